This design comes from an exercise in tuning for small area on the open sky130 flow, not from production work.
RTL that was checked went through simulation tests only; none was proved equivalent to the original.
Runs are listed by start time; runs that overlapped did not see each other's results, and the first one shown may already differ from the original design.
Not every run is shown, and edits may drop behaviour that the tests do not exercise.
Only the layout flow was run in runs 1 and 3; the RTL was not checked for function there.
No driver is modelled on the clock port, so clocking that relies on it looks cheaper here than on a real chip.
Power figures rest on the tool's default switching activity, not on a simulated workload.

<file path="flow/config.mk">
export PLATFORM = sky130hd
export DESIGN_NAME = my_fifo
export DESIGN_NICKNAME = my_fifo
export VERILOG_FILES = /design/flow/design.v
export SDC_FILE = /design/flow/constraint.sdc
export NUM_CORES = 4
export LEC_CHECK = 0
export CAP_MARGIN = 20
export CORE_MARGIN = 2
export CORE_UTILIZATION = 40
export SLEW_MARGIN = 20
</file>
<file path="flow/constraint.sdc">
create_clock -name core_clock -period 5.0 [get_ports {clk}]
set_input_delay 1.0000 -clock core_clock [delete_from_list [all_inputs] [get_ports {clk}]]
set_output_delay 1.0000 -clock core_clock [all_outputs]
set_load 0.01 [all_outputs]
</file>
<file path="flow/design.v">
module my_fifo #(
                   parameter DATA_W           = 128      ,         
                   parameter DEPTH            = 10      ,         
                   parameter UPP_TH           = 4      ,         
                   parameter LOW_TH           = 2                
                )
                (
                   input                   clk         ,         
                   input                   rstn        ,         
                   input                   i_wren      ,         
                   input  [DATA_W - 1 : 0] i_wrdata    ,         
                   output                  o_alm_full  ,         
                   output                  o_full      ,         
                   input                   i_rden      ,         
                   output [DATA_W - 1 : 0] o_rddata    ,         
                   output                  o_alm_empty ,         
                   output                  o_empty               
                );
logic [DATA_W - 1        : 0] data_rg [DEPTH] ;         
logic [$clog2(DEPTH) - 1 : 0] wrptr_rg        ;         
logic [$clog2(DEPTH) - 1 : 0] rdptr_rg        ;         
logic [$clog2(DEPTH)     : 0] dcount_rg       ;         
logic                         wren_s          ;         
logic                         rden_s          ;         
logic                         full_s          ;         
logic                         empty_s         ;         
always @ (posedge clk) begin
   if (!rstn) begin      
      for (int i = 0; i < DEPTH; i++) data_rg[i] <= '0 ;
      wrptr_rg  <= 0              ;
      rdptr_rg  <= 0              ;      
      dcount_rg <= 0              ;
   end
   else begin   
      if (wren_s) begin                          
         data_rg [wrptr_rg] <= i_wrdata ;         
         if (wrptr_rg == DEPTH - 1) begin
            wrptr_rg <= 0               ;         
         end
         else begin
            wrptr_rg <= wrptr_rg + 1    ;         
         end
      end
      if (rden_s) begin         
         if (rdptr_rg == DEPTH - 1) begin
            rdptr_rg <= 0               ;         
         end
         else begin
            rdptr_rg <= rdptr_rg + 1    ;         
         end
      end
      if (wren_s && !rden_s) begin                
         dcount_rg <= dcount_rg + 1 ;
      end                    
      else if (!wren_s && rden_s) begin           
         dcount_rg <= dcount_rg - 1 ;         
      end
   end
end
assign full_s      = (dcount_rg == DEPTH) ? 1'b1 : 0                ; 
assign empty_s     = (dcount_rg == 0    ) ? 1'b1 : 0                ;
assign wren_s      = i_wren & !full_s                               ;  
assign rden_s      = i_rden & !empty_s                              ;
assign o_full      = full_s                             ;
assign o_empty     = empty_s                                        ;
assign o_alm_full  = ((dcount_rg > UPP_TH) ? 1'b1 : 0)              ;
assign o_alm_empty = (dcount_rg < LOW_TH) ? 1'b1 : 0                ;  
assign o_rddata    = data_rg [rdptr_rg]                             ;   
endmodule
</file>
<file path="flow/run.sh">
#!/bin/bash
# synth_recipe.tcl (not shown) runs the flow's synth.tcl, then flattens the netlist and writes it again
# the make line also repeats each setting of config.mk as NAME=value (left out here)
make -C /OpenROAD-flow-scripts/flow DESIGN_CONFIG=/design/flow/config.mk WORK_HOME=/design/flow/orfs CLKGATE_MAP_FILE= SYNTH_SCRIPT=/design/flow/synth_recipe.tcl finish
</file>
==> impl_metrics.env, run 1 <==
export IMPL_drive_gt1_frac=0.1983
export IMPL_power_total_mw=43.13
export IMPL_final_cells=8050
export IMPL_fp_dieW_um=461.8
export IMPL_die_height_um=461.8
export IMPL_synthFlopType="edfxtp_1"
export IMPL_path_max_fanout=16
export IMPL_cts_tree="yes"
export IMPL_area_sequential_um2=61850
export IMPL_p_leak_nw=32.39
export IMPL_ir_drop_uv=325.9
export IMPL_yosysMostFrequentCell="edfxtp_1"
export IMPL_post_cts_resized=0
export IMPL_start_util=0.4013
export IMPL_place_inst=7683
export IMPL_power_frac_seq=0.458
export IMPL_gp_congestion=0.7343
export IMPL_switchingPower_mw=10.92
export IMPL_dp_hpwl_mm=116.7
export IMPL_grt_max_degree=129
export IMPL_cts_inserted_buffers=206
export IMPL_maxSlewHeadroom=0.2927
export IMPL_cpPeakStageDelay_ns=0.80
export IMPL_cts_setup_buffers=0
export IMPL_area_growth_pct=15.97
export IMPL_drv_max_cap_violation_count=0
export IMPL_yosysTopAreaCellShare=0.7335
export IMPL_overflow=0
export IMPL_vias_per_cell=5.571
export IMPL_drt_iter0_markers=4932
export IMPL_cts_hold_buf=0
export IMPL_placement_setup_worst_slack_ns=0.8125
export IMPL_yosys_warnings=1
export IMPL_sw_frac_of_total=0.2531
export IMPL_ys_ff_latch=2065
export IMPL_multi_input_area_um2=20240
export IMPL_finalSetupViolCount=0
export IMPL_antenna_found_initial=11
export IMPL_period_needed_ns=4.788
export IMPL_ys_types=46
export IMPL_synth_edff_count=2048
export IMPL_synth_top_area_cell="edfxtp_1"
export IMPL_yosys_top_cells_area="edfxtp_1 (73%), mux4_2 (14%), nor2_1 (4.8%)"
export IMPL_firstDrtPassIters=5
export IMPL_crit_type="reg2out"
export IMPL_drt_antenna_violating_nets=0
export IMPL_ys_seq_area_frac=0.7376
export IMPL_internal_power_mw=32.21
export IMPL_power_frac_comb=0.191
export IMPL_synth_nets=4955
export IMPL_htreeDepth=4
export IMPL_start_kind="flop"
export IMPL_ctsRootBufferMaster="clkbuf_16"
export IMPL_vias=44847
export IMPL_synthArstFlopShare=0
export IMPL_critPathRequiredTime_ns=4.00
export IMPL_clkTransAtPathRegs_ns=0.06
export IMPL_synth_common_cells="edfxtp_1 (2048), nor2_1 (1069), mux4_2 (512)"
export IMPL_setup_ws_ns=0.2121
export IMPL_die_area_um2=213300
export IMPL_avgSynthCellArea_um2=17.40
export IMPL_slew_viol_final=0
export IMPL_fillers=17766
export IMPL_wl_mm=224.7
export IMPL_coreArea_um2=208900
export IMPL_clock_skew_final_ns=0.02741
export IMPL_rsz0062_at_grt="false"
export IMPL_grt_usage=0.2111
export IMPL_fmax_mhz=208.9
export IMPL_status="timing/DRC/antenna clean"
export IMPL_syn_inst=4818
export IMPL_hold_violations=0
export IMPL_tns_ns=0
export IMPL_syn_area_um2=83840
export IMPL_ioPinCount=264
export IMPL_worstPathArrival_ns=3.79
export IMPL_port_buffers=263
export IMPL_cp_cell_sequence="or2_2 > o22ai_1 > nor2_1 > clkdlybuf4s50_1"
export IMPL_p_clk_frac=0.351
export IMPL_fp_row_count=168
export IMPL_grt_pass1_vias=46141
export IMPL_crit_slowest_cell="dfxtp_1"
export IMPL_cts_buffer_depth=3
export IMPL_clkLatencyLatePin_ns=0.86
export IMPL_worstMarginPinSlew_ns=1.056
export IMPL_power_density_nw_per_um2=443.6
export IMPL_endpoint_kind="primary output"
export IMPL_drc=0
export IMPL_finalCritPeriodShare=0.9576
export IMPL_hold_path_class="reg2reg"
export IMPL_wl_per_cell_um=27.91
export IMPL_cts_sinks=2065
export IMPL_utilization=0.4653
export IMPL_grt_pass1_wl_mm=323.4
export IMPL_num_nets_final=5223
-- layer usage --
layer  global-route usage  wire [µm]  part of all wire
met5                    0         81           0.00036
met4              0.05857       5707             0.025
met3              0.04305      18140             0.081
met2               0.3367     107000              0.48
met1               0.2954      93790              0.42
-- placed cells by master (no fill, tap or decap), types with 5 or more instances in the layout --
cell / Yosys / layout
dfxtp_1: 17 / 14
o22ai_1: 43 / 43
nand2_2: 110 / 110
nand2b_1: 9 / 8
clkinv_16: 0 / 6
and2_1: 130 / 129
nor2_1: 1069 / 1064
nand4_1: 5 / 5
clkbuf_16: 0 / 209
inv_6: 0 / 5
clkdlybuf4s50_1: 0 / 263
nand2_4: 0 / 8
clkinv_2: 0 / 23
mux4_2: 512 / 512
inv_1: 133 / 133
buf_4: 4 / 29
clkbuf_1: 131 / 51
nand2_1: 148 / 140
buf_12: 0 / 86
a22oi_1: 214 / 214
clkinv_1: 1 / 49
a21oi_1: 7 / 7
bufinv_16: 0 / 17
edfxtp_1: 2048 / 2048
-- power by group through the flow --
stage                     Combinational, mW  Clock (mW)  Sequential, mW
after detailed placement               8.40           0            20.1
final                                  8.23        15.1            19.8
after CTS                              8.44        15.4            19.8
after global routing                   8.84        16.0            19.8
after floorplan                        5.36           0            20.0
after global placement                 8.38           0            20.1
-- worst max-delay path, delay by kind of cell (launching register included) --
| family | cells | cell delay, ns |
|---|---|---|
| and+or+nand+nor | 2 | 1.26 |
| AOI/OAI and AO/OA | 1 | 0.19 |
| buffers and inverters | 1 | 0.67 |
| DFF | 1 | 0.80 |
-- logic make-up after synthesis --
| logic type | synth area share |
|---|---|
| muxes | 0.1380 |
| buffers and inverters | 0.02362 |
| adders and majority gates | 0.0008357 |
| DFF | 0.7376 |
| and+or+nand+nor | 0.07532 |
| AOI/OAI and AO/OA | 0.02433 |
| xor gates and xnor gates | 0.0003134 |
-- metrics by stage --
| stage | instance area (µm²) | hold WS [ns] |
|---|---|---|
| after floorplan | 83910 | 0.4661 |
| after global placement | 90670 | 0.4961 |
| after detailed placement | 90670 | 0.5060 |
| after CTS | 97220 | 0.5305 |
| after global routing | 97230 | 0.5627 |
| final | 97230 | 0.5420 |
-- final timing paths --
kind / slack [ns] / from / end / depth (start not counted)
worst max-delay path: 0.21 / flop / o_rddata[78] / 4
worst min-delay path: 0.54 / dcount_rg[4] / dcount_rg[4] / 2
worst max register to register: 1.96 / dcount_rg[0] / dcount_rg[4] / 9
worst min register to register: 0.54 / dcount_rg[4] / dcount_rg[4] / 2
-- final cells by class --
cell class / count / share of cell area
multi-input combinational: 2300 / 0.2081
timing repair buffer: 378 / 0.04702
clock inverter: 102 / 0.01104
sequential: 2065 / 0.6361
tap: 2805 / 0.03610
clock buffer: 264 / 0.05633
antenna: 1 / 0.00002574
inverter: 135 / 0.005212
-- registers in the layout (all words and copies together), names as in the netlist, named ones only --
signal     cells
data_rg     2048
rdptr_rg       4
dcount_rg      5
wrptr_rg       4
==> run 2, diff against run 1 <==
==> flow/design.v (replaced) <==
module my_fifo #(
                   parameter DATA_W           = 128      ,         
                   parameter DEPTH            = 10      ,         
                   parameter UPP_TH           = 4      ,         
                   parameter LOW_TH           = 2                
                )
                (
                   input                   clk         ,         
                   input                   rstn        ,         
                   input                   i_wren      ,         
                   input  [DATA_W - 1 : 0] i_wrdata    ,         
                   output                  o_alm_full  ,         
                   output                  o_full      ,         
                   input                   i_rden      ,         
                   output [DATA_W - 1 : 0] o_rddata    ,         
                   output                  o_alm_empty ,         
                   output                  o_empty               
                );
localparam AW = $clog2(DEPTH);
logic [DEPTH - 1 : 0] wrsel_rg  ;         
logic [DEPTH - 1 : 0] rdsel_rg  ;         
logic [AW        : 0] dcount_rg ;         
wire full_s  = (dcount_rg == DEPTH);
wire empty_s = (dcount_rg == 0);
wire wren_s  = i_wren & ~full_s;
wire rden_s  = i_rden & ~empty_s;
always @ (posedge clk) begin
   if (!rstn) begin
      wrsel_rg  <= 1;
      rdsel_rg  <= 1;
      dcount_rg <= 0;
   end
   else begin
      if (wren_s) wrsel_rg <= {wrsel_rg[DEPTH - 2 : 0], wrsel_rg[DEPTH - 1]};
      if (rden_s) rdsel_rg <= {rdsel_rg[DEPTH - 2 : 0], rdsel_rg[DEPTH - 1]};
      if (wren_s && !rden_s)      dcount_rg <= dcount_rg + 1;
      else if (!wren_s && rden_s) dcount_rg <= dcount_rg - 1;
   end
end
logic [DATA_W - 1 : 0] rddata_s;
genvar g;
generate
   for (g = 0; g < DEPTH; g++) begin : g_word
      logic [DATA_W - 1 : 0] data_rg;
      always @ (posedge clk)
         if (wren_s & wrsel_rg[g]) data_rg <= i_wrdata;
   end
endgenerate
always_comb begin
   rddata_s = '0;
   rddata_s = rddata_s | ({DATA_W{rdsel_rg[0]}} & g_word[0].data_rg);
   rddata_s = rddata_s | ({DATA_W{rdsel_rg[1]}} & g_word[1].data_rg);
   rddata_s = rddata_s | ({DATA_W{rdsel_rg[2]}} & g_word[2].data_rg);
   rddata_s = rddata_s | ({DATA_W{rdsel_rg[3]}} & g_word[3].data_rg);
   rddata_s = rddata_s | ({DATA_W{rdsel_rg[4]}} & g_word[4].data_rg);
   rddata_s = rddata_s | ({DATA_W{rdsel_rg[5]}} & g_word[5].data_rg);
   rddata_s = rddata_s | ({DATA_W{rdsel_rg[6]}} & g_word[6].data_rg);
   rddata_s = rddata_s | ({DATA_W{rdsel_rg[7]}} & g_word[7].data_rg);
   rddata_s = rddata_s | ({DATA_W{rdsel_rg[8]}} & g_word[8].data_rg);
   rddata_s = rddata_s | ({DATA_W{rdsel_rg[9]}} & g_word[9].data_rg);
end
assign o_full      = full_s;
assign o_empty     = empty_s;
assign o_alm_full  = (dcount_rg > UPP_TH);
assign o_alm_empty = (dcount_rg < LOW_TH);
assign o_rddata    = rddata_s;
endmodule
==> run 2 against run 1 <==
Via count decreased by 45%. Hold slack got worse by 0.064 ns. First-iteration DRC count decreased by 48%. Fmax increased by 15%. Synthesized area decreased by 45%. Clock power decreased by about 40%. Clock skew decreased by 0.012 ns. Register-to-register slack got worse by 0.27 ns. Sequential share of layout area increased by 7.5 points. Design area decreased by 44%. Largest power group unchanged.
==> impl_metrics.env, run 2 <==
export IMPL_utilization=0.4794
export IMPL_crit_buf_inv=2
export IMPL_yosys_warnings=1
export IMPL_clock_skew_final_ns=0.01571
export IMPL_gp_congestion=0.7443
export IMPL_r2r_slack_ns=1.69
export IMPL_yosys_top_cells_area="edfxtp_1 (83%), a22oi_1 (6.3%), a221oi_1 (2.4%)"
export IMPL_top_register="g_word.data_rg"
export IMPL_internal_power_mw=18.81
export IMPL_worstHoldPathCells=2
export IMPL_min_from="wrsel_rg[0]"
export IMPL_tns_ns=0
export IMPL_finalCritPeriodShare=0.8305
export IMPL_cts_tree="yes"
export IMPL_slew_viol_final=0
export IMPL_hold_path_class="reg2reg"
export IMPL_status="timing/DRC/antenna clean"
export IMPL_drv_max_cap_violation_count=0
export IMPL_die_area_um2=118000
export IMPL_die_height_um=343.6
export IMPL_cts_sinks=1305
export IMPL_synth_common_cells="edfxtp_1 (1280), a22oi_1 (384), a221oi_1 (128), a22o_1 (128), nand4_1 (128)"
export IMPL_rr_worst_depth=9
export IMPL_crit_slowest_cell="dfxtp_4"
export IMPL_drt_antenna_violating_nets=0
export IMPL_ys_ff_latch=1305
export IMPL_yosysTopAreaCellShare=0.8334
export IMPL_crit_type="reg2out"
export IMPL_dp_hpwl_mm=60.97
export IMPL_firstDrtPassIters=7
export IMPL_final_cell_area_um2=54820
export IMPL_drive_gt1_frac=0.08973
export IMPL_critPathRequiredTime_ns=4.00
export IMPL_syn_area_um2=46120
export IMPL_vias_per_cell=5.849
export IMPL_vias=24636
export IMPL_antenna_found_initial=21
export IMPL_path_max_fanout=56
export IMPL_power_frac_seq=0.512
export IMPL_cts_hold_buf=0
export IMPL_ir_drop_uv=265.4
export IMPL_ys_seq_area_frac=0.8442
export IMPL_synthArstFlopShare=0
export IMPL_r2r_start="dcount_rg[0]"
export IMPL_reg_top3="g_word.data_rg x1280, rdsel_rg x10, wrsel_rg x10"
export IMPL_synthFlopType="edfxtp_1"
export IMPL_grt_pass1_wl_mm=173.5
export IMPL_ctsRootBufferMaster="clkbuf_16"
export IMPL_coreArea_um2=114300
export IMPL_ys_types=37
export IMPL_sw_frac_of_total=0.2288
export IMPL_clkLatencyLatePin_ns=0.70
export IMPL_maxSlewHeadroom=0.2774
export IMPL_worstPathArrival_ns=3.15
export IMPL_grt_usage=0.2018
export IMPL_post_cts_resized=0
export IMPL_overflow=0
export IMPL_grt_max_degree=87
export IMPL_setup_ws_ns=0.8476
export IMPL_cp_top_family="flip-flops"
export IMPL_p_leak_nw=16.76
export IMPL_clkTransAtPathRegs_ns=0.06
export IMPL_start_util=0.4034
export IMPL_synth_top_area_cell="edfxtp_1"
export IMPL_cts_inserted_buffers=121
export IMPL_fmax_mhz=240.8
export IMPL_final_cell_mix="edfxtp_1 (1280), a22oi_1 (384), clkdlybuf4s50_1 (263)"
export IMPL_ioPinCount=264
export IMPL_cts_setup_buffers=0
export IMPL_synth_nets=2446
export IMPL_power_frac_comb=0.117
export IMPL_cpPeakStageDelay_ns=1.02
export IMPL_reg2reg_to="dcount_rg[3]"
export IMPL_yosysMostFrequentCell="edfxtp_1"
export IMPL_hold_end="wrsel_rg[0]"
export IMPL_wl_mm=121.0
export IMPL_start_kind="flop"
export IMPL_wl_per_cell_um=28.73
export IMPL_power_density_nw_per_um2=445.0
export IMPL_cts_buffer_depth=3
export IMPL_endpoint_kind="primary output"
export IMPL_post_dp_cell_area_um2=50900
export IMPL_period_needed_ns=4.152
export IMPL_port_buffers=263
export IMPL_synth_edff_count=1280
export IMPL_area_growth_pct=18.86
export IMPL_avgSynthCellArea_um2=19.97
export IMPL_syn_inst=2309
export IMPL_hold_violations=0
export IMPL_largest_register_ff_count=1280
export IMPL_fp_row_count=124
export IMPL_fp_dieW_um=343.6
export IMPL_grt_pass1_vias=25006
export IMPL_p_clk_frac=0.371
export IMPL_num_nets_final=2736
export IMPL_cp_cell_sequence="buf_12 > a22o_1 > a221oi_1 > nand4_1 > clkdlybuf4s50_1"
export IMPL_htreeDepth=3
export IMPL_placement_setup_worst_slack_ns=1.520
export IMPL_rsz0062_at_grt="false"
export IMPL_worstMarginPinSlew_ns=1.084
export IMPL_switchingPower_mw=5.582
export IMPL_drt_iter0_markers=2545
export IMPL_drc=0
export IMPL_finalSetupViolCount=0
export IMPL_final_common_cell="edfxtp_1"
## run 2: kinds of logic after synthesis
group / Yosys count / share of synthesized area
XOR/XNOR: 2 / 0.0003799
AND/OR/NAND/NOR: 178 / 0.02431
multiplexers: 12 / 0.002604
AO/OA/AOI/OAI: 658 / 0.1141
flip-flops: 1305 / 0.8442
adder cells (fa/ha/maj): 5 / 0.001519
buffers and inverters: 149 / 0.01283
## run 2: how the worst max path moves through the flow
stage / end / startpoint / cells after the start
3_5_place_dp: g_word[7].data_rg[18] / i_wren / 5
2_1_floorplan: g_word[8].data_rg[0] / i_wren / 3
3_3_place_gp: dcount_rg[3] / i_wren / 10
6_report: o_rddata[10] / rdsel_rg[0] / 5
4_1_cts: o_rddata[29] / rdsel_rg[0] / 5
5_1_grt: o_rddata[4] / rdsel_rg[0] / 4
## run 2: area by class of cell
cell class / count / area, µm²
inverter: 2 / 7.507
tap: 1512 / 1892
timing repair buffer: 314 / 3428
clock buffer: 159 / 3328
clock inverter: 62 / 586.8
sequential: 1305 / 38970
multi-input combinational: 855 / 6595
antenna: 3 / 7.507
fill: 9280 / 59520
## run 2: worst reg2reg max path, stage by stage, from the launching register on
cell	delay, ns
dfxtp_1	0.38
or3_4	0.43
o31ai_4	0.77
ha_1	0.34
inv_1	0.13
ha_1	0.31
a21o_1	0.12
a21oi_1	0.08
or4b_2	0.62
nand3_1	0.09
## run 2: layer usage
metal,up-vias,track usage,part of all wire
met5,-,0,0.0018
met1,12895,0.2773,0.41
met3,170,0.04288,0.084
met2,997,0.3282,0.48
li1,10540,-,-
met4,34,0.05267,0.021
## run 2: power groups by stage
stage          Clock, mW  Combinational (mW)  Sequential [mW]
6_report            9.05                2.86             12.5
5_1_grt             9.61                3.06             12.5
4_1_cts             9.21                2.90             12.5
3_5_place_dp           0                2.89             12.7
3_3_place_gp           0                2.87             12.7
2_1_floorplan          0                1.34             12.5
## run 2: per-stage QoR
| stage | total power, mW | hold WS (ns) | std cells |
|---|---|---|---|
| after detailed placement | 15.60 | 0.4629 | 3988 |
| after global placement | 15.56 | 0.4583 | 3988 |
| after floorplan | 13.88 | 0.4391 | 2309 |
| final | 24.39 | 0.4777 | 4212 |
| after CTS | 24.59 | 0.4775 | 4209 |
| after global routing | 25.16 | 0.4988 | 4210 |
==> run 3, diff against run 2 <==
--- a/flow/design.v
+++ b/flow/design.v
@@ -48,15 +48,15 @@
 endgenerate
-always_comb begin
-   rddata_s = '0;
-   rddata_s = rddata_s | ({DATA_W{rdsel_rg[0]}} & g_word[0].data_rg);
-   rddata_s = rddata_s | ({DATA_W{rdsel_rg[1]}} & g_word[1].data_rg);
-   rddata_s = rddata_s | ({DATA_W{rdsel_rg[2]}} & g_word[2].data_rg);
-   rddata_s = rddata_s | ({DATA_W{rdsel_rg[3]}} & g_word[3].data_rg);
-   rddata_s = rddata_s | ({DATA_W{rdsel_rg[4]}} & g_word[4].data_rg);
-   rddata_s = rddata_s | ({DATA_W{rdsel_rg[5]}} & g_word[5].data_rg);
-   rddata_s = rddata_s | ({DATA_W{rdsel_rg[6]}} & g_word[6].data_rg);
-   rddata_s = rddata_s | ({DATA_W{rdsel_rg[7]}} & g_word[7].data_rg);
-   rddata_s = rddata_s | ({DATA_W{rdsel_rg[8]}} & g_word[8].data_rg);
-   rddata_s = rddata_s | ({DATA_W{rdsel_rg[9]}} & g_word[9].data_rg);
-end
+genvar b;
+generate
+   for (b = 0; b < DATA_W; b++) begin : g_bit
+      logic [2 : 0] grp_n;
+      my_fifo_aoi222 u_g0 (.a({g_word[0].data_rg[b], g_word[1].data_rg[b], g_word[2].data_rg[b]}),
+                           .s(rdsel_rg[2 : 0]), .y(grp_n[0]));
+      my_fifo_aoi222 u_g1 (.a({g_word[3].data_rg[b], g_word[4].data_rg[b], g_word[5].data_rg[b]}),
+                           .s(rdsel_rg[5 : 3]), .y(grp_n[1]));
+      my_fifo_aoi222 u_g2 (.a({g_word[6].data_rg[b], g_word[7].data_rg[b], g_word[8].data_rg[b]}),
+                           .s(rdsel_rg[8 : 6]), .y(grp_n[2]));
+      my_fifo_tail   u_t  (.g(grp_n), .a(g_word[9].data_rg[b]), .s(rdsel_rg[9]), .y(rddata_s[b]));
+   end
+endgenerate
 assign o_full      = full_s;
@@ -67 +67,7 @@
 endmodule
+module my_fifo_aoi222 (input [2 : 0] a, input [2 : 0] s, output y);
+   assign y = ~((a[0] & s[2]) | (a[1] & s[1]) | (a[2] & s[0]));
+endmodule
+module my_fifo_tail (input [2 : 0] g, input a, input s, output y);
+   assign y = ~(g[0] & g[1] & g[2] & ~(a & s));
+endmodule
--- a/flow/config.mk
+++ b/flow/config.mk
@@ -11 +11,2 @@
 export SLEW_MARGIN = 20
+export SYNTH_HIERARCHICAL = 1
==> run 3 against run 2 <==
Still clean on timing, DRC and antenna. Final cell count decreased by 2.4%. Via count down 1.7%. Design area fell by 0.65%. Clock skew up 0.013 ns. Clock power grew 8.5%. Wire length fell by 3.1%. Sequential power is essentially flat. Setup slack got worse by 0.019 ns. Core utilization is 1.2 points higher. Critical path type unchanged. Largest cell class unchanged.
==> impl_metrics.env, run 3 <==
export IMPL_syn_area_um2=44780
export IMPL_hold_end="wrsel_rg[0]"
export IMPL_gp_congestion=0.7348
export IMPL_start_util=0.4041
export IMPL_synth_top_area_cell="edfxtp_1"
export IMPL_yosysTopAreaCellShare=0.8584
export IMPL_wl_mm=117.3
export IMPL_yosys_top_cells_area="edfxtp_1 (86%), a222oi_1 (8.6%), nand4_1 (1.8%)"
export IMPL_drt_antenna_violating_nets=0
export IMPL_drive_gt1_frac=0.1073
export IMPL_multi_input_area_um2=5794
export IMPL_final_cell_area_um2=54460
export IMPL_power_frac_comb=0.107
export IMPL_synth_compound_area_frac=0.08894
export IMPL_fp_dieW_um=338.6
export IMPL_avgSynthCellArea_um2=21.94
export IMPL_clock_skew_final_ns=0.02838
export IMPL_drt_iter0_markers=3322
export IMPL_ctsRootBufferMaster="clkbuf_16"
export IMPL_grt_pass1_vias=25071
export IMPL_p_clk_frac=0.394
export IMPL_synth_top_family_by_area="compound AO/OA/AOI/OAI gates"
export IMPL_coreArea_um2=110800
export IMPL_worstPathArrival_ns=3.17
export IMPL_port_buffers=263
export IMPL_vias=24222
export IMPL_area_sequential_um2=38970
export IMPL_slew_viol_final=0
export IMPL_synthFlopType="edfxtp_1"
export IMPL_cts_hold_buf=0
export IMPL_synth_nets=2178
export IMPL_wl_per_cell_um=28.55
export IMPL_top_register="g_word.data_rg"
export IMPL_crit_type="reg2out"
export IMPL_yosys_warnings=7
export IMPL_drc=0
export IMPL_worstMarginPinSlew_ns=0.9101
export IMPL_ys_ff_latch=1305
export IMPL_rr_worst_depth=9
export IMPL_grt_usage=0.2014
export IMPL_reg_top3="g_word.data_rg x1280, rdsel_rg x10, wrsel_rg x10"
export IMPL_reg2reg_to="dcount_rg[3]"
export IMPL_post_cts_resized=0
export IMPL_tns_ns=0
export IMPL_start_kind="flop"
export IMPL_hold_path_class="reg2reg"
export IMPL_clkLatencyLatePin_ns=0.74
export IMPL_grt_pass1_wl_mm=170.3
export IMPL_cts_tree="yes"
export IMPL_die_area_um2=114600
export IMPL_syn_inst=2041
export IMPL_synthArstFlopShare=0
export IMPL_final_common_cell="edfxtp_1"
export IMPL_utilization=0.4914
export IMPL_dp_hpwl_mm=64.33
export IMPL_yosysMostFrequentCell="edfxtp_1"
export IMPL_antenna_found_initial=24
export IMPL_power_frac_seq=0.500
export IMPL_critPathRequiredTime_ns=4.00
export IMPL_htreeDepth=4
export IMPL_power_density_nw_per_um2=457.9
export IMPL_synth_area_mux_share=0.002682
export IMPL_post_dp_cell_area_um2=50060
export IMPL_finalCritPeriodShare=0.8344
export IMPL_grt_max_degree=87
export IMPL_vias_per_cell=5.895
export IMPL_fp_row_count=122
export IMPL_synth_edff_count=1280
export IMPL_r2r_start="dcount_rg[0]"
export IMPL_ioPinCount=264
export IMPL_die_height_um=338.6
export IMPL_drv_max_cap_violation_count=0
export IMPL_rsz0062_at_grt="false"
export IMPL_hold_violations=0
export IMPL_ys_seq_area_frac=0.8696
export IMPL_fmax_mhz=239.7
export IMPL_ir_drop_uv=292.4
export IMPL_cts_sinks=1305
export IMPL_synth_adder_area_share=0.001565
export IMPL_status="timing/DRC/antenna clean"
export IMPL_r2r_slack_ns=1.79
export IMPL_path_max_fanout=47
export IMPL_final_cell_mix="edfxtp_1 (1280), a222oi_1 (384), clkdlybuf4s50_1 (263)"
export IMPL_num_nets_final=2639
export IMPL_endpoint_kind="primary output"
export IMPL_p_leak_nw=16.80
export IMPL_sw_frac_of_total=0.2333
export IMPL_synth_common_cells="edfxtp_1 (1280), a222oi_1 (384), nand2_1 (134)"
export IMPL_cts_inserted_buffers=136
export IMPL_largest_register_ff_count=1280
export IMPL_min_from="wrsel_rg[0]"
export IMPL_fillers=8949
export IMPL_switchingPower_mw=5.818
export IMPL_cts_setup_buffers=0
export IMPL_internal_power_mw=19.12
export IMPL_maxSlewHeadroom=0.3913
export IMPL_overflow=0
export IMPL_synth_xor_xnor_area_share=0.0003912
export IMPL_ys_types=33
export IMPL_worstHoldPathCells=2
export IMPL_cts_buffer_depth=3
export IMPL_clkTransAtPathRegs_ns=0.06
export IMPL_area_growth_pct=21.63
export IMPL_period_needed_ns=4.172
export IMPL_yosys_area_share_simple=0.03577
export IMPL_firstDrtPassIters=14
export IMPL_finalSetupViolCount=0
[run 3: changes by cell type in the layout (fill, tap and decap cells not counted), moves of 3 or more]
cell,change
buf_4,+26
inv_6,+5
diode_2,+9
a22oi_1,-384
clkinv_1,+3
a221oi_1,-128
clkinv_8,+7
clkinv_2,-4
a22o_1,-128
buf_12,-10
clkbuf_16,+11
nand2_1,+128
a222oi_1,+384
clkinvlp_4,+3
[run 3: cell families (layout without fill, tap and decap cells)]
| logic type | Yosys count | after routing |
|---|---|---|
| AOI/OAI and AO/OA | 402 | 402 |
| xor gates and xnor gates | 2 | 2 |
| adders and majority gates | 5 | 5 |
| buffers and inverters | 9 | 577 |
| DFF | 1305 | 1305 |
| muxes | 12 | 12 |
| other | 0 | 12 |
| and+or+nand+nor | 306 | 306 |
[run 3: worst max path at each step]
stage / cells past startpoint / to / start
after floorplan: 3 / g_word[8].data_rg[0] / i_wren
after global placement: 10 / dcount_rg[3] / i_wren
after CTS: 4 / o_rddata[17] / rdsel_rg[0]
final: 4 / o_rddata[58] / rdsel_rg[3]
after detailed placement: 10 / dcount_rg[3] / i_wren
after global routing: 4 / o_rddata[58] / rdsel_rg[3]
[run 3: cell type report]
class,instances,share of cell area
sequential,1305,0.7156
antenna,12,0.0005514
clock inverter,78,0.01466
multi-input combinational,727,0.1064
inverter,2,0.0001378
timing repair buffer,330,0.06286
clock buffer,167,0.06559
tap,1488,0.03418
[run 3: power by group through the flow]
stage / Combinational [mW] / Clock, mW / Sequential, mW
final: 2.66 / 9.82 / 12.5
after global routing: 2.84 / 10.4 / 12.5
after CTS: 2.72 / 10.0 / 12.5
after detailed placement: 2.70 / 0 / 12.7
after global placement: 2.69 / 0 / 12.7
after floorplan: 0.984 / 0 / 12.7
[run 3: critical path, cell delays in order, from the launching register on]
cell and delay (ns):
dfxtp_4 0.83, buf_4 0.50, a222oi_1 0.16, nand4_1 0.31, clkdlybuf4s50_1 0.61
[run 3: per-layer routing]
layer,vias up,GRT usage,wire (µm)
met5,-,0,177
met4,28,0.06333,2484
met3,187,0.04884,10310
met2,1169,0.3411,58580
met1,12471,0.2559,45740
li1,10367,-,-
[run 3: per-module statistics from Yosys (local to each module, per instance)]
module / times used / cell area (µm²) / cells / flip-flops and latches
my_fifo: 1 / 39650 / 1401 / 1305
my_fifo_aoi222: 384 / 10.01 / 1 / 0
my_fifo_tail: 128 / 10.01 / 2 / 0
[run 3: stage by stage]
stage	hold WS (ns)	setup WS (ns)	cells	power, mW
after floorplan	0.4391	0.4297	2041	13.68
after global placement	0.4656	1.369	3852	15.36
after detailed placement	0.4671	1.494	3852	15.39
after CTS	0.4781	0.7867	4097	25.18
after global routing	0.5049	0.7229	4103	25.75
final	0.4850	0.8282	4109	24.94
==> run 4, diff against run 3 <==
--- a/flow/design.v
+++ b/flow/design.v
@@ -44,4 +44,8 @@
       logic [DATA_W - 1 : 0] data_rg;
+      logic [DATA_W - 1 : 0] next_s;
+      wire we_s   = wren_s & wrsel_rg[g];
+      wire hold_s = ~we_s;
+      my_fifo_ao22 #(.W(DATA_W)) u_hold (.a(i_wrdata), .sa(we_s), .b(data_rg), .sb(hold_s), .y(next_s));
       always @ (posedge clk)
-         if (wren_s & wrsel_rg[g]) data_rg <= i_wrdata;
+         data_rg <= next_s;
    end
@@ -73 +77,4 @@
 endmodule
+module my_fifo_ao22 #(parameter W = 1) (input [W - 1 : 0] a, input sa, input [W - 1 : 0] b, input sb, output [W - 1 : 0] y);
+   assign y = ({W{sa}} & a) | ({W{sb}} & b);
+endmodule
==> run 4 against run 3 <==
Still clean on timing, DRC and antenna. Sequential cell count stayed put. Die area is 1.7% higher. Sequential power grew 3%. Setup slack worse by 0.26 ns. Non-clock buffer count is 5 higher. Wire length rose by 35%. Power is 11% higher. Combinational power up 64%. Synthesized area increased by 1.7%. Synthesized cell count grew 77%. Critical path depth stayed put. Clock skew is 0.0084 ns higher. Critical endpoint is now o_rddata[31]. Largest cell class unchanged.
==> impl_metrics.env, run 4 <==
export IMPL_status="timing/DRC/antenna clean"
export IMPL_start_kind="flop"
export IMPL_period_needed_ns=4.427
export IMPL_die_height_um=341.4
export IMPL_cp_cell_sequence="buf_12 > a222oi_1 > nand4_1 > clkdlybuf4s50_1"
export IMPL_grt_max_degree=130
export IMPL_fillers=10033
export IMPL_clock_skew_final_ns=0.03674
export IMPL_ir_drop_uv=312.6
export IMPL_r2r_start="dcount_rg[0]"
export IMPL_yosys_warnings=7
export IMPL_yosysTopAreaCellShare=0.5736
export IMPL_fmax_mhz=225.9
export IMPL_largest_register_ff_count=1280
export IMPL_avgSynthCellArea_um2=12.61
export IMPL_reg2reg_to="dcount_rg[4]"
export IMPL_tns_ns=0
export IMPL_area_sequential_um2=26160
export IMPL_fp_row_count=123
export IMPL_grt_pass1_vias=35358
export IMPL_cts_sinks=1305
export IMPL_min_from="g_word[9].data_rg[37]"
export IMPL_worstHoldPathCells=1
export IMPL_clkTransAtPathRegs_ns=0.05
export IMPL_num_nets_final=3936
export IMPL_drv_max_cap_violation_count=0
export IMPL_crit_slowest_cell="dfxtp_4"
export IMPL_grt_usage=0.2603
export IMPL_cts_buffer_depth=3
export IMPL_gp_congestion=0.7389
export IMPL_post_cts_resized=0
export IMPL_htreeDepth=4
export IMPL_syn_inst=3611
export IMPL_cts_setup_buffers=0
export IMPL_worstPathArrival_ns=3.43
export IMPL_clkLatencyLatePin_ns=0.76
export IMPL_drt_iter0_markers=5175
export IMPL_worstMarginPinSlew_ns=1.136
export IMPL_ys_seq_area_frac=0.5736
export IMPL_hold_end="g_word[9].data_rg[37]"
export IMPL_hold_path_class="reg2reg"
export IMPL_endpoint_kind="primary output"
export IMPL_finalCritPeriodShare=0.8854
export IMPL_rsz0062_at_grt="false"
export IMPL_antenna_found_initial=19
export IMPL_firstDrtPassIters=9
export IMPL_fp_dieW_um=341.4
export IMPL_synth_common_cells="dfxtp_1 (1305), a22o_1 (1280), a222oi_1 (384)"
export IMPL_path_max_fanout=59
export IMPL_synth_top_area_cell="dfxtp_1"
export IMPL_yosysMostFrequentCell="dfxtp_1"
export IMPL_critPathRequiredTime_ns=4.00
export IMPL_wl_mm=158.4
export IMPL_synth_nets=3748
export IMPL_wl_per_cell_um=29.27
export IMPL_rr_worst_depth=10
export IMPL_coreArea_um2=112700
export IMPL_placement_setup_worst_slack_ns=1.025
export IMPL_utilization=0.4726
export IMPL_ys_ff_latch=1305
export IMPL_top_register="g_word.data_rg"
export IMPL_synthArstFlopShare=0
export IMPL_hold_violations=0
export IMPL_dp_hpwl_mm=77.53
export IMPL_drt_antenna_violating_nets=0
export IMPL_final_cell_mix="dfxtp_1 (1295), a22o_1 (1280), a222oi_1 (384)"
export IMPL_reg_top3="g_word.data_rg x1280, rdsel_rg x10, wrsel_rg x10"
export IMPL_maxSlewHeadroom=0.2428
export IMPL_ys_types=33
export IMPL_final_common_cell="dfxtp_1"
export IMPL_synth_edff_count=0
export IMPL_cts_tree="yes"
export IMPL_ctsRootBufferMaster="clkbuf_16"
export IMPL_synthFlopType="dfxtp_1"
export IMPL_p_leak_nw=20.63
export IMPL_cpPeakStageDelay_ns=0.97
export IMPL_slew_viol_final=0
export IMPL_area_growth_pct=16.89
export IMPL_overflow=0
export IMPL_vias=35850
export IMPL_cts_inserted_buffers=138
export IMPL_syn_area_um2=45550
export IMPL_cts_hold_buf=0
export IMPL_yosys_top_cells_area="dfxtp_1 (57%), a22o_1 (25%), a222oi_1 (8.4%)"
export IMPL_drive_gt1_frac=0.07937
export IMPL_setup_ws_ns=0.5729
export IMPL_multi_input_area_um2=17000
export IMPL_finalSetupViolCount=0
export IMPL_start_util=0.4043
export IMPL_power_density_nw_per_um2=519.0
export IMPL_vias_per_cell=6.625
export IMPL_ioPinCount=264
export IMPL_grt_pass1_wl_mm=234.3
export IMPL_power_total_mw=27.63
export IMPL_crit_type="reg2out"
export IMPL_die_area_um2=116600
export IMPL_drc=0
export IMPL_port_buffers=263
export IMPL_r2r_slack_ns=1.35
[run 4: worst max-delay path by stage]
| stage | startpoint | end | slack [ns] | depth (start not counted) |
|---|---|---|---|---|
| floorplan | rdsel_rg[8] | o_rddata[0] | 1.15 | 2 |
| global placement | i_wren | dcount_rg[4] | 1.01 | 10 |
| detailed placement | i_wren | dcount_rg[4] | 1.03 | 10 |
| CTS | rdsel_rg[0] | o_rddata[83] | 0.63 | 5 |
| global route | rdsel_rg[8] | o_rddata[32] | 0.53 | 4 |
| finish | rdsel_rg[8] | o_rddata[31] | 0.57 | 4 |
[run 4: critical path: cells and delay by family, from the launching register on]
kind	cells	cell delay (ns)
buffers and inverters	2	1.04
flip-flops	1	0.97
AND/OR/NAND/NOR	1	0.31
AO/OA/AOI/OAI	1	0.20
[run 4: kinds of logic (layout without fill, tap and decap cells)]
logic type	after synthesis	after routing	share of synthesized area
adders and majority gates	5	5	0.001538
xor gates and xnor gates	2	2	0.0003847
buffers and inverters	299	594	0.05480
muxes	12	12	0.002637
AOI/OAI and AO/OA	1682	1682	0.3335
DFF	1305	1305	0.5736
and+or+nand+nor	306	306	0.03357
other	0	5	0
[run 4: modules after synthesis, one instance, submodules excluded, excerpt]
module          copies in the design  flip-flops and latches  cells  cell area (µm²)
my_fifo                            1                    1305   1411            26800
my_fifo_aoi222                   384                       0      1            10.01
my_fifo_tail                     128                       0      2            10.01
[run 4: power breakdown]
group / total [mW] / switching [mW] / leakage [nW] / internal (mW)
clock: 10.4 / 4.35 / 2.24 / 6.04
combinational: 4.35 / 2.09 / 7.69 / 2.26
sequential: 12.9 / 0.970 / 10.7 / 11.9
total: 27.6 / 7.40 / 20.6 / 20.2
[run 4: metrics by stage]
step | instance area, µm² | hold slack [ns] | cells
floorplan | 45550 | 0.4353 | 3611
global placement | 48660 | 0.4515 | 5159
detailed placement | 48660 | 0.4522 | 5159
CTS | 53230 | 0.4716 | 5406
global route | 53240 | 0.4743 | 5411
finish | 53240 | 0.4677 | 5411
[run 4: layout make-up]
cell class,count,area share
multi-input combinational,2007,0.3193
sequential,1305,0.4914
tap,1500,0.03525
inverter,12,0.001786
clock inverter,39,0.009941
antenna,5,0.0002350
clock buffer,208,0.07591
timing repair buffer,335,0.06618
[run 4: per-layer routing]
metal | vias up | share of wire | global-route usage
li1 | 15546 | - | -
met2 | 1887 | 0.46 | 0.4169
met5 | - | 0.0010 | 0
met3 | 310 | 0.083 | 0.04861
met4 | 24 | 0.029 | 0.09747
met1 | 18083 | 0.42 | 0.3490
==> run 5, diff against run 4 <==
==> flow/design.v (replaced) <==
module my_fifo #(
                   parameter DATA_W           = 128      ,         
                   parameter DEPTH            = 10      ,         
                   parameter UPP_TH           = 4      ,         
                   parameter LOW_TH           = 2                
                )
                (
                   input                   clk         ,         
                   input                   rstn        ,         
                   input                   i_wren      ,         
                   input  [DATA_W - 1 : 0] i_wrdata    ,         
                   output                  o_alm_full  ,         
                   output                  o_full      ,         
                   input                   i_rden      ,         
                   output [DATA_W - 1 : 0] o_rddata    ,         
                   output                  o_alm_empty ,         
                   output                  o_empty               
                );
localparam NB = DEPTH - 1;                        
localparam CW = $clog2(DEPTH + 1);                
logic [CW - 1     : 0] dcount_rg ;                
logic [NB - 1     : 0] wrsel_rg  ;                
logic [NB - 1     : 0] rdsel_rg  ;                
logic [NB - 1     : 0] pol_rg    ;                
logic [DATA_W - 1 : 0] head_rg   ;                
logic                  headpol_rg;                
wire full_s   = (dcount_rg == DEPTH);
wire empty_s  = (dcount_rg == 0);
wire one_s    = (dcount_rg == 1);
wire wren_s   = i_wren & ~full_s;
wire rden_s   = i_rden & ~empty_s;
wire head_d_s = wren_s & (empty_s | (one_s & rden_s));    
wire head_b_s = rden_s & ~empty_s & ~one_s;              
wire head_h_s = ~(head_d_s | head_b_s);                  
wire bwr_s    = wren_s & ~head_d_s;                      
always @ (posedge clk) begin
   if (!rstn) begin
      dcount_rg <= 0;
      wrsel_rg  <= 1;
      rdsel_rg  <= 1;
   end
   else begin
      if (bwr_s)    wrsel_rg <= {wrsel_rg[NB - 2 : 0], wrsel_rg[NB - 1]};
      if (head_b_s) rdsel_rg <= {rdsel_rg[NB - 2 : 0], rdsel_rg[NB - 1]};
      if (wren_s && !rden_s)      dcount_rg <= dcount_rg + 1;
      else if (!wren_s && rden_s) dcount_rg <= dcount_rg - 1;
   end
end
wire [NB - 1 : 0] bwrsel_s   = {NB{bwr_s}} & wrsel_rg;        
wire [NB - 1 : 0] head_bsel_s = {NB{head_b_s}} & rdsel_rg;     
always @ (posedge clk) begin
   pol_rg <= bwrsel_s | ~pol_rg;
   if (head_b_s)      headpol_rg <= |(rdsel_rg & pol_rg);
   else if (head_d_s) headpol_rg <= 1'b0;
end
genvar g;
generate
   for (g = 0; g < NB; g++) begin : g_word
      logic [DATA_W - 1 : 0] data_rg;
      logic [DATA_W - 1 : 0] next_s;
      wire we_s   = bwrsel_s[g];
      wire hold_s = ~we_s;
      my_fifo_oai22 #(.W(DATA_W)) u_next (.a(i_wrdata), .an(hold_s), .b(data_rg), .bn(we_s), .y(next_s));
      always @ (posedge clk)
         data_rg <= next_s;
   end
endgenerate
logic [DATA_W - 1 : 0] head_next_s;
genvar b;
generate
   for (b = 0; b < DATA_W; b++) begin : g_bit
      logic [2 : 0] grp_n;
      my_fifo_aoi222 u_g0 (.a({g_word[0].data_rg[b], g_word[1].data_rg[b], g_word[2].data_rg[b]}),
                           .s(head_bsel_s[2 : 0]), .y(grp_n[0]));
      my_fifo_aoi222 u_g1 (.a({g_word[3].data_rg[b], g_word[4].data_rg[b], g_word[5].data_rg[b]}),
                           .s(head_bsel_s[5 : 3]), .y(grp_n[1]));
      my_fifo_aoi222 u_g2 (.a({g_word[6].data_rg[b], g_word[7].data_rg[b], g_word[8].data_rg[b]}),
                           .s(head_bsel_s[8 : 6]), .y(grp_n[2]));
      my_fifo_tail   u_t  (.g(grp_n), .a({i_wrdata[b], head_rg[b]}), .s({head_d_s, head_h_s}), .y(head_next_s[b]));
   end
endgenerate
always @ (posedge clk)
   head_rg <= head_next_s;
assign o_full      = full_s;
assign o_empty     = empty_s;
assign o_alm_full  = (dcount_rg > UPP_TH);
assign o_alm_empty = (dcount_rg < LOW_TH);
my_fifo_xor #(.W(DATA_W)) u_out (.a(head_rg), .s(headpol_rg), .y(o_rddata));
endmodule
module my_fifo_oai22 #(parameter W = 1) (input [W - 1 : 0] a, input an, input [W - 1 : 0] b, input bn, output [W - 1 : 0] y);
   assign y = ~((a | {W{an}}) & (b | {W{bn}}));
endmodule
module my_fifo_xor #(parameter W = 1) (input [W - 1 : 0] a, input s, output [W - 1 : 0] y);
   assign y = a ^ {W{s}};
endmodule
module my_fifo_aoi222 (input [2 : 0] a, input [2 : 0] s, output y);
   assign y = ~((a[0] & s[2]) | (a[1] & s[1]) | (a[2] & s[0]));
endmodule
module my_fifo_tail (input [2 : 0] g, input [1 : 0] a, input [1 : 0] s, output y);
   assign y = ~(g[0] & g[1] & g[2] & ~((a[0] & s[0]) | (a[1] & s[1])));
endmodule
==> flow/flow/run.sh (new file) <==
#!/bin/bash
# The standard layout, with each port buffered by the smallest buffer (buf_1)
# instead of the cell buffer_ports picks by default. ORFS writes each step's
# full log under orfs/logs/; make's own output goes to standard.log.
set -euo pipefail
export BUFFER_PORTS_ARGS="-buffer_cell sky130_fd_sc_hd__buf_1"
bash standard.sh > standard.log 2>&1
==> flow/standard.sh (new file) <==
#!/bin/bash
# synth_recipe.tcl (not shown) runs the flow's synth.tcl, then flattens the netlist and writes it again
# the make line also repeats each setting of config.mk as NAME=value (left out here)
make -C /OpenROAD-flow-scripts/flow DESIGN_CONFIG=/design/flow/config.mk WORK_HOME=/design/flow/orfs CLKGATE_MAP_FILE= SYNTH_SCRIPT=/design/flow/synth_recipe.tcl "${@:-finish}"
--- a/flow/config.mk
+++ b/flow/config.mk
@@ -10,2 +10,5 @@
 export CORE_UTILIZATION = 40
+export CTS_BUF_LIST = sky130_fd_sc_hd__clkbuf_16
+export CTS_CLUSTER_DIAMETER = 100
+export CTS_CLUSTER_SIZE = 24
 export SLEW_MARGIN = 20
removed: flow/run.sh
==> run 5 against run 4 <==
Sequential cell count grew 7. Setup slack improved by 0.85 ns. Power up 4.4%. Clock power shrank 47%. Sequential share of layout area grew 7.6 points. First-iteration DRC count down 2.0%. Combinational power increased by 94%. Design area fell by 13%. Die area shrank 4.4%. Synthesized cell count rose by 0.25%. Non-clock buffer count down 6. Clock-buffer cell count decreased by 146.
==> impl_metrics.env, run 5 <==
export IMPL_drt_iter0_markers=5072
export IMPL_crit_type="reg2out"
export IMPL_finalSetupViolCount=0
export IMPL_dp_hpwl_mm=75.06
export IMPL_overflow=0
export IMPL_coreArea_um2=107500
export IMPL_synth_common_cells="dfxtp_1 (1311), o22ai_1 (1152), a222oi_1 (385)"
export IMPL_num_nets_final=3878
export IMPL_hold_path_class="reg2reg"
export IMPL_crit_buf_inv=2
export IMPL_worstPathArrival_ns=2.58
export IMPL_fp_row_count=120
export IMPL_syn_area_um2=43500
export IMPL_status="timing/DRC/antenna clean"
export IMPL_htreeDepth=2
export IMPL_synth_nets=3758
export IMPL_syn_inst=3620
export IMPL_grt_usage=0.2576
export IMPL_ys_seq_area_frac=0.6040
export IMPL_min_from="pol_rg[8]"
export IMPL_final_cells=5159
export IMPL_final_common_cell="dfxtp_1"
export IMPL_slew_viol_final=0
export IMPL_hold_violations=0
export IMPL_synthFlopType="dfxtp_1"
export IMPL_top_register="g_word.data_rg"
export IMPL_grt_pass1_wl_mm=224.1
export IMPL_vias=35204
export IMPL_utilization=0.4310
export IMPL_clkTransAtPathRegs_ns=0.10
export IMPL_multi_input_area_um2=14730
export IMPL_reg2reg_to="head_rg[121]"
export IMPL_fmax_mhz=279.4
export IMPL_fillers=10074
export IMPL_ys_types=40
export IMPL_r2r_slack_ns=1.65
export IMPL_ctsRootBufferMaster="clkbuf_16"
export IMPL_place_inst=5080
export IMPL_cts_inserted_buffers=60
export IMPL_cts_hold_buf=0
export IMPL_cts_buffer_depth=3
export IMPL_synth_top_area_cell="dfxtp_1"
export IMPL_yosysTopAreaCellShare=0.6033
export IMPL_yosys_top_cells_area="dfxtp_1 (60%), o22ai_1 (17%), a222oi_1 (8.9%)"
export IMPL_start_util=0.4046
export IMPL_crit_slowest_cell="buf_12"
export IMPL_cp_depth=3
export IMPL_cpPeakStageDelay_ns=0.67
export IMPL_p_leak_nw=16.47
export IMPL_grt_pass1_vias=34096
export IMPL_tns_ns=0
export IMPL_yosys_warnings=7
export IMPL_reg_top3="g_word.data_rg x1152, head_rg x128"
export IMPL_period_needed_ns=3.579
export IMPL_worstHoldPathCells=1
export IMPL_cts_sinks=1312
export IMPL_drc=0
export IMPL_drv_max_cap_violation_count=0
export IMPL_r2r_start="dcount_rg[0]"
export IMPL_die_height_um=333.8
export IMPL_ys_ff_latch=1312
export IMPL_cts_tree="yes"
export IMPL_gp_congestion=0.7455
export IMPL_placement_setup_worst_slack_ns=1.525
export IMPL_wl_mm=150.8
export IMPL_maxSlewHeadroom=0.1609
export IMPL_area_sequential_um2=26280
export IMPL_synthArstFlopShare=0
export IMPL_post_cts_resized=0
export IMPL_cp_top_family="buffers and inverters"
export IMPL_clkLatencyLatePin_ns=0.71
export IMPL_power_density_nw_per_um2=622.7
export IMPL_rsz0062_at_grt="false"
export IMPL_hold_end="pol_rg[8]"
export IMPL_largest_register_ff_count=1152
export IMPL_worst_hold_slack_ns=0.3914
export IMPL_avgSynthCellArea_um2=12.02
export IMPL_die_area_um2=111400
export IMPL_wl_per_cell_um=29.22
export IMPL_firstDrtPassIters=10
export IMPL_synth_edff_count=1
export IMPL_grt_max_degree=131
export IMPL_critPathRequiredTime_ns=4.00
export IMPL_ioPinCount=264
export IMPL_endpoint_kind="primary output"
export IMPL_drive_gt1_frac=0.04380
export IMPL_cts_setup_buffers=0
export IMPL_finalCritPeriodShare=0.7159
export IMPL_worstMarginPinSlew_ns=1.259
export IMPL_area_growth_pct=6.520
export IMPL_fp_dieW_um=333.8
export IMPL_path_max_fanout=106
export IMPL_setup_ws_ns=1.421
export IMPL_rr_worst_depth=8
export IMPL_final_cell_mix="dfxtp_1 (1311), o22ai_1 (1152), a222oi_1 (385)"
export IMPL_antenna_found_initial=20
export IMPL_start_kind="flop"
export IMPL_yosysMostFrequentCell="dfxtp_1"
export IMPL_port_buffers=263
export IMPL_ir_drop_uv=812.2
export IMPL_clock_skew_final_ns=0.03409
export IMPL_cp_cell_sequence="buf_12 > xor2_1 > buf_1"
export IMPL_vias_per_cell=6.824
export IMPL_drt_antenna_violating_nets=0
==> run 5: kinds of logic after synthesis <==
family | synth area share
flops | 0.6040
xor+xnor | 0.02638
mux | 0.0002301
simple gates | 0.02569
compound gates | 0.2818
fa+ha+maj | 0.001726
buf+inv | 0.06014
==> run 5: where the power goes <==
group / switching [mW] / leakage [nW] / internal [mW]
combinational: 5.35 / 4.00 / 3.07
clock: 3.27 / 0.786 / 2.22
sequential: 1.70 / 11.7 / 13.2
total: 10.3 / 16.5 / 18.5
==> run 5: layout make-up <==
cell class              instances  share of cell area
diodes                         12           0.0006481
clock buffers                  62             0.03348
clock inverters                 4           0.0007021
inverters                      14            0.002106
multi-input cells            2023              0.3180
flip-flops and latches       1312              0.5670
well taps                    1403             0.03788
repair buffers                329             0.04018
==> run 5: how the worst max path moves through the flow <==
stage	to	slack, ns	start
global route	o_rddata[68]	1.38	headpol_rg
detailed placement	head_rg[1]	1.53	i_rden
global placement	head_rg[101]	1.55	i_rden
CTS	o_rddata[68]	1.40	headpol_rg
finish	o_rddata[68]	1.42	headpol_rg
floorplan	head_rg[100]	-3.91	i_rden
==> run 5: per-layer routing <==
layer  GRT usage  share of wire  vias up
met4     0.07523          0.021       16
met3     0.04714          0.098      237
met1      0.3679           0.44    17527
met5           0        0.00072        -
met2      0.3965           0.44     1919
li1            -              -    15505
==> run 5: per-module statistics from Yosys (local to each module, per instance), excerpt <==
module | times used | cell area [µm²] | cells inside
my_fifo | 1 | 27030 | 1434
my_fifo_aoi222 | 384 | 10.01 | 1
my_fifo_tail | 128 | 13.76 | 2
==> run 5: per-stage QoR <==
stage	total power [mW]	area, µm²
final	28.85	46340
after global routing	30.26	46320
after CTS	28.85	46300
after detailed placement	23.48	44710
after global placement	23.29	44710
after floorplan	20.23	43530
==> run 5: worst reg2reg max path: stages, from the launching register on <==
cell	delay [ns]
dfxtp_1	0.46
inv_1	0.12
ha_1	0.27
nor2_1	0.19
o31a_1	0.46
and2_4	0.94
buf_4	0.54
a222oi_1	0.18
nand4_1	0.13
==> run 6, diff against run 5 <==
==> flow/design.v (replaced) <==
module my_fifo #(
                   parameter DATA_W           = 128      ,         
                   parameter DEPTH            = 10      ,         
                   parameter UPP_TH           = 4      ,         
                   parameter LOW_TH           = 2                
                )
                (
                   input                   clk         ,         
                   input                   rstn        ,         
                   input                   i_wren      ,         
                   input  [DATA_W - 1 : 0] i_wrdata    ,         
                   output                  o_alm_full  ,         
                   output                  o_full      ,         
                   input                   i_rden      ,         
                   output [DATA_W - 1 : 0] o_rddata    ,         
                   output                  o_alm_empty ,         
                   output                  o_empty               
                );
localparam CW = $clog2(DEPTH + 1);                
logic [CW - 1 : 0] dcount_rg ;                    
logic [DEPTH - 1 : 0] pol_rg ;                    
wire full_s  = (dcount_rg == DEPTH);
wire empty_s = (dcount_rg == 0);
wire wren_s  = i_wren & ~full_s;
wire rden_s  = i_rden & ~empty_s;
wire [CW - 1 : 0] wrpos_s = rden_s ? dcount_rg - 1'b1 : dcount_rg;
logic [DEPTH - 1 : 0] ld_s;                       
logic [DEPTH - 1 : 0] sh_s;                       
logic [DEPTH - 1 : 0] hd_s;                       
always_comb begin
   for (int i = 0; i < DEPTH; i++) begin
      ld_s[i] = wren_s & (wrpos_s == i);
      sh_s[i] = (i < DEPTH - 1) ? rden_s & ~ld_s[i] : 1'b0;
      hd_s[i] = ~(ld_s[i] | sh_s[i]);
   end
end
always @ (posedge clk) begin
   if (!rstn) begin
      dcount_rg <= 0;
   end
   else begin
      if (wren_s && !rden_s)      dcount_rg <= dcount_rg + 1'b1;
      else if (!wren_s && rden_s) dcount_rg <= dcount_rg - 1'b1;
   end
end
always @ (posedge clk)
   for (int i = 0; i < DEPTH; i++)
      pol_rg[i] <= ld_s[i] | (sh_s[i] ? ~pol_rg[(i < DEPTH - 1) ? i + 1 : i] : ~pol_rg[i]);
genvar g, b;
generate
   for (g = 0; g < DEPTH; g++) begin : g_word
      logic [DATA_W - 1 : 0] data_rg;
      logic [DATA_W - 1 : 0] next_s;
      always @ (posedge clk)
         data_rg <= next_s;
   end
   for (g = 0; g < DEPTH - 1; g++) begin : g_mid
      for (b = 0; b < DATA_W; b++) begin : g_bit
         my_fifo_aoi222 u_next (.a({g_word[g].data_rg[b], g_word[g + 1].data_rg[b], i_wrdata[b]}),
                                .s({hd_s[g], sh_s[g], ld_s[g]}), .y(g_word[g].next_s[b]));
      end
   end
endgenerate
my_fifo_oai22 #(.W(DATA_W)) u_last (.a(i_wrdata), .an(~ld_s[DEPTH - 1]), .b(g_word[DEPTH - 1].data_rg),
                                    .bn(ld_s[DEPTH - 1]), .y(g_word[DEPTH - 1].next_s));
assign o_full      = full_s;
assign o_empty     = empty_s;
assign o_alm_full  = (dcount_rg > UPP_TH);
assign o_alm_empty = (dcount_rg < LOW_TH);
my_fifo_xor #(.W(DATA_W)) u_out (.a(g_word[0].data_rg), .s(pol_rg[0]), .y(o_rddata));
endmodule
module my_fifo_aoi222 (input [2 : 0] a, input [2 : 0] s, output y);
   assign y = ~((a[0] & s[0]) | (a[1] & s[1]) | (a[2] & s[2]));
endmodule
module my_fifo_oai22 #(parameter W = 1) (input [W - 1 : 0] a, input an, input [W - 1 : 0] b, input bn, output [W - 1 : 0] y);
   assign y = ~((a | {W{an}}) & (b | {W{bn}}));
endmodule
module my_fifo_xor #(parameter W = 1) (input [W - 1 : 0] a, input s, output [W - 1 : 0] y);
   assign y = a ^ {W{s}};
endmodule
==> run 6 against run 5 <==
Largest power group unchanged. Synthesized area down 6.4%. Still clean on timing, DRC and antenna. Sequential share of layout area shrank 0.42 points. Largest cell class unchanged. Global-route usage fell by 3.0 points. First-iteration DRC count rose by 58%.
==> impl_metrics.env, run 6 <==
export IMPL_grt_pass1_vias=30852
export IMPL_yosysTopAreaCellShare=0.6359
export IMPL_ioPinCount=264
export IMPL_crit_buf_inv=2
export IMPL_final_common_cell="dfxtp_1"
export IMPL_syn_area_um2=40740
export IMPL_ys_ff_latch=1294
export IMPL_finalCritPeriodShare=0.7577
export IMPL_crit_type="reg2reg"
export IMPL_dp_hpwl_mm=63.84
export IMPL_ctsRootBufferMaster="clkbuf_16"
export IMPL_maxSlewHeadroom=0.2807
export IMPL_period_needed_ns=3.789
export IMPL_endpoint_kind="flop"
export IMPL_fp_dieW_um=323.1
export IMPL_drc=0
export IMPL_num_nets_final=3339
export IMPL_crit_slowest_cell="a21oi_4"
export IMPL_slew_viol_final=0
export IMPL_ys_seq_area_frac=0.6359
export IMPL_yosys_warnings=7
export IMPL_synthArstFlopShare=0
export IMPL_cts_tree="yes"
export IMPL_cts_sinks=1294
export IMPL_coreArea_um2=101400
export IMPL_cpPeakStageDelay_ns=0.89
export IMPL_antenna_found_initial=12
export IMPL_vias_per_cell=7.164
export IMPL_wl_mm=124.5
export IMPL_clkLatencyLatePin_ns=0.67
export IMPL_clkTransAtPathRegs_ns=0.09
export IMPL_gp_congestion=0.7230
export IMPL_cts_hold_buf=0
export IMPL_die_height_um=323.1
export IMPL_start_kind="flop"
export IMPL_firstDrtPassIters=22
export IMPL_final_cell_mix="dfxtp_1 (1292), a222oi_1 (1152), buf_1 (263)"
export IMPL_drive_gt1_frac=0.05770
export IMPL_synth_top_area_cell="dfxtp_1"
export IMPL_cts_buffer_depth=3
export IMPL_p_leak_nw=16.20
export IMPL_drt_iter0_markers=8007
export IMPL_grt_usage=0.2276
export IMPL_top_register="g_word.data_rg"
export IMPL_yosysMostFrequentCell="dfxtp_1"
export IMPL_fp_row_count=117
export IMPL_yosys_top_cells_area="dfxtp_1 (64%), a222oi_1 (28%), xor2_1 (2.8%)"
export IMPL_drv_max_cap_violation_count=0
export IMPL_critPathRequiredTime_ns=5.56
export IMPL_vias=32789
export IMPL_grt_pass1_wl_mm=190.4
export IMPL_syn_inst=2864
export IMPL_area_growth_pct=13.00
export IMPL_cp_top_family="compound AO/OA/AOI/OAI gates"
export IMPL_die_area_um2=104400
export IMPL_port_buffers=263
export IMPL_htreeDepth=2
export IMPL_avgSynthCellArea_um2=14.22
export IMPL_wl_per_cell_um=27.21
export IMPL_ir_drop_uv=676.7
export IMPL_cts_setup_buffers=0
export IMPL_worstMarginPinSlew_ns=1.077
export IMPL_start_util=0.4015
export IMPL_finalSetupViolCount=0
export IMPL_fmax_mhz=264.0
export IMPL_cp_cell_sequence="inv_8 > ha_4 > or3b_4 > and2_4 > a21oi_4 > a31oi_4 > buf_12 > a222oi_1"
export IMPL_cts_inserted_buffers=60
export IMPL_grt_max_degree=129
export IMPL_rsz0062_at_grt="false"
export IMPL_clock_skew_final_ns=0.02079
export IMPL_post_cts_resized=0
export IMPL_power_density_nw_per_um2=898.6
export IMPL_hold_path_class="reg2reg"
export IMPL_worstPathArrival_ns=4.35
export IMPL_drt_antenna_violating_nets=0
export IMPL_tns_ns=0
export IMPL_overflow=0
export IMPL_synth_nets=3000
export IMPL_status="timing/DRC/antenna clean"
export IMPL_path_max_fanout=43
export IMPL_synth_edff_count=0
export IMPL_ys_types=44
export IMPL_largest_register_ff_count=1280
export IMPL_utilization=0.4537
export IMPL_synthFlopType="dfxtp_1"
export IMPL_synth_common_cells="dfxtp_1 (1294), a222oi_1 (1152), xor2_1 (130)"
export IMPL_reg_top3="g_word.data_rg x1280, pol_rg x10, dcount_rg x4"
export IMPL_hold_violations=0
==> run 6: cell count changes after synthesis, moves of 10 or more <==
cell and change:
a222oi_1 +767, buf_4 -94, buf_2 -22, and2_1 -18, buf_6 -102, nand2_1 -26
nand4_1 -127, dfxtp_1 -17, nor4_1 +10, o22ai_1 -1024, o41ai_1 +10, a22oi_1 -128
a31oi_1 +17
==> run 6: final cells by class <==
type / count / area (µm²)
Fill cell: 9402 / 55420
Sequential cell: 1294 / 25910
Multi-Input combinational cell: 1506 / 14630
Timing Repair Buffer: 334 / 2146
Tap cell: 1368 / 1712
Clock buffer: 61 / 1526
Clock inverter: 4 / 57.56
Inverter: 7 / 38.79
Antenna cell: 3 / 7.507
==> run 6: where the power goes <==
| part | switching, mW | internal (mW) | total, mW | leakage (nW) |
|---|---|---|---|---|
| logic | 9.31 | 6.98 | 16.3 | 4.48 |
| clock network | 3.18 | 2.24 | 5.41 | 0.777 |
| registers | 3.30 | 16.4 | 19.7 | 10.9 |
| total | 15.8 | 25.6 | 41.4 | 16.2 |
==> run 6: worst paths after layout <==
path                                    from                    end  slack [ns]  depth (start not counted)
worst max-delay path            dcount_rg[0]  g_word[6].data_rg[78]        1.21                          8
worst min-delay path               pol_rg[9]              pol_rg[9]        0.40                          1
worst max register to register  dcount_rg[0]  g_word[6].data_rg[78]        1.21                          8
worst min register to register     pol_rg[9]              pol_rg[9]        0.40                          1
==> run 6: kinds of logic after synthesis <==
family          synth area share
flops                     0.6359
compound gates            0.3102
buf+inv                  0.01573
fa+ha+maj               0.001229
xor+xnor                 0.02878
mux                     0.002734
simple gates            0.005406
==> run 6: per-module statistics from Yosys (local to each module, per instance), a selection <==
| module | flip-flops and latches | cell area, µm² |
|---|---|---|
| my_fifo_aoi222 | 0 | 10.01 |
| my_fifo | 1294 | 26760 |
==> run 6: layer usage <==
metal | track usage | wire length [µm] | vias up
met3 | 0.04214 | 10810 | 115
met2 | 0.3575 | 55770 | 1401
met1 | 0.3273 | 56230 | 16868
li1 | - | - | 14387
met5 | 0 | 107 | -
met4 | 0.04382 | 1619 | 18
==> run 6: per-stage QoR <==
stage	hold WS [ns]	power (mW)	setup WS (ns)	instances	area (µm²)
finish	0.3982	41.36	1.211	4577	46030
global route	0.4207	44.00	0.9658	4575	46030
CTS	0.3975	41.42	1.196	4574	46020
detailed placement	0.3770	36.04	1.171	4509	44440
global placement	0.3663	35.62	1.178	4509	44440
floorplan	0.3587	30.39	-0.2869	2864	41130
==> run 7, diff against run 6 <==
==> flow/flow/run.sh (replaced) <==
#!/bin/bash
# The standard layout (standard.sh) with two changes:
#  - each port is buffered by the smallest buffer (buf_1) instead of the cell buffer_ports picks;
#  - after clock tree synthesis, flow/downsize.tcl gives each upsized non-clock cell the smallest
#    drive strength that keeps slew, capacitance and timing within margins (area recovery).
# ORFS writes each step's full log under orfs/logs/; make's own output goes to standard.log.
set -euo pipefail
export BUFFER_PORTS_ARGS="-buffer_cell sky130_fd_sc_hd__buf_1"
export POST_CTS_TCL="$PWD/flow/downsize.tcl"
bash standard.sh > standard.log 2>&1
==> flow/flow/downsize.tcl (new file) <==
# Area recovery after CTS: give each upsized non-clock cell the smallest drive strength of its
# kind that keeps every max-slew and max-capacitance check at least 20% below its limit (the
# margin ORFS's own repair aims for), setup slack at least 0.3 ns and hold slack at least 0.
# Placement-estimated parasitics; the repair after global routing fixes what the estimate missed.
estimate_parasitics -placement
proc ds_ok {} {
  if {[sta::max_slew_check_slack_limit] < min(0.2, $::ds_slew0)} { return 0 }
  if {[sta::max_capacitance_check_slack_limit] < min(0.2, $::ds_cap0)} { return 0 }
  if {[sta::worst_slack_cmd max] < min(0.3e-9, $::ds_setup0)} { return 0 }
  if {[sta::worst_slack_cmd min] < min(0.0, $::ds_hold0)} { return 0 }
  return 1
}
set ::ds_slew0 [sta::max_slew_check_slack_limit]
set ::ds_cap0 [sta::max_capacitance_check_slack_limit]
set ::ds_setup0 [sta::worst_slack_cmd max]
set ::ds_hold0 [sta::worst_slack_cmd min]
puts "downsize: before: slew slack/limit $::ds_slew0, capacitance slack/limit $::ds_cap0, setup slack $::ds_setup0, hold slack $::ds_hold0"
set ds_saved 0.0
set ds_before [ds_ok]
puts "downsize: design ok before: $ds_before"
foreach inst [get_cells *] {
  set ref [get_property $inst ref_name]
  if {![regexp {^(sky130_fd_sc_hd__[a-z0-9]+)_([0-9]+)$} $ref -> base sz]} { continue }
  if {$sz <= 1} { continue }
  if {[regexp {__(clk|df|edf|sdf|dl|tap|fill|decap|conb|diode)} $base]} { continue }
  set dbi [[ord::get_db_block] findInst [get_full_name $inst]]
  if {[$dbi isFixed]} { continue }
  set cur [[$dbi getMaster] getName]
  set a0 [expr {[[$dbi getMaster] getWidth] * [[$dbi getMaster] getHeight] / 1e6}]
  foreach s {0 1 2 3 4 6 8 12} {
    if {$s >= $sz} { break }
    set cand ${base}_$s
    set m [[ord::get_db] findMaster $cand]
    if {$m eq "NULL" || $m eq ""} { continue }
    if {[llength [get_lib_cells -quiet */$cand]] == 0} { continue }
    set lc [get_lib_cells */$cand]
    if {[get_property $lc dont_use]} { continue }
    replace_cell $inst $cand
    if {[ds_ok]} {
      set a1 [expr {[$m getWidth] * [$m getHeight] / 1e6}]
      set ds_saved [expr {$ds_saved + $a0 - $a1}]
      break
    }
    replace_cell $inst $cur
  }
}
puts "downsize: saved $ds_saved um2"
detailed_placement
check_placement
==> run 7 against run 6 <==
Die area did not move. Clock power shrank 0.9%. Power fell by 2.2%. Core utilization is 0.98 points lower. Wire length barely moved. Design area fell by 2.2%. Clock skew about the same. Register-to-register slack lost 0.72 ns. Setup slack got worse by 0.72 ns. Via count increased by 0.33%. Hold slack worse by 0.0033 ns. Non-clock buffer count increased by 2.
==> impl_metrics.env, run 7 <==
export IMPL_multi_input_area_um2=14280
export IMPL_drc=0
export IMPL_finalCritPeriodShare=0.9019
export IMPL_area_growth_pct=10.56
export IMPL_worstPathArrival_ns=4.98
export IMPL_grt_usage=0.2278
export IMPL_final_common_cell="dfxtp_1"
export IMPL_wl_mm=124.6
export IMPL_overflow=0
export IMPL_drt_antenna_violating_nets=0
export IMPL_yosysTopAreaCellShare=0.6359
export IMPL_clkLatencyLatePin_ns=0.68
export IMPL_status="timing/DRC/antenna clean"
export IMPL_synthArstFlopShare=0
export IMPL_synth_nets=3000
export IMPL_firstDrtPassIters=17
export IMPL_ys_seq_area_frac=0.6359
export IMPL_dp_hpwl_mm=63.84
export IMPL_hold_violations=0
export IMPL_final_cell_mix="dfxtp_1 (1292), a222oi_1 (1152), buf_1 (275)"
export IMPL_ys_types=44
export IMPL_port_buffers=263
export IMPL_drv_max_cap_violation_count=0
export IMPL_syn_area_um2=40740
export IMPL_reg_top3="g_word.data_rg x1280, pol_rg x10, dcount_rg x4"
export IMPL_fmax_mhz=221.7
export IMPL_ir_drop_uv=662.3
export IMPL_gp_congestion=0.7230
export IMPL_period_needed_ns=4.510
export IMPL_yosysMostFrequentCell="dfxtp_1"
export IMPL_crit_type="reg2reg"
export IMPL_antenna_found_initial=10
export IMPL_synth_edff_count=0
export IMPL_drt_iter0_markers=7983
export IMPL_largest_register_ff_count=1280
export IMPL_clkTransAtPathRegs_ns=0.09
export IMPL_fp_dieW_um=323.1
export IMPL_start_util=0.4015
export IMPL_grt_max_degree=129
export IMPL_synth_top_area_cell="dfxtp_1"
export IMPL_fillers=9535
export IMPL_tns_ns=0
export IMPL_num_nets_final=3341
export IMPL_wl_per_cell_um=27.20
export IMPL_top_register="g_word.data_rg"
export IMPL_critPathRequiredTime_ns=5.47
export IMPL_area_sequential_um2=25910
export IMPL_synthFlopType="dfxtp_1"
export IMPL_die_area_um2=104400
export IMPL_endpoint_kind="flop"
export IMPL_grt_pass1_vias=30874
export IMPL_drive_gt1_frac=0.04271
export IMPL_rsz0062_at_grt="false"
export IMPL_fp_row_count=117
export IMPL_avgSynthCellArea_um2=14.22
export IMPL_die_height_um=323.1
export IMPL_vias_per_cell=7.185
export IMPL_ioPinCount=264
export IMPL_worst_hold_slack_ns=0.3949
export IMPL_worstMarginPinSlew_ns=1.174
export IMPL_syn_inst=2864
export IMPL_slew_viol_final=0
export IMPL_hold_path_class="reg2reg"
export IMPL_power_density_nw_per_um2=898.5
export IMPL_coreArea_um2=101400
export IMPL_synth_common_cells="dfxtp_1 (1294), a222oi_1 (1152), xor2_1 (130)"
export IMPL_path_max_fanout=50
export IMPL_cts_tree="yes"
export IMPL_p_leak_nw=15.96
export IMPL_grt_pass1_wl_mm=190.7
export IMPL_vias=32898
export IMPL_maxSlewHeadroom=0.2174
export IMPL_clock_skew_final_ns=0.02095
export IMPL_start_kind="flop"
export IMPL_ys_ff_latch=1294
export IMPL_yosys_top_cells_area="dfxtp_1 (64%), a222oi_1 (28%), xor2_1 (2.8%)"
export IMPL_finalSetupViolCount=0
export IMPL_cts_sinks=1294
export IMPL_yosys_warnings=7
[run 7: cell counts after synthesis]
Identical to the previous run, type by type.
[run 7: path summary, 6_finish.rpt]
| path | startpoint | end | slack, ns | cells after the start |
|---|---|---|---|---|
| min reg2reg | pol_rg[9] | pol_rg[9] | 0.39 | 1 |
| max | dcount_rg[0] | g_word[6].data_rg[94] | 0.49 | 9 |
| min | pol_rg[9] | pol_rg[9] | 0.39 | 1 |
| max reg2reg | dcount_rg[0] | g_word[6].data_rg[94] | 0.49 | 9 |
[run 7: power breakdown]
part           internal [mW]  switching, mW  leakage (nW)
Sequential              16.4           3.29          10.9
Clock                   2.20           3.16         0.775
Combinational           6.42           9.04          4.24
[run 7: cell families (layout without fill, tap and decap cells)]
family          Yosys count  count (layout)  synth area share
compound gates         1322            1322            0.3102
flops                  1294            1294            0.6359
xor+xnor                133             133           0.02878
buf+inv                  64             408           0.01573
simple gates             37              37          0.005406
mux                      10              10          0.002734
fa+ha+maj                 4               4          0.001229
other cells               0               3                 0
[run 7: metal layers]
metal  track usage  vias up  share of wire
li1              -    14379              -
met1        0.3293    16927           0.45
met2        0.3554     1453           0.45
met3       0.04170      125          0.089
met4       0.04599       14          0.015
met5             0        -        0.00066
[run 7: area by class of cell]
cell class	instances	share of cell area
repair buffers	336	0.03434
multi-input cells	1506	0.3170
well taps	1368	0.03801
inverters	7	0.0005834
diodes	3	0.0001667
clock buffers	61	0.03389
flip-flops and latches	1294	0.5753
clock inverters	4	0.0007223
[run 7: modules after synthesis (local to each module, per instance), a selection]
| module | times used | area (µm²) | cells inside |
|---|---|---|---|
| my_fifo | 1 | 26760 | 1414 |
| my_fifo_aoi222 | 1152 | 10.01 | 1 |
[run 7: worst max-delay path, cell delays in order (launching register included)]
cell	delay, ns
dfxtp_1	0.60
inv_1	0.21
ha_1	0.35
or3b_1	0.26
and2_2	0.55
xnor2_2	0.32
nor4_2	0.55
buf_6	0.52
buf_2	0.68
a222oi_1	0.22
[run 7: stage by stage]
step	worst slack, ns	cell area [µm²]	utilization	power (mW)	std cells
6_report	0.4904	45040	0.4439	40.47	4579
5_1_grt	0.2024	45030	0.4439	43.09	4576
3_5_place_dp	1.171	44440	0.4380	36.04	4509
3_3_place_gp	1.178	44440	0.4380	35.62	4509
2_1_floorplan	-0.2869	41130	-	30.39	2864
==> run 8, diff against run 7 <==
==> flow/flow/run.sh (replaced) <==
#!/bin/bash
set -euo pipefail
export BUFFER_PORTS_ARGS="-buffer_cell sky130_fd_sc_hd__buf_1"
export CTS_ARGS="-sink_clustering_enable -repair_clock_nets -dont_use_dummy_load -buf_list sky130_fd_sc_hd__clkbuf_16 -sink_clustering_size 28 -sink_clustering_max_diameter 100"
export POST_CTS_TCL="$PWD/flow/downsize.tcl"
bash standard.sh > standard.log 2>&1
--- a/flow/config.mk
+++ b/flow/config.mk
@@ -12,3 +12,3 @@
 export CTS_CLUSTER_DIAMETER = 100
-export CTS_CLUSTER_SIZE = 24
+export CTS_CLUSTER_SIZE = 28
 export SLEW_MARGIN = 20
==> run 8 against run 7 <==
Still clean. Register-to-register slack got worse by 0.02 ns. Via count down 0.80%. Fmax decreased by 0.55%. Synthesized cell count is the same. Largest cell class unchanged.
==> impl_metrics.env, run 8 <==
export IMPL_synthFlopType="dfxtp_1"
export IMPL_synth_nets=3000
export IMPL_dp_hpwl_mm=63.84
export IMPL_synthArstFlopShare=0
export IMPL_p_leak_nw=15.83
export IMPL_firstDrtPassIters=17
export IMPL_die_area_um2=104400
export IMPL_clkTransAtPathRegs_ns=0.10
export IMPL_worstPathArrival_ns=4.99
export IMPL_antenna_found_initial=11
export IMPL_grt_pass1_wl_mm=190.1
export IMPL_drv_max_cap_violation_count=0
export IMPL_synth_edff_count=0
export IMPL_crit_type="reg2reg"
export IMPL_grt_usage=0.2273
export IMPL_ys_types=44
export IMPL_hold_path_class="reg2reg"
export IMPL_path_max_fanout=50
export IMPL_synth_top_family_by_area="compound AO/OA/AOI/OAI gates"
export IMPL_final_cell_area_um2=44780
export IMPL_grt_max_degree=129
export IMPL_cts_sinks=1294
export IMPL_fmax_mhz=220.5
export IMPL_area_growth_pct=9.933
export IMPL_syn_area_um2=40740
export IMPL_gp_congestion=0.7230
export IMPL_finalCritPeriodShare=0.9069
export IMPL_drt_iter0_markers=8037
export IMPL_final_cell_mix="dfxtp_1 (1292), a222oi_1 (1152), buf_1 (275)"
export IMPL_largest_register_ff_count=1280
export IMPL_start_util=0.4015
export IMPL_yosys_area_share_simple=0.005406
export IMPL_rsz0062_at_grt="false"
export IMPL_vias_per_cell=7.146
export IMPL_final_common_cell="dfxtp_1"
export IMPL_grt_pass1_vias=30782
export IMPL_clkLatencyLatePin_ns=0.64
export IMPL_worstMarginPinSlew_ns=1.171
export IMPL_finalSetupViolCount=0
export IMPL_synth_common_cells="dfxtp_1 (1294), a222oi_1 (1152), xor2_1 (130)"
export IMPL_avgSynthCellArea_um2=14.22
export IMPL_worst_hold_slack_ns=0.4019
export IMPL_critPathRequiredTime_ns=5.46
export IMPL_period_needed_ns=4.534
export IMPL_reg_top3="g_word.data_rg x1280, pol_rg x10, dcount_rg x4"
export IMPL_die_height_um=323.1
export IMPL_vias=32635
export IMPL_synth_adder_area_share=0.001229
export IMPL_fp_row_count=117
export IMPL_status="timing/DRC/antenna clean"
export IMPL_r2r_slack_ns=0.47
export IMPL_ys_ff_latch=1294
export IMPL_power_density_nw_per_um2=893.9
export IMPL_synth_compound_area_frac=0.3102
export IMPL_wl_per_cell_um=27.23
export IMPL_overflow=0
export IMPL_synth_top_area_cell="dfxtp_1"
export IMPL_cts_tree="yes"
export IMPL_ys_seq_area_frac=0.6359
export IMPL_drc=0
export IMPL_drive_gt1_frac=0.03944
export IMPL_yosys_warnings=7
export IMPL_start_kind="flop"
export IMPL_drt_antenna_violating_nets=0
export IMPL_top_register="g_word.data_rg"
export IMPL_syn_inst=2864
export IMPL_yosysMostFrequentCell="dfxtp_1"
export IMPL_yosys_top_cells_area="dfxtp_1 (64%), a222oi_1 (28%), xor2_1 (2.8%)"
export IMPL_num_nets_final=3333
export IMPL_maxSlewHeadroom=0.2193
export IMPL_synth_area_mux_share=0.002734
export IMPL_synth_xor_xnor_area_share=0.02878
export IMPL_ir_drop_uv=658.8
export IMPL_ioPinCount=264
export IMPL_slew_viol_final=0
export IMPL_endpoint_kind="flop"
export IMPL_fp_dieW_um=323.1
export IMPL_post_dp_cell_area_um2=44440
export IMPL_port_buffers=263
export IMPL_clock_skew_final_ns=0.01815
export IMPL_wl_mm=124.3
export IMPL_yosysTopAreaCellShare=0.6359
export IMPL_hold_violations=0
export IMPL_coreArea_um2=101400
[run 8: cell counts after synthesis]
No cell type changed its count.
[run 8: metal layers]
| layer | wire length (µm) | GRT usage | part of all wire |
|---|---|---|---|
| met4 | 1918 | 0.04744 | 0.015 |
| met5 | 87 | 0 | 0.00070 |
| met2 | 55380 | 0.3542 | 0.45 |
| met3 | 10810 | 0.03982 | 0.087 |
| met1 | 56140 | 0.3292 | 0.45 |
[run 8: cell type report]
class | instances | area, µm²
Fill cell | 9568 | 56670
Sequential cell | 1294 | 25910
Multi-Input combinational cell | 1506 | 14280
Tap cell | 1368 | 1712
Timing Repair Buffer | 336 | 1546
Clock buffer | 52 | 1301
Inverter | 7 | 26.28
Antenna cell | 4 | 10.01
[run 8: worst max-delay path, stage by stage, from the launching register on]
cell      delay (ns)
dfxtp_1         0.61
inv_1           0.21
ha_1            0.35
or3b_1          0.27
and2_2          0.56
xnor2_2         0.32
nor4_2          0.56
buf_6           0.52
buf_2           0.68
a222oi_1        0.22
[run 8: where the power goes]
group / leakage, nW / switching, mW / internal, mW
Combinational: 4.24 / 9.03 / 6.42
Clock: 0.641 / 3.07 / 1.87
Sequential: 10.9 / 3.29 / 16.4
Total: 15.8 / 15.4 / 24.6
[run 8: cell families (layout without fill, tap and decap cells)]
family                     count (synthesis)  count (layout)
AOI/OAI and AO/OA                       1322            1322
and+or+nand+nor                           37              37
DFF                                     1294            1294
adders and majority gates                  4               4
muxes                                     10              10
buffers and inverters                     64             395
other                                      0               4
xor gates and xnor gates                 133             133
[run 8: worst paths after layout]
kind | depth (start not counted) | start | endpoint
hold / removal | 1 | pol_rg[9] | pol_rg[9]
setup / recovery | 9 | dcount_rg[0] | g_word[6].data_rg[94]
setup reg to reg | 9 | dcount_rg[0] | g_word[6].data_rg[94]
hold reg to reg | 1 | pol_rg[9] | pol_rg[9]
[run 8: metrics by stage]
| step | instances | setup TNS (ns) | setup WS, ns | total power [mW] | util |
|---|---|---|---|---|---|
| after floorplan | 2864 | -194.17 | -0.2869 | 30.39 | - |
| after global placement | 4509 | 0 | 1.178 | 35.62 | 0.4380 |
| after detailed placement | 4509 | 0 | 1.171 | 36.04 | 0.4380 |
| after global routing | 4564 | 0 | 0.2057 | 42.65 | 0.4413 |
| final | 4567 | 0 | 0.4656 | 40.03 | 0.4414 |
[run 8: Yosys stat by module, one instance, submodules excluded, a selection]
module	area, µm²	copies in the design	flip-flops and latches	cells
my_fifo	26760	1	1294	1414
my_fifo_aoi222	10.01	1152	0	1
==> run 9, diff against run 8 <==
==> flow/flow/run.sh (replaced) <==
#!/bin/bash
# The standard layout (standard.sh) with three changes:
#  - each port is buffered by the smallest buffer (buf_1) instead of the cell buffer_ports picks;
#  - clock tree synthesis builds the tree from buf_12 cells, clusters of at most 26 sinks
#    within 100 um, and no dummy loads;
#  - after clock tree synthesis, flow/downsize.tcl gives each upsized non-clock cell the smallest
#    drive strength that keeps slew, capacitance and timing within margins (area recovery).
# ORFS writes each step's full log under orfs/logs/; make's own output goes to standard.log.
set -euo pipefail
export BUFFER_PORTS_ARGS="-buffer_cell sky130_fd_sc_hd__buf_1"
export CTS_ARGS="-sink_clustering_enable -repair_clock_nets -dont_use_dummy_load -buf_list sky130_fd_sc_hd__buf_12 -sink_clustering_size 26 -sink_clustering_max_diameter 100"
export POST_CTS_TCL="$PWD/flow/downsize.tcl"
bash standard.sh > standard.log 2>&1
--- a/flow/flow/downsize.tcl
+++ b/flow/flow/downsize.tcl
@@ -3,3 +3,4 @@
 # margin ORFS's own repair aims for), setup slack at least 0.3 ns and hold slack at least 0.
-# Placement-estimated parasitics; the repair after global routing fixes what the estimate missed.
+# Cells on clock nets are left alone. Placement-estimated parasitics; the repair after global
+# routing fixes what the estimate missed.
 estimate_parasitics -placement
@@ -27,2 +28,8 @@
   if {[$dbi isFixed]} { continue }
+  set on_clock 0
+  foreach it [$dbi getITerms] {
+    set n [$it getNet]
+    if {$n ne "NULL" && $n ne "" && [$n getSigType] eq "CLOCK"} { set on_clock 1 }
+  }
+  if {$on_clock} { continue }
   set cur [[$dbi getMaster] getName]
--- a/flow/config.mk
+++ b/flow/config.mk
@@ -10,5 +10,2 @@
 export CORE_UTILIZATION = 40
-export CTS_BUF_LIST = sky130_fd_sc_hd__clkbuf_16
-export CTS_CLUSTER_DIAMETER = 100
-export CTS_CLUSTER_SIZE = 28
 export SLEW_MARGIN = 20
==> run 9 against run 8 <==
Still clean on timing, DRC and antenna. Clock skew grew 0.026 ns. Synthesized area stayed put. Via count rose by 0.59%. Die area is the same. Clock power fell by 0.8%. Sequential share of layout area is 0.24 points higher. Fmax up 0.54%. Core utilization fell by 0.18 points. Register-to-register slack better by 0.02 ns. Final cell count barely moved. Power hardly changed. Hold slack lost 0.0069 ns. Critical endpoint unchanged.
==> impl_metrics.env, run 9 <==
export IMPL_sw_frac_of_total=0.3871
export IMPL_cp_top_family="buffers and inverters"
export IMPL_status="timing/DRC/antenna clean"
export IMPL_power_density_nw_per_um2=897.3
export IMPL_reg_top3="g_word.data_rg x1280, pol_rg x10, dcount_rg x4"
export IMPL_reg2reg_to="g_word[6].data_rg[94]"
export IMPL_period_needed_ns=4.510
export IMPL_critPathRequiredTime_ns=5.41
export IMPL_clkLatencyLatePin_ns=0.62
export IMPL_cts_sinks=1294
export IMPL_crit_slowest_cell="buf_2"
export IMPL_synth_top_area_cell="dfxtp_1"
export IMPL_wl_mm=124.6
export IMPL_synth_edff_count=0
export IMPL_yosys_warnings=7
export IMPL_power_frac_seq=0.491
export IMPL_vias=32828
export IMPL_endpoint_kind="flop"
export IMPL_hold_path_class="reg2reg"
export IMPL_fp_dieW_um=323.1
export IMPL_fp_row_count=117
export IMPL_wl_per_cell_um=27.28
export IMPL_top_register="g_word.data_rg"
export IMPL_maxSlewHeadroom=0.2377
export IMPL_vias_per_cell=7.185
export IMPL_drive_gt1_frac=0.04064
export IMPL_largest_register_ff_count=1280
export IMPL_cpPeakStageDelay_ns=0.68
export IMPL_rr_worst_depth=9
export IMPL_gp_congestion=0.7230
export IMPL_hold_end="g_word[8].data_rg[76]"
export IMPL_worstPathArrival_ns=4.92
export IMPL_start_util=0.4015
export IMPL_firstDrtPassIters=15
export IMPL_overflow=0
export IMPL_drv_max_cap_violation_count=0
export IMPL_dp_hpwl_mm=63.84
export IMPL_drc=0
export IMPL_final_common_cell="dfxtp_1"
export IMPL_min_from="g_word[9].data_rg[76]"
export IMPL_crit_type="reg2reg"
export IMPL_synthArstFlopShare=0
export IMPL_path_max_fanout=50
export IMPL_drt_antenna_violating_nets=0
export IMPL_power_frac_comb=0.387
export IMPL_syn_area_um2=40740
export IMPL_start_kind="flop"
export IMPL_num_nets_final=3337
export IMPL_post_dp_cell_area_um2=44440
export IMPL_grt_max_degree=129
export IMPL_grt_usage=0.2274
export IMPL_worstHoldPathCells=1
export IMPL_grt_pass1_wl_mm=190.3
export IMPL_die_area_um2=104400
export IMPL_crit_buf_inv=3
export IMPL_rsz0062_at_grt="false"
export IMPL_finalSetupViolCount=0
export IMPL_clock_skew_final_ns=0.04459
export IMPL_utilization=0.4396
export IMPL_final_cell_area_um2=44600
export IMPL_yosysMostFrequentCell="dfxtp_1"
export IMPL_r2r_start="dcount_rg[0]"
export IMPL_avgSynthCellArea_um2=14.22
export IMPL_worstMarginPinSlew_ns=1.143
export IMPL_ys_ff_latch=1294
export IMPL_ys_seq_area_frac=0.6359
export IMPL_tns_ns=0
export IMPL_die_height_um=323.1
export IMPL_r2r_slack_ns=0.49
export IMPL_switchingPower_mw=15.49
export IMPL_synth_nets=3000
export IMPL_cp_cell_sequence="inv_1 > ha_1 > or3b_1 > and2_2 > xnor2_2 > nor4_2 > buf_6 > buf_2 > a222oi_1"
export IMPL_coreArea_um2=101400
export IMPL_area_growth_pct=9.479
export IMPL_yosys_top_cells_area="dfxtp_1 (64%), a222oi_1 (28%), xor2_1 (2.8%)"
export IMPL_yosysTopAreaCellShare=0.6359
export IMPL_fmax_mhz=221.7
export IMPL_worst_hold_slack_ns=0.3950
export IMPL_ys_types=44
export IMPL_grt_pass1_vias=30769
export IMPL_cts_tree="yes"
export IMPL_p_clk_frac=0.122
export IMPL_ir_drop_uv=666.4
export IMPL_clkTransAtPathRegs_ns=0.10
export IMPL_antenna_found_initial=10
export IMPL_p_leak_nw=15.71
export IMPL_drt_iter0_markers=8093
export IMPL_ioPinCount=264
export IMPL_internal_power_mw=24.53
export IMPL_slew_viol_final=0
export IMPL_hold_violations=0
export IMPL_synthFlopType="dfxtp_1"
export IMPL_finalCritPeriodShare=0.9020
export IMPL_port_buffers=263
export IMPL_final_cell_mix="dfxtp_1 (1292), a222oi_1 (1152), buf_1 (275)"
export IMPL_synth_common_cells="dfxtp_1 (1294), a222oi_1 (1152), xor2_1 (130)"
export IMPL_syn_inst=2864
-- run 9: kinds of logic (layout without fill, tap and decap cells) --
kind of cell | count (synthesis) | in the layout | synth area share
adder cells (fa/ha/maj) | 4 | 4 | 0.001229
AND/OR/NAND/NOR | 37 | 37 | 0.005406
multiplexers | 10 | 10 | 0.002734
AO/OA/AOI/OAI | 1322 | 1322 | 0.3102
buffers and inverters | 64 | 399 | 0.01573
XOR/XNOR | 133 | 133 | 0.02878
other | 0 | 2 | 0
flip-flops | 1294 | 1294 | 0.6359
-- run 9: per-module statistics from Yosys (local to each module, per instance), excerpt --
module | flops+latches | cells inside | copies in the design | cell area (µm²)
my_fifo_aoi222 | 0 | 1 | 1152 | 10.01
my_fifo | 1294 | 1414 | 1 | 26760
-- run 9: how the worst max path moves through the flow --
stage / startpoint / end / slack, ns / depth (start not counted)
after global routing: dcount_rg[0] / g_word[6].data_rg[10] / 0.20 / 9
after global placement: i_rden / g_word[5].data_rg[71] / 1.18 / 6
final: dcount_rg[0] / g_word[6].data_rg[94] / 0.49 / 9
after detailed placement: i_rden / g_word[5].data_rg[8] / 1.17 / 6
after floorplan: dcount_rg[0] / g_word[6].data_rg[0] / -0.29 / 11
-- run 9: routing by layer --
metal  routed length [µm]  part of all wire  up-vias  global-route usage
li1                     -                 -    14357                   -
met1                55940              0.45    16842              0.3301
met2                55610              0.45     1467              0.3555
met3                10900             0.087      146             0.03688
met4                 2086             0.017       16             0.04786
met5                   94           0.00075        -                   0
-- run 9: stage by stage --
step,setup WS [ns],power [mW],cells
6_report,0.4901,40.02,4569
5_1_grt,0.2033,42.61,4567
3_5_place_dp,1.171,36.04,4509
3_3_place_gp,1.178,35.62,4509
2_1_floorplan,-0.2869,30.39,2864
-- run 9: power by group through the flow --
| stage | logic [mW] | registers, mW | clock network [mW] |
|---|---|---|---|
| 2_1_floorplan | 11.6 | 18.8 | 0 |
| 3_5_place_dp | 16.2 | 19.8 | 0 |
| 3_3_place_gp | 15.9 | 19.7 | 0 |
| 5_1_grt | 16.9 | 20.3 | 5.39 |
| 6_report | 15.5 | 19.6 | 4.90 |
-- run 9: layout make-up --
cell class	count	area [µm²]
Timing Repair Buffer	336	1546
Clock buffer	56	1121
Multi-Input combinational cell	1506	14280
Inverter	7	26.28
Fill cell	9593	56850
Tap cell	1368	1712
Sequential cell	1294	25910
Antenna cell	2	5.005
==> run 10, diff against run 9 <==
--- a/flow/design.v
+++ b/flow/design.v
@@ -25,3 +25,5 @@
 wire rden_s  = i_rden & ~empty_s;
-wire [CW - 1 : 0] wrpos_s = rden_s ? dcount_rg - 1'b1 : dcount_rg;
+logic [DEPTH : 0] cnt_is_s;                       
+always_comb
+   for (int j = 0; j <= DEPTH; j++) cnt_is_s[j] = (dcount_rg == j);
 logic [DEPTH - 1 : 0] ld_s;                       
@@ -31,3 +33,3 @@
    for (int i = 0; i < DEPTH; i++) begin
-      ld_s[i] = wren_s & (wrpos_s == i);
+      ld_s[i] = wren_s & (rden_s ? cnt_is_s[i + 1] : cnt_is_s[i]);
       sh_s[i] = (i < DEPTH - 1) ? rden_s & ~ld_s[i] : 1'b0;
--- a/flow/flow/run.sh
+++ b/flow/flow/run.sh
@@ -3,3 +3,3 @@
 #  - each port is buffered by the smallest buffer (buf_1) instead of the cell buffer_ports picks;
-#  - clock tree synthesis builds the tree from buf_12 cells, clusters of at most 26 sinks
+#  - clock tree synthesis builds the tree from buf_12 cells, clusters of at most 28 sinks
 #    within 100 um, and no dummy loads;
@@ -10,3 +10,3 @@
 export BUFFER_PORTS_ARGS="-buffer_cell sky130_fd_sc_hd__buf_1"
-export CTS_ARGS="-sink_clustering_enable -repair_clock_nets -dont_use_dummy_load -buf_list sky130_fd_sc_hd__buf_12 -sink_clustering_size 26 -sink_clustering_max_diameter 100"
+export CTS_ARGS="-sink_clustering_enable -repair_clock_nets -dont_use_dummy_load -buf_list sky130_fd_sc_hd__buf_12 -sink_clustering_size 28 -sink_clustering_max_diameter 100"
 export POST_CTS_TCL="$PWD/flow/downsize.tcl"
==> run 10 against run 9 <==
Still clean on timing, DRC and antenna. Via count down 0.51%. Critical path depth grew 1. Fmax grew 0.67%. Clock power decreased by 3%. Sequential cell count unchanged. Combinational power decreased by 13%. Setup slack improved by 0.030 ns. Die area fell by 0.11%. Synthesized cell count about the same. Synthesized area is 0.11% lower. Critical endpoint is now g_word[5].data_rg[112].
==> impl_metrics.env, run 10 <==
export IMPL_grt_pass1_vias=31002
export IMPL_synthFlopType="dfxtp_1"
export IMPL_area_growth_pct=9.016
export IMPL_fmax_mhz=223.2
export IMPL_worstMarginPinSlew_ns=1.208
export IMPL_clkTransAtPathRegs_ns=0.11
export IMPL_gp_congestion=0.7553
export IMPL_hold_path_class="reg2reg"
export IMPL_status="timing/DRC/antenna clean"
export IMPL_yosys_warnings=7
export IMPL_p_leak_nw=15.53
export IMPL_dp_hpwl_mm=62.83
export IMPL_sw_frac_of_total=0.3750
export IMPL_grt_max_degree=130
export IMPL_multi_input_area_um2=14140
export IMPL_drt_iter0_markers=7919
export IMPL_syn_inst=2866
export IMPL_hold_end="g_word[6].data_rg[17]"
export IMPL_power_frac_comb=0.358
export IMPL_ys_ff_latch=1294
export IMPL_grt_pass1_wl_mm=192.9
export IMPL_top_register="g_word.data_rg"
export IMPL_clkLatencyLatePin_ns=0.61
export IMPL_rsz0062_at_grt="false"
export IMPL_period_needed_ns=4.480
export IMPL_wl_mm=127.3
export IMPL_crit_path_start="dcount_rg[0]"
export IMPL_final_common_cell="dfxtp_1"
export IMPL_wl_per_cell_um=27.96
export IMPL_synth_common_cells="dfxtp_1 (1294), a222oi_1 (1152), o22ai_1 (129), xor2_1 (129), buf_6 (16)"
export IMPL_cts_tree="yes"
export IMPL_clock_skew_final_ns=0.02852
export IMPL_min_from="g_word[7].data_rg[17]"
export IMPL_syn_area_um2=40690
export IMPL_slew_viol_final=0
export IMPL_switchingPower_mw=14.13
export IMPL_worst_hold_slack_ns=0.4231
export IMPL_yosys_top_cells_area="dfxtp_1 (64%), a222oi_1 (28%), xor2_1 (2.8%)"
export IMPL_cts_sinks=1294
export IMPL_reg_top3="g_word.data_rg x1280, pol_rg x10, dcount_rg x4"
export IMPL_r2r_slack_ns=0.52
export IMPL_drv_max_cap_violation_count=0
export IMPL_worstPathArrival_ns=4.89
export IMPL_synth_nets=3004
export IMPL_place_inst=4497
export IMPL_fillers=9508
export IMPL_crit_type="reg2reg"
export IMPL_yosysTopAreaCellShare=0.6367
export IMPL_drc=0
export IMPL_reg2reg_to="g_word[5].data_rg[112]"
export IMPL_die_height_um=322.9
export IMPL_overflow=0
export IMPL_path_max_fanout=75
export IMPL_finalSetupViolCount=0
export IMPL_ys_types=49
export IMPL_start_util=0.4051
export IMPL_avgSynthCellArea_um2=14.20
export IMPL_p_clk_frac=0.126
export IMPL_ir_drop_uv=563.9
export IMPL_yosysMostFrequentCell="dfxtp_1"
export IMPL_final_cells=4552
export IMPL_largest_register_ff_count=1280
export IMPL_vias_per_cell=7.175
export IMPL_num_nets_final=3334
export IMPL_start_kind="flop"
export IMPL_rr_worst_depth=10
export IMPL_endpoint_kind="flop"
export IMPL_port_buffers=263
export IMPL_power_frac_seq=0.515
export IMPL_final_cell_mix="dfxtp_1 (1293), a222oi_1 (1152), buf_1 (275)"
export IMPL_antenna_found_initial=5
export IMPL_grt_usage=0.2318
export IMPL_internal_power_mw=23.55
export IMPL_drt_antenna_violating_nets=0
export IMPL_fp_dieW_um=322.9
export IMPL_area_sequential_um2=25910
export IMPL_power_density_nw_per_um2=849.4
export IMPL_critPathRequiredTime_ns=5.41
export IMPL_tns_ns=0
export IMPL_synthArstFlopShare=0
export IMPL_maxSlewHeadroom=0.1944
export IMPL_coreArea_um2=100400
export IMPL_worstHoldPathCells=1
export IMPL_finalCritPeriodShare=0.8959
export IMPL_hold_violations=0
export IMPL_synth_edff_count=0
export IMPL_drive_gt1_frac=0.03507
export IMPL_ioPinCount=264
export IMPL_vias=32659
export IMPL_r2r_start="dcount_rg[0]"
export IMPL_synth_top_area_cell="dfxtp_1"
export IMPL_fp_row_count=116
export IMPL_firstDrtPassIters=17
export IMPL_die_area_um2=104300
export IMPL_ys_seq_area_frac=0.6367
==> run 10: cell types whose count changed in the layout (fill, tap and decap cells not counted), moves of 5 or more <==
| cell | before | now |
|---|---|---|
| nand3_1 | 1 | 7 |
| buf_4 | 17 | 22 |
| a21oi_1 | 2 | 14 |
| buf_2 | 24 | 15 |
| mux2_1 | 9 | 0 |
| o41ai_1 | 11 | 0 |
| nor4_1 | 7 | 0 |
| a31oi_1 | 14 | 3 |
==> run 10: modules after synthesis (local to each module, per instance), excerpt <==
module / cells / flip-flops and latches / times used / cell area (µm²)
my_fifo_aoi222: 1 / 0 / 1152 / 10.01
my_fifo: 1416 / 1294 / 1 / 26710
==> run 10: layer usage <==
| layer | share of wire | up-vias | global-route usage | routed length [µm] |
|---|---|---|---|---|
| met2 | 0.47 | 1512 | 0.3930 | 60040 |
| li1 | - | 14308 | - | - |
| met5 | 0.00042 | - | 0 | 53 |
| met3 | 0.087 | 141 | 0.03237 | 11080 |
| met4 | 0.017 | 8 | 0.05333 | 2135 |
| met1 | 0.42 | 16690 | 0.3125 | 53970 |
==> run 10: worst max path at each step <==
stage | end | slack [ns] | depth (start not counted)
2_1_floorplan | g_word[0].data_rg[0] | -3.55 | 5
3_3_place_gp | g_word[0].data_rg[92] | 1.56 | 5
3_5_place_dp | g_word[1].data_rg[54] | 1.51 | 5
5_1_grt | g_word[5].data_rg[112] | 0.29 | 10
6_report | g_word[5].data_rg[112] | 0.52 | 10
==> run 10: cells by family (layout without fill, tap and decap cells) <==
family          Yosys count  in the layout  synth area share
flops                  1294           1294            0.6367
simple gates             47             47          0.006673
buf+inv                  63            391           0.01550
mux                       4              4         0.0009840
compound gates         1322           1322            0.3104
xor+xnor                130            130           0.02798
other cells               0              1                 0
fa+ha+maj                 6              6          0.001845
==> run 10: final cells by class <==
| type | count | share of cell area |
|---|---|---|
| Timing Repair Buffer | 328 | 0.03433 |
| Tap cell | 1357 | 0.03828 |
| Clock buffer | 52 | 0.02347 |
| Sequential cell | 1294 | 0.5841 |
| Antenna cell | 1 | 0.00005641 |
| Multi-Input combinational cell | 1509 | 0.3188 |
| Inverter | 11 | 0.0009590 |
==> run 10: critical path: stages (launching register included) <==
cell	delay (ns)
dfxtp_1	0.48
inv_1	0.13
ha_1	0.35
or3b_1	0.46
clkinv_2	0.20
nor2_1	0.12
buf_1	0.45
inv_1	0.36
a21oi_1	0.53
buf_4	0.95
a222oi_1	0.22
==> run 10: metrics by stage <==
stage | setup slack (ns) | area (µm²) | utilization | power [mW]
floorplan | -3.546 | 40730 | - | 28.77
global placement | 1.555 | 43920 | 0.4373 | 33.00
detailed placement | 1.509 | 43920 | 0.4373 | 33.39
global route | 0.2889 | 44360 | 0.4416 | 40.01
finish | 0.5203 | 44360 | 0.4416 | 37.68
==> run 10: power groups by stage <==
stage / combinational [mW] / clock (mW) / sequential, mW
global placement: 13.5 / 0 / 19.5
finish: 13.5 / 4.76 / 19.4
detailed placement: 13.8 / 0 / 19.6
global route: 14.7 / 5.22 / 20.0
floorplan: 10.1 / 0 / 18.7
==> run 11, diff against run 10 <==
--- a/flow/flow/run.sh
+++ b/flow/flow/run.sh
@@ -3,3 +3,3 @@
 #  - each port is buffered by the smallest buffer (buf_1) instead of the cell buffer_ports picks;
-#  - clock tree synthesis builds the tree from buf_12 cells, clusters of at most 28 sinks
+#  - clock tree synthesis builds the tree from buf_12 cells, clusters of at most 26 sinks
 #    within 100 um, and no dummy loads;
@@ -10,3 +10,3 @@
 export BUFFER_PORTS_ARGS="-buffer_cell sky130_fd_sc_hd__buf_1"
-export CTS_ARGS="-sink_clustering_enable -repair_clock_nets -dont_use_dummy_load -buf_list sky130_fd_sc_hd__buf_12 -sink_clustering_size 28 -sink_clustering_max_diameter 100"
+export CTS_ARGS="-sink_clustering_enable -repair_clock_nets -dont_use_dummy_load -buf_list sky130_fd_sc_hd__buf_12 -sink_clustering_size 26 -sink_clustering_max_diameter 100"
 export POST_CTS_TCL="$PWD/flow/downsize.tcl"
==> run 11 against run 10 <==
Design area increased by 0.18%. Clock power is 3% higher. Via count about the same. Synthesized area did not move. Power up 0.30%. Wire length decreased by 0.31%. Non-clock buffer count is the same.
==> impl_metrics.env, run 11 <==
export IMPL_port_buffers=263
export IMPL_synth_adder_area_share=0.001845
export IMPL_coreArea_um2=100400
export IMPL_crit_path_start="dcount_rg[0]"
export IMPL_power_frac_comb=0.357
export IMPL_yosysMostFrequentCell="dfxtp_1"
export IMPL_synth_top_family_by_area="compound AO/OA/AOI/OAI gates"
export IMPL_top_register="g_word.data_rg"
export IMPL_fp_dieW_um=322.9
export IMPL_finalCritPeriodShare=0.8875
export IMPL_ioPinCount=264
export IMPL_tns_ns=0
export IMPL_ys_ff_latch=1294
export IMPL_synth_compound_area_frac=0.3104
export IMPL_drc=0
export IMPL_area_growth_pct=9.213
export IMPL_clock_skew_final_ns=0.05097
export IMPL_die_area_um2=104300
export IMPL_num_nets_final=3338
export IMPL_gp_congestion=0.7553
export IMPL_final_common_cell="dfxtp_1"
export IMPL_p_leak_nw=15.57
export IMPL_grt_usage=0.2323
export IMPL_synth_edff_count=0
export IMPL_avgSynthCellArea_um2=14.20
export IMPL_hold_violations=0
export IMPL_dr_wl_met2_mm=60.16
export IMPL_endpoint_kind="flop"
export IMPL_ir_drop_uv=566.9
export IMPL_wl_per_cell_um=27.85
export IMPL_die_height_um=322.9
export IMPL_finalSetupViolCount=0
export IMPL_area_sequential_um2=25910
export IMPL_period_needed_ns=4.437
export IMPL_r2r_start="dcount_rg[0]"
export IMPL_power_frac_seq=0.514
export IMPL_power_density_nw_per_um2=850.4
export IMPL_multi_input_area_um2=14140
export IMPL_fillers=9517
export IMPL_slew_viol_final=0
export IMPL_reg_top3="g_word.data_rg x1280, pol_rg x10, dcount_rg x4"
export IMPL_drive_gt1_frac=0.03627
export IMPL_start_kind="flop"
export IMPL_ys_seq_area_frac=0.6367
export IMPL_drt_antenna_violating_nets=0
export IMPL_yosys_warnings=7
export IMPL_largest_register_ff_count=1280
export IMPL_min_from="g_word[3].data_rg[10]"
export IMPL_grt_pass1_vias=31056
export IMPL_hold_path_class="reg2reg"
export IMPL_worstMarginPinSlew_ns=1.212
export IMPL_syn_area_um2=40690
export IMPL_vias=32665
export IMPL_yosys_area_share_simple=0.006673
export IMPL_synth_nets=3004
export IMPL_syn_inst=2866
export IMPL_wl_mm=126.9
export IMPL_synth_top_area_cell="dfxtp_1"
export IMPL_p_clk_frac=0.129
export IMPL_synthFlopType="dfxtp_1"
export IMPL_switchingPower_mw=14.12
export IMPL_vias_per_cell=7.170
export IMPL_synth_area_mux_share=0.0009840
export IMPL_drv_max_cap_violation_count=0
export IMPL_antenna_found_initial=5
export IMPL_setup_ws_ns=0.5627
export IMPL_maxSlewHeadroom=0.1920
export IMPL_path_max_fanout=75
export IMPL_synth_xor_xnor_area_share=0.02798
export IMPL_worstPathArrival_ns=4.87
export IMPL_final_cell_mix="dfxtp_1 (1293), a222oi_1 (1152), buf_1 (275)"
export IMPL_synthArstFlopShare=0
export IMPL_start_util=0.4051
export IMPL_synth_common_cells="dfxtp_1 (1294), a222oi_1 (1152), o22ai_1 (129), xor2_1 (129), buf_6 (16)"
export IMPL_wl_met1_mm=54.02
export IMPL_place_inst=4497
export IMPL_crit_type="reg2reg"
export IMPL_overflow=0
export IMPL_dp_hpwl_mm=62.83
export IMPL_clkTransAtPathRegs_ns=0.11
export IMPL_clkLatencyLatePin_ns=0.62
export IMPL_internal_power_mw=23.67
export IMPL_fp_row_count=116
export IMPL_placement_setup_worst_slack_ns=1.509
export IMPL_yosysTopAreaCellShare=0.6367
export IMPL_firstDrtPassIters=19
export IMPL_grt_pass1_wl_mm=193.2
export IMPL_rsz0062_at_grt="false"
export IMPL_final_cells=4556
export IMPL_cts_tree="yes"
export IMPL_cts_sinks=1294
export IMPL_yosys_top_cells_area="dfxtp_1 (64%), a222oi_1 (28%), xor2_1 (2.8%)"
export IMPL_highest_layer="met5"
export IMPL_ys_types=49
export IMPL_critPathRequiredTime_ns=5.43
export IMPL_drt_iter0_markers=7917
export IMPL_sw_frac_of_total=0.3735
export IMPL_status="timing/DRC/antenna clean"
export IMPL_fmax_mhz=225.4
export IMPL_grt_max_degree=130
export IMPL_route_met3_wl_mm=10.46
[run 11: cell type report]
class / count / area share
antenna: 1 / 0.00005631
clock buffer: 56 / 0.02523
inverter: 11 / 0.0009573
multi-input combinational: 1509 / 0.3183
sequential: 1294 / 0.5830
tap: 1357 / 0.03821
timing repair buffer: 328 / 0.03427
[run 11: critical path, stage by stage (launching register included)]
cell and delay [ns]:
dfxtp_1 0.48, inv_1 0.13, ha_1 0.35, or3b_1 0.46, clkinv_2 0.19, nor2_1 0.12, buf_1 0.45, inv_1 0.35
a21oi_1 0.53, buf_4 0.96, a222oi_1 0.18
[run 11: power by group through the flow]
stage | combinational (mW) | sequential (mW) | clock [mW]
6_report | 13.5 | 19.4 | 4.88
5_1_grt | 14.8 | 20.0 | 5.38
3_5_place_dp | 13.8 | 19.6 | 0
2_1_floorplan | 10.1 | 18.7 | 0
3_3_place_gp | 13.5 | 19.5 | 0
[run 11: path summary, 6_finish.rpt]
path | endpoint | slack, ns | cells after the start
worst max-delay path | g_word[5].data_rg[88] | 0.56 | 10
worst max register to register | g_word[5].data_rg[88] | 0.56 | 10
worst min-delay path | g_word[2].data_rg[10] | 0.43 | 1
worst min register to register | g_word[2].data_rg[10] | 0.43 | 1
[run 11: routing by layer]
layer	track usage	vias to the layer above
met1	0.3136	16710
met5	0	-
met4	0.05685	8
li1	-	14330
met2	0.3928	1475
met3	0.03118	142
[run 11: per-module statistics from Yosys (local to each module, per instance), excerpt]
module,flops+latches,cells inside,times used,cell area (µm²)
my_fifo_aoi222,0,1,1152,10.01
my_fifo,1294,1416,1,26710
[run 11: cells by family (layout without fill, tap and decap cells)]
logic type | Yosys count | count (layout)
AOI/OAI and AO/OA | 1322 | 1322
DFF | 1294 | 1294
xor gates and xnor gates | 130 | 130
buffers and inverters | 63 | 395
and+or+nand+nor | 47 | 47
adders and majority gates | 6 | 6
muxes | 4 | 4
other | 0 | 1
[run 11: through the flow]
step | utilization | cell area [µm²] | total power, mW | hold WS, ns
after global routing | 0.4424 | 44440 | 40.17 | 0.4416
after detailed placement | 0.4373 | 43920 | 33.39 | 0.4007
final | 0.4424 | 44440 | 37.79 | 0.4251
after global placement | 0.4373 | 43920 | 33.00 | 0.3853
after floorplan | - | 40730 | 28.77 | 0.3742

port drivers added, routing unchanged:
In the flow no input, the clock included, has a driving cell. The finished layouts below were timed again as built, in two steps.
Step 1, drivers: a clkbuf_16 drives clk and a buf_2 each remaining input, both assumed.
Step 2 adds t to the input delays and takes it off the output delays; t is the mean of the earliest and latest rising clock arrival at the registers after step 1. Input paths then give back, and output paths get back, about the clock's delay inside the block.
Three values: ideal ports, drivers, drivers and shift; two values: the first two.
run | t (ns) | slack for setup (ns) | worst setup path after step 2 | clock arrival spread, ns
run 1 | 0.913 | 0.212 / 0.129 / 0.812 | input to register | 0.051 / 0.050
run 2 | 0.750 | 0.848 / 0.780 / 1.471 | input to register | 0.027 / 0.027
run 3 | 0.793 | 0.828 / 0.761 / 1.524 | input to register | 0.034 / 0.034
run 4 | 0.821 | 0.573 / 0.498 / 0.986 | input to register | 0.039 / 0.039
run 5 | 0.770 | 1.421 / 1.347 / 1.399 | input to register | 0.038 / 0.038
run 6 | 0.734 | 1.211 / 1.211 / 1.129 | input to register | 0.032 / 0.031
run 7 | 0.734 | 0.490 / 0.490 / 0.490 | register to register | 0.034 / 0.034
run 8 | 0.708 | 0.466 / 0.466 / 0.466 | register to register | 0.035 / 0.035
run 9 | 0.663 | 0.490 / 0.490 / 0.490 | register to register | 0.046 / 0.047
run 10 | 0.667 | 0.520 / 0.520 / 0.008 | input to register | 0.041 / 0.041
run 11 | 0.662 | 0.563 / 0.563 / 0.073 | input to register | 0.058 / 0.058
After both steps every run listed still meets setup and hold. The setup slack of run 10, which loses most, moves by 0.000 ns with the drivers and by -0.512 ns with both steps.
